This design comes from an exercise in tuning for small area on the open sky130 flow, not from production work. The RTL was checked by simulation tests, not by an equivalence proof against the original design. The runs stand in the order in which they began. Some may have run side by side, so a run need not build on the results above it, and the first need not be the original design. Not every run is shown, and edits may drop behaviour that the tests do not exercise. The clock cells of runs 8 to 10 and 12 to 14 come from the design's own scripts or RTL, not from TritonCTS. No driver is modelled on the clock port, so clock power and skew are understated where the tree is cut down; a real chip needs a root buffer or a tree. Power and IR drop assume default switching activity.

`flow/design.v`:
```
module PWM(
input PCLK,
input PRESERN,  
input PSEL,  
input PENABLE,  
output wire PREADY,  
output wire PSLVERR,  
input PWRITE,  
input [31:0] PADDR,  
input wire [31:0] PWDATA,  
output wire [31:0] PRDATA,  
output reg power,
output reg pitch,
output reg yaw
);
reg [31:0] motorduty_cycle;
reg [31:0] motorpwm_count; 
reg [31:0] yawduty_cycle;
reg [31:0] yawpwm_count;
reg [31:0] pitchduty_cycle;
reg [31:0] pitchpwm_count;
wire power_write_enable = (PENABLE && PWRITE && PADDR[3:0] == 'h0);
wire yaw_write_enable = (PENABLE && PWRITE && PADDR[3:0] == 'h4);
wire pitch_write_enable = (PENABLE && PWRITE && PADDR[3:0] == 'h8);
assign PSLVERR = 0;
assign PREADY = 1;
assign PRDATA = 0;
always @(posedge PCLK)
begin
	if (!PRESERN)
	begin
		motorpwm_count <= 0;
		motorduty_cycle <= 0;
		power <= 0;
	end
	else
	begin
	if (motorpwm_count >= 1000000)
		motorpwm_count <= 0;
	else 
		motorpwm_count <= motorpwm_count + 1;
	if (power_write_enable)
		motorduty_cycle <= PWDATA;
	if (motorpwm_count >= motorduty_cycle)
		power <= 0;
	else
		power <= 1;
	end
end
always @(posedge PCLK)
begin
	if (!PRESERN)
	begin
		yawpwm_count <= 0;
		yawduty_cycle <= 0;
		yaw <= 0;
	end
	else
	begin
	if (yawpwm_count >= 2000000)
		yawpwm_count <= 0;
	else
		yawpwm_count <= yawpwm_count + 1;
	if (yaw_write_enable)
		yawduty_cycle <= PWDATA;
	if (yawpwm_count >= yawduty_cycle)
		yaw <= 0;
	else
		yaw <= 1;
	end
end
always @(posedge PCLK)
begin
	if (!PRESERN)
	begin
		pitchpwm_count <= 0;
		pitchduty_cycle <= 0;
		pitch <= 0;
	end
	else
	begin
	if (pitchpwm_count >= 2000000)
		pitchpwm_count <= 0;
	else
		pitchpwm_count <= pitchpwm_count + 1;
	if (pitch_write_enable)
		pitchduty_cycle <= PWDATA;
	if (pitchpwm_count >= pitchduty_cycle)
		pitch <= 0;
	else
		pitch <= 1;
	end
end
endmodule
```
`flow/run.sh`:
```
#!/bin/bash
# synth_recipe.tcl (not shown) runs the flow's synth.tcl, then flattens the netlist and writes it again
# the make line also repeats each setting of config.mk as NAME=value (left out here)
make -C /OpenROAD-flow-scripts/flow DESIGN_CONFIG=/design/flow/config.mk WORK_HOME=/design/flow/orfs CLKGATE_MAP_FILE= SYNTH_SCRIPT=/design/flow/synth_recipe.tcl finish
```
`flow/config.mk`:
```
export PLATFORM = sky130hd
export DESIGN_NAME = PWM
export DESIGN_NICKNAME = PWM
export VERILOG_FILES = /design/flow/design.v
export SDC_FILE = /design/flow/constraint.sdc
export NUM_CORES = 4
export LEC_CHECK = 0
export CAP_MARGIN = 20
export CORE_MARGIN = 2
export CORE_UTILIZATION = 40
export PLACE_DENSITY = 0.6
export SLEW_MARGIN = 20
```
`flow/constraint.sdc`:
```
create_clock -name core_clock -period 4.0 [get_ports {PCLK}]
set_input_delay 0.8000 -clock core_clock [delete_from_list [all_inputs] [get_ports {PCLK}]]
set_output_delay 0.8000 -clock core_clock [all_outputs]
set_load 0.01 [all_outputs]
```
==> results.txt, run 1 <==
mapped cell area 0.00972 mm^2; die area 0.0256 mm^2; crit path kind register to register; clock share of power 43.6%; Clock Skew 0.00856 ns; CP Data Required Time 4.29 ns; cell count after synthesis 1163; Worst Setup End Kind register; largest area contributor in the netlist dfxtp_1; root buf cell clkbuf_16; Starting Density 40.3%; Reg clk slew, reported paths 0.07 ns; Avg Cell Area, Syn 8.36 um^2; hold_buf cts 0; post-layout min period 2.21 ns; share of layout cells above drive strength 1 4.04%; sequential element share of the synthesized area 40.1%; DR vias 7312; PD cells 349 mW/mm^2; Resized Gates After CTS 0; IO Port Bufs 42; main area contributors after synthesis dfxtp_1 (40%), ha_1 (13%), nand2_1 (9.6%); Net Sw Frac 23.6%; TritonRoute pass-1 iters 6; Boundary Pins 106; initial antenna violation count 2; Arr. time, crit path 2.50 ns; Yosys cell types 45; RSZ-0062 raised after global routing no; Yosys top cell area share 40.1%; Fmax 453 MHz; dpl hpwl 14.8 mm; Psw 909 uW; Die Ht 160 um; Core Area 0.0241 mm^2; # clock sinks 195; # fillers 2478; TritonCTS clock tree built; Worst Hold Slack 0.452 ns; Ys Warns 1; clock latency (worst-skew pair) 0.44 ns; final net count 1396; gpl congestion 0.780; largest net degree at the start of global routing 96; CTS Buf Count 17; FF-to-FF setup slack 1.79 ns; Main synth FF type dfxtp_1; worst-margin pin slew 0.802 ns; Setup Viol. Count Final 0; number of vias per cell 4.68; Worst setup SP type register; crit-path max FO 7; H-tree depth 4; first-pass GRT wire length 33.9 mm; most common cell after layout, fill and taps aside nand2_1; register cell area after layout 0.00390 mm^2; Inst Count DP 1530; fraction of registers with async set/reset 0%; Pins Over Slew Limit 0; met2 wire length 9.01 mm; met3 wire length 848 um; Die X 160 um; total gr overflow 0; multi-input logic area 0.00525 mm^2; Flop pwr share 51.5%; Post-Route WL 20.1 mm; setup TNS 0 ns; Post-synth EDFFs 0; drt drc 0; non-filler cells, final 1562; Min-Delay Path Class register to register; Pint 2940 uW; Max-Cap Viols 0; ANT nets after route 0; area grow syn2layout 13.3%; wire length on met1 9.89 mm; status complete, no violations; Antenna diodes 0; FP Rows 57; maximum clock insertion buffer count 2; routed len/inst 12.8 um; Max Used Layer met5; postcts setup bufs 0; Leak 0.00405 uW; Final Total Pwr 3850 uW; Tcrit/Tclk final 55.1%; vias in the first global route 6871; maximum vdd drop 0.200 mV; Fin. Hold Viols 0; Slew HR 46.5%; gr usage total 16.2%; most frequent cells in the layout nand2_1 (248), dfxtp_1 (195), inv_1 (107), ha_1 (102), nor2_1 (90); FF+latch count, synth 195; Initial DRC Count 305; Comb power frac 4.9%
path summary, 6_finish.rpt:
kind,startpoint,endpoint,cells after the start
worst max-delay path,yawpwm_count[2],yaw,6
worst min register to register,pitchduty_cycle[12],pitchduty_cycle[12],2
worst min-delay path,pitchduty_cycle[12],pitchduty_cycle[12],2
worst max register to register,yawpwm_count[2],yaw,6
area by class of cell:
class | instances | area share, %
repair buffers | 51 | 4.39
clock inverters | 13 | 1.16
clock buffers | 19 | 4.02
inverters | 107 | 3.65
flip-flops and latches | 195 | 35.4
well taps | 324 | 3.68
multi-input cells | 853 | 47.7
flip-flops by register name, summed over array words and instances, names as in the netlist:
signal,flops
pitchpwm_count,32
yawpwm_count,32
yaw,1
motorpwm_count,32
power,1
motorduty_cycle,32
yawduty_cycle,32
pitchduty_cycle,32
pitch,1
routing by layer:
metal	vias up	track usage, %
met5	-	0
met4	4	5.57
met3	25	3.66
met2	89	26.1
met1	3343	21.5
li1	3851	-
synthesized netlist by cell type, drive strengths merged, types with 25 or more instances:
master	count
clkbuf	28
xor2	36
buf	46
a21oi	36
ha	102
a21boi	96
dfxtp	195
nand2	249
nor2	91
nand3	25
inv	107
per-stage QoR:
stage / cell area [um^2] / setup WS [ns] / utilization, %
2_1_floorplan: 9970 / 2.12 / -
3_3_place_gp: 10400 / 1.14 / 43.3
3_5_place_dp: 10400 / 1.12 / 43.3
4_1_cts: 11000 / 1.60 / 45.7
5_1_grt: 11000 / 1.69 / 45.7
6_report: 11000 / 1.79 / 45.7
power by group through the flow:
stage	clock network, uW	logic [uW]	registers [uW]
after floorplan	0	125	2020
after global placement	0	188	2030
after detailed placement	0	190	2030
after CTS	1730	190	1980
after global routing	1810	213	1980
final	1680	188	1980
cells by family after synthesis:
family | after synthesis | share of synthesized area, %
AO/OA/AOI/OAI | 181 | 12.6
XOR/XNOR | 54 | 4.86
adder cells (fa/ha/maj) | 102 | 13.1
buffers and inverters | 181 | 8.47
flip-flops | 195 | 40.1
other | 2 | 0.0772
AND/OR/NAND/NOR | 448 | 20.7
worst max-delay path, cell delays in order, from the launching register on:
cell     delay, ns
dfxtp_1       0.48
ha_1          0.31
a211o_1       0.29
a31oi_1       0.15
o31ai_1       0.11
a211o_1       0.34
a21oi_1       0.38
==> run 2, diff against run 1 <==
==> flow/design.v (replaced) <==
module PWM(
input PCLK,
input PRESERN,  
input PSEL,  
input PENABLE,  
output wire PREADY,  
output wire PSLVERR,  
input PWRITE,  
input [31:0] PADDR,  
input wire [31:0] PWDATA,  
output wire [31:0] PRDATA,  
output reg power,
output reg pitch,
output reg yaw
);
assign PSLVERR = 0;
assign PREADY = 1;
assign PRDATA = 0;
wire wr = PENABLE & PWRITE;
wire power_write_enable = wr & (PADDR[3:0] == 4'h0);
wire yaw_write_enable   = wr & (PADDR[3:0] == 4'h4);
wire pitch_write_enable = wr & (PADDR[3:0] == 4'h8);
wire big21 = |PWDATA[31:21];
wire big20 = big21 | PWDATA[20];
reg [19:0] mcnt;
reg [20:0] ycnt;
wire mwrap = &(mcnt | ~20'hF4240);
wire ywrap = &(ycnt | ~21'h1E8480);
always @(posedge PCLK) begin
	if (!PRESERN || mwrap)
		mcnt <= 0;
	else
		mcnt <= mcnt + 1'b1;
	if (!PRESERN || ywrap)
		ycnt <= 0;
	else
		ycnt <= ycnt + 1'b1;
end
reg [19:0] mduty;
reg [20:0] yduty, pduty;
reg mbig, ybig, pbig;
reg mvalid, yvalid, pvalid;
always @(posedge PCLK) begin
	if (power_write_enable) begin
		mduty <= PWDATA[19:0];
		mbig  <= big20;
	end
	if (yaw_write_enable) begin
		yduty <= PWDATA[20:0];
		ybig  <= big21;
	end
	if (pitch_write_enable) begin
		pduty <= PWDATA[20:0];
		pbig  <= big21;
	end
end
always @(posedge PCLK) begin
	if (!PRESERN) begin
		mvalid <= 0;
		yvalid <= 0;
		pvalid <= 0;
		power <= 0;
		yaw <= 0;
		pitch <= 0;
	end else begin
		if (power_write_enable) mvalid <= 1;
		if (yaw_write_enable)   yvalid <= 1;
		if (pitch_write_enable) pvalid <= 1;
		power <= mvalid & (mbig | (mcnt < mduty));
		yaw   <= yvalid & (ybig | (ycnt < yduty));
		pitch <= pvalid & (pbig | (ycnt < pduty));
	end
end
endmodule
==> run 2 against run 1 <==
Clock skew is 0.0027 ns lower. Core utilization is 1.3 points higher. Area after synthesis is 42% lower. Largest cell class is now registers.
==> results.txt, run 2 <==
Post-Route WL 10.6 mm (-47%); Reg clk slew, reported paths 0.07 ns (about the same); cell count after synthesis 520 (-55%); Slew HR 66.7% (+20 points); postcts setup bufs 0 (unchanged); Min-Delay Path Class register to register; TritonCTS clock tree built; final net count 702 (-50%); number of vias per cell 4.93 (+5.3%); CTS Buf Count 9 (-8); setup TNS 0 ns (unchanged); sequential element share of the synthesized area 51.5% (+11 points); hold_buf cts 0 (unchanged); initial antenna violation count 0 (-2); CP peak stage delay 0.40 ns (-0.08 ns); Clock Skew 0.00583 ns (-0.00273 ns); Post-synth EDFFs 65 (+65); dpl hpwl 8.01 mm (-46%); ANT nets after route 0 (unchanged); Antenna diodes 0 (unchanged); total gr overflow 0 (unchanged); Yosys cell types 43 (-4.4%); PD cells 355 mW/mm^2 (+1.6%); area grow syn2layout 15.5%; CP Data Required Time 4.01 ns (-0.28 ns); RSZ-0062 raised after global routing no; largest area contributor in the netlist edfxtp_1; maximum clock insertion buffer count 2 (unchanged); Main synth FF type edfxtp_1; root buf cell clkbuf_16; gr usage total 15.1% (-1.1 points); maximum vdd drop 0.195 mV (-3.0%); FF+latch count, synth 112 (-43%); mapped cell area 0.00562 mm^2 (-42%); Boundary Pins 106 (unchanged); routed len/inst 14.0 um (+9.0%); Final Total Pwr 2300 uW (-40%); largest net degree at the start of global routing 24 (-75%); Fmax 488 MHz (+7.5%); status complete, no violations; drt drc 0 (unchanged); Die Ht 123 um (-23%); DR vias 3733 (-49%); crit path kind input pin to register; Inst Count DP 741 (-52%); Leak 0.00278 uW (-31%); Avg Cell Area, Syn 10.8 um^2 (+29%); Pins Over Slew Limit 0 (unchanged); count leader, synth edfxtp_1; TritonRoute pass-1 iters 4 (-2); most frequent cells in the layout edfxtp_1 (65), inv_1 (64), ha_1 (61), dfxtp_1 (47), nor2_1 (44); slowest CP cell clkdlybuf4s50_1; Initial DRC Count 182 (-40%); H-tree depth 3 (-1); vias in the first global route 3697 (-46%); fraction of registers with async set/reset 0% (unchanged); Die X 123 um (-23%); Worst setup SP type input pin; Starting Density 40.6% (+0.30 points); Yosys top cell area share 34.7% (-5.4 points); main area contributors after synthesis edfxtp_1 (35%), dfxtp_1 (17%), ha_1 (14%); Fin. Hold Viols 0 (unchanged); share of layout cells above drive strength 1 5.03% (+0.99 points); Commonest cells post-synth edfxtp_1 (65), inv_1 (64), ha_1 (61); # fillers 1252 (-49%); clock latency (worst-skew pair) 0.34 ns (-0.10 ns); IO Port Bufs 42 (unchanged); Worst Setup End Kind register; Ys Warns 1 (unchanged); worst-margin pin slew 0.494 ns (-0.308 ns); worst path cell trace clkdlybuf4s50_1 -> nor2_1 -> nand3_1 -> nor3b_2 -> buf_4; post-layout min period 2.05 ns (-0.154 ns); largest registers pduty (21), ycnt (21), yduty (21); Setup Viol. Count Final 0 (unchanged); Arr. time, crit path 2.06 ns (-0.44 ns); FP Rows 43 (-25%); gpl congestion 0.859 (+10%); # clock sinks 112 (-43%); non-filler cells, final 757 (-52%); die area 0.0150 mm^2 (-41%); Resized Gates After CTS 0 (unchanged); Max-Cap Viols 0 (unchanged); first-pass GRT wire length 17.5 mm (-48%); Core Area 0.0138 mm^2 (-43%); Tcrit/Tclk final 51.3% (-3.9 points); crit-path max FO 23 (+16); most common cell after layout, fill and taps aside edfxtp_1
run 2: worst paths after layout:
check	end	slack [ns]	start	depth (start not counted)
worst max-delay path	yduty[0]	1.95	PADDR[1]	5
worst min register to register	yaw	0.45	yvalid	2
worst max register to register	yaw	2.03	ycnt[15]	6
worst min-delay path	yaw	0.45	yvalid	2
run 2: cell type report:
type	instances	area, um^2	area share (%)
inverter	64	240	3.70
tap	180	225	3.47
clock buffer	11	243	3.74
clock inverter	5	80.1	1.23
sequential	112	2890	44.6
multi-input combinational	338	2350	36.2
timing repair buffer	47	458	7.06
run 2: power by group:
part | switching (uW) | internal (uW)
registers | 8.12 | 1230
logic | 56.0 | 51.1
clock network | 394 | 565
run 2: worst max-delay path, delay by kind of cell:
kind | cells | cell delay, ns
buf+inv | 2 | 0.75
simple gates | 3 | 0.50
run 2: cell families after synthesis:
family	share of synthesized area [%]
fa+ha+maj	13.6
buf+inv	9.08
flops	51.5
simple gates	13.7
xor+xnor	4.52
compound gates	7.50
other cells	0.134
run 2: metal layers:
| metal | routed length (um) | global-route usage (%) | up-vias | share of wire [%] |
|---|---|---|---|---|
| met5 | 0 | 0 | - | 0 |
| met4 | 158 | 5.82 | 0 | 1.5 |
| met3 | 372 | 2.93 | 8 | 3.5 |
| met2 | 5170 | 25.7 | 77 | 49 |
| met1 | 4900 | 19.1 | 1786 | 46 |
| li1 | - | - | 1862 | - |
run 2: metrics by stage:
stage	hold WS, ns	util (%)	worst slack, ns	cell area (um^2)
final	0.452	46.9	1.95	6490
after global routing	0.474	46.9	1.85	6490
after CTS	0.459	46.9	1.96	6490
after detailed placement	0.444	44.6	1.59	6170
after global placement	0.440	44.6	1.64	6170
after floorplan	0.421	-	0.807	5740
==> run 3, diff against run 2 <==
--- a/flow/design.v
+++ b/flow/design.v
@@ -22,6 +22,7 @@
 wire pitch_write_enable = wr & (PADDR[3:0] == 4'h8);
 wire big21 = |PWDATA[31:21];
 wire big20 = big21 | PWDATA[20];
+wire [20:0] nwdata = ~PWDATA[20:0];
 reg [19:0] mcnt;
 reg [20:0] ycnt;
 wire mwrap = &(mcnt | ~20'hF4240);
@@ -36,22 +37,32 @@
 	else
 		ycnt <= ycnt + 1'b1;
 end
-reg [19:0] mduty;
-reg [20:0] yduty, pduty;
+function lt21(input [20:0] c, input [20:0] nd);
+	integer i;
+	reg k;
+	begin
+		k = 1'b1;
+		for (i = 0; i < 21; i = i + 1)
+			k = (c[i] & nd[i]) | ((c[i] | nd[i]) & k);
+		lt21 = ~k;
+	end
+endfunction
+reg [19:0] mnduty;           
+reg [20:0] ynduty, pnduty;   
 reg mbig, ybig, pbig;
 reg mvalid, yvalid, pvalid;
 always @(posedge PCLK) begin
 	if (power_write_enable) begin
-		mduty <= PWDATA[19:0];
-		mbig  <= big20;
+		mnduty <= nwdata[19:0];
+		mbig   <= big20;
 	end
 	if (yaw_write_enable) begin
-		yduty <= PWDATA[20:0];
-		ybig  <= big21;
+		ynduty <= nwdata;
+		ybig   <= big21;
 	end
 	if (pitch_write_enable) begin
-		pduty <= PWDATA[20:0];
-		pbig  <= big21;
+		pnduty <= nwdata;
+		pbig   <= big21;
 	end
 end
 always @(posedge PCLK) begin
@@ -66,9 +77,9 @@
 		if (power_write_enable) mvalid <= 1;
 		if (yaw_write_enable)   yvalid <= 1;
 		if (pitch_write_enable) pvalid <= 1;
-		power <= mvalid & (mbig | (mcnt < mduty));
-		yaw   <= yvalid & (ybig | (ycnt < yduty));
-		pitch <= pvalid & (pbig | (ycnt < pduty));
+		power <= mvalid & (mbig | lt21({1'b0, mcnt}, {1'b1, mnduty}));
+		yaw   <= yvalid & (ybig | lt21(ycnt, ynduty));
+		pitch <= pvalid & (pbig | lt21(ycnt, pnduty));
 	end
 end
 endmodule
==> flow/flow/run.sh (new file) <==
#!/bin/bash
# Own layout flow: the standard ORFS flow (standard.sh), with two changes to how the layout
# is made:
#  * synthesis is the standard script, but the ABC step maps the combinational logic
#    with an area-oriented script (flow/area.abc) instead of ORFS's speed script;
#    registers, their names and cell types are untouched (mapped before ABC runs);
#  * the port buffers that ORFS inserts on every input and output use the smallest
#    buffer cell (buf_1) instead of the default choice.
# Each tool's output goes to its own log in this folder (ORFS keeps per-step logs under orfs/logs).
set -euo pipefail
cd "$(dirname "$0")/.."
W=$PWD
ABC_SCRIPT=$W/flow/area.abc

{
  echo 'proc synth {args} { yosys synth -nofsm -noshare {*}$args }'
  cat <<TCL
proc abc {args} {
  set i [lsearch -exact \$args -script]
  if { \$i >= 0 } { set args [lreplace \$args [expr {\$i+1}] [expr {\$i+1}] {$ABC_SCRIPT}] }
  puts "area abc: \$args"
  yosys abc {*}\$args
}
TCL
  tail -n +2 synth_recipe.tcl
} > own_synth.tcl

bash standard.sh SYNTH_SCRIPT=$W/own_synth.tcl \
  "BUFFER_PORTS_ARGS=-buffer_cell sky130_fd_sc_hd__buf_1" finish > make_flow.log 2>&1
==> flow/flow/area.abc (new file) <==
strash
ifraig
scorr
dc2
dretime
strash
&get -n
&dch -f
&nf -a
&put
topo
==> flow/standard.sh (new file) <==
#!/bin/bash
# synth_recipe.tcl (not shown) runs the flow's synth.tcl, then flattens the netlist and writes it again
# the make line also repeats each setting of config.mk as NAME=value (left out here)
make -C /OpenROAD-flow-scripts/flow DESIGN_CONFIG=/design/flow/config.mk WORK_HOME=/design/flow/orfs CLKGATE_MAP_FILE= SYNTH_SCRIPT=/design/flow/synth_recipe.tcl "${@:-finish}"
removed: flow/run.sh
==> run 3 against run 2 <==
Global-route usage fell by 1.0 points. Non-clock buffer count did not move. Routed wire length fell by 19%. Count of clock-buffer cells in the layout shrank 2. Flip-flop and latch count did not move. Die area fell by 17%. Worst setup slack got worse by 0.92 ns. Fmax shrank 31%. Critical path type is now register to register. Largest cell class unchanged.
==> results.txt, run 3 <==
Yosys cell types 37 (-14%); maximum clock insertion buffer count 2 (unchanged); Main synth FF type edfxtp_1; post-synthesis adder-cell area fraction 0.537% (-13 points); gpl congestion 0.800 (-6.9%); Arr. time, crit path 3.26 ns (+1.20 ns); non-filler cells, final 608 (-20%); status complete, no violations; routed len/inst 14.2 um (+1.2%); Resized Gates After CTS 0 (unchanged); dpl hpwl 6.10 mm (-24%); CP peak stage delay 0.39 ns (about the same); area grow syn2layout 12.9%; Worst Setup End Kind register; initial antenna violation count 0 (unchanged); cell count after synthesis 404 (-22%); post-layout min period 2.97 ns (+0.923 ns); pre-CTS setup slack 1.05 ns (-0.540 ns); largest registers pnduty (21), ycnt (21), ynduty (21); drt drc 0 (unchanged); number of vias per cell 5.35 (+8.5%); vias in the first global route 2971 (-20%); slowest CP cell edfxtp_1; Inst Count DP 592 (-20%); Tcrit/Tclk final 74.3% (+23 points); count leader, synth edfxtp_1; maximum vdd drop 0.268 mV (+38%); mux cell area share after synthesis 0% (unchanged); Fin. Hold Viols 0 (unchanged); Post-Route WL 8.61 mm (-19%); largest net degree at the start of global routing 24 (unchanged); H-tree depth 3 (unchanged); main area contributors after synthesis edfxtp_1 (42%), dfxtp_1 (20%), buf_4 (5.5%); Min-Delay Path Class register to register; Antenna diodes 0 (unchanged); crit-path max FO 2 (-91%); gr usage total 14.1% (-1.0 points); most common cell after layout, fill and taps aside edfxtp_1; Initial DRC Count 162 (-11%); Boundary Pins 106 (unchanged); CP Data Required Time 4.29 ns (+0.28 ns); PD cells 445 mW/mm^2 (+25%); share of layout cells above drive strength 1 5.16% (+0.14 points); Commonest cells post-synth edfxtp_1 (65), dfxtp_1 (47), buf_4 (34); mapped cell area 0.00466 mm^2 (-17%); Starting Density 41.0% (+0.34 points); Ys Warns 1 (unchanged); FF+latch count, synth 112 (unchanged); post-route cell area 0.00526 mm^2 (-19%); Worst setup SP type register; Yosys top cell area share 41.9% (+7.2 points); TritonCTS clock tree built; Avg Cell Area, Syn 11.5 um^2 (+6.7%); first-pass GRT wire length 14.1 mm (-20%); clock latency (worst-skew pair) 0.34 ns (about the same); Reg clk slew, reported paths 0.07 ns (about the same); compound-cell area share of the yosys netlist 16.8% (+9.3 points); Clock Skew 0.00661 ns (+0.000778 ns); final net count 531 (-24%); largest family of logic cells by synthesized area compound AO/OA/AOI/OAI gates; RSZ-0062 raised after global routing no; Setup Viol. Count Final 0 (unchanged); most frequent cells in the layout edfxtp_1 (65), dfxtp_1 (47), buf_1 (42), conb_1 (34), a21oi_1 (29); post-synthesis xor/xnor area fraction 0.752% (-3.8 points); worst path cell trace a22oi_1 -> a21oi_1 -> a221oi_1 -> o21ai_0 -> a22oi_1 -> o21ai_0 -> a222oi_1 -> a2bb2oi_1 -> o21ai_0 -> a22oi_1 -> o21ai_0 -> a222oi_1 -> a2bb2oi_1 -> o311a_1; Fmax 336 MHz (-31%); worst setup margin 1.03 ns (-0.923 ns); total gr overflow 0 (unchanged); fraction of registers with async set/reset 0% (unchanged); root buf cell clkbuf_16; largest area contributor in the netlist edfxtp_1; crit path kind register to register; die area 0.0125 mm^2 (-17%); IO Port Bufs 42 (unchanged); ANT nets after route 0 (unchanged); Pins Over Slew Limit 0 (unchanged); TritonRoute pass-1 iters 6 (+2); Final Util 46.3% (-0.65 points); Core Area 0.0114 mm^2 (-18%); Die Ht 112 um (-8.6%); DR vias 3252 (-13%); crit-path most repeated cell o21ai_0; # clock sinks 112 (unchanged); setup TNS 0 ns (unchanged); Leak 0.00182 uW (-35%); sequential element share of the synthesized area 62.1% (+11 points); Die X 112 um (-8.6%); Max-Cap Viols 0 (unchanged); Synth Area in Simple Gates 12.4% (-1.3 points); FP Rows 39 (-9.3%); Post-synth EDFFs 65 (unchanged); Cell Area, Placed 0.00491 mm^2 (-20%); postcts setup bufs 0 (unchanged); hold_buf cts 0 (unchanged); # fillers 1022 (-18%); CTS Buf Count 9 (unchanged)
run 3: cell types whose count changed in the layout (fill, tap and decap cells not counted), moves of 16 or more:
cell,previous run,this run
a22oi_1,0,20
and3_1,5,24
buf_1,0,42
clkdlybuf4s50_1,42,0
clkinv_1,0,23
ha_1,61,2
inv_1,64,0
nand2_1,25,7
nor2_1,44,26
nor3_1,6,27
o22ai_1,0,19
xor2_1,17,1
run 3: path summary, 6_finish.rpt:
kind	start	endpoint	slack (ns)	depth (start not counted)
max	pnduty[2]	pitch	1.03	14
min	mvalid	power	0.45	1
max reg2reg	pnduty[2]	pitch	1.03	14
min reg2reg	mvalid	power	0.45	1
run 3: layout make-up:
cell class              instances  area [um^2]  area share [%]
clock inverters                 7          126            2.40
repair buffers                 47          195            3.71
multi-input cells             267         1560            29.6
flip-flops and latches        112         2890            55.0
inverters                      23         86.3            1.64
well taps                     143          179            3.40
clock buffers                   9          225            4.28
run 3: layer usage:
| metal | GRT usage (%) | vias to the layer above | share of wire (%) |
|---|---|---|---|
| met3 | 2.01 | 11 | 3.9 |
| met1 | 18.5 | 1566 | 46 |
| met4 | 7.56 | 0 | 1.9 |
| met5 | 0 | - | 0 |
| met2 | 22.9 | 81 | 48 |
| li1 | - | 1594 | - |
run 3: per-stage QoR:
step / power [uW] / hold WS (ns)
floorplan: 1330 / 0.428
global placement: 1340 / 0.435
detailed placement: 1340 / 0.445
CTS: 2370 / 0.456
global route: 2430 / 0.469
finish: 2340 / 0.452
run 3: kinds of logic (layout without fill, tap and decap cells):
family | after synthesis | in the layout
compound gates | 116 | 116
xor+xnor | 4 | 4
fa+ha+maj | 2 | 2
buf+inv | 57 | 86
flops | 112 | 112
other cells | 2 | 34
simple gates | 111 | 111
run 3: where the power goes:
| part | total [uW] | switching, uW | internal, uW |
|---|---|---|---|
| Sequential | 1240 | 11.3 | 1230 |
| Clock | 1020 | 404 | 620 |
| Combinational | 76.4 | 52.3 | 24.1 |
run 3: critical path: cells and delay by family (launching register included):
kind,cells,cell delay (ns)
flip-flops,1,0.39
AO/OA/AOI/OAI,14,2.56
==> run 4, diff against run 3 <==
==> flow/design.v (replaced) <==
module PWM(
input PCLK,
input PRESERN,  
input PSEL,  
input PENABLE,  
output wire PREADY,  
output wire PSLVERR,  
input PWRITE,  
input [31:0] PADDR,  
input wire [31:0] PWDATA,  
output wire [31:0] PRDATA,  
output reg power,
output reg pitch,
output reg yaw
);
assign PSLVERR = 0;
assign PREADY = 1;
assign PRDATA = 0;
wire wr = PENABLE & PWRITE;
wire power_write_enable = wr & (PADDR[3:0] == 4'h0);
wire yaw_write_enable   = wr & (PADDR[3:0] == 4'h4);
wire pitch_write_enable = wr & (PADDR[3:0] == 4'h8);
wire big = |PWDATA[31:21];
wire [20:0] nload = ~({21{PRESERN}} & (PWDATA[20:0] | {21{big}}));
reg [19:0] mcnt;
reg [20:0] ycnt;
wire mwrap = &(mcnt | ~20'hF4240);
wire ywrap = &(ycnt | ~21'h1E8480);
always @(posedge PCLK) begin
	if (!PRESERN || mwrap)
		mcnt <= 0;
	else
		mcnt <= mcnt + 1'b1;
	if (!PRESERN || ywrap)
		ycnt <= 0;
	else
		ycnt <= ycnt + 1'b1;
end
function lt21(input [20:0] c, input [20:0] nd);
	integer i;
	reg k;
	begin
		k = 1'b1;
		for (i = 0; i < 21; i = i + 1)
			k = (c[i] & nd[i]) | ((c[i] | nd[i]) & k);
		lt21 = ~k;
	end
endfunction
reg [20:0] mnduty, ynduty, pnduty;   
always @(posedge PCLK) begin
	if (power_write_enable || !PRESERN) mnduty <= nload;
	if (yaw_write_enable   || !PRESERN) ynduty <= nload;
	if (pitch_write_enable || !PRESERN) pnduty <= nload;
end
always @(posedge PCLK) begin
	power <= PRESERN & lt21({1'b0, mcnt}, mnduty);
	yaw   <= PRESERN & lt21(ycnt, ynduty);
	pitch <= PRESERN & lt21(ycnt, pnduty);
end
endmodule
==> flow/flow/run.sh (replaced) <==
#!/bin/bash
# Own layout flow: the standard ORFS flow (standard.sh), with these changes to how the
# layout is made:
#  * synthesis is the standard script, but the ABC step maps the combinational logic
#    with an area-oriented script (flow/area.abc) instead of ORFS's speed script;
#    registers, their names and cell types are untouched (mapped before ABC runs);
#  * the port buffers that ORFS inserts on every input and output use the smallest
#    buffer cell (buf_1) instead of the default choice;
#  * clock tree synthesis uses smaller clock buffers and no dummy loads.
# Each tool's output goes to its own log in this folder (ORFS keeps per-step logs under orfs/logs).
set -euo pipefail
cd "$(dirname "$0")/.."
W=$PWD
ABC_SCRIPT=$W/flow/area.abc

{
  echo 'proc synth {args} { yosys synth -nofsm -noshare {*}$args }'
  cat <<TCL
proc abc {args} {
  set i [lsearch -exact \$args -script]
  if { \$i >= 0 } { set args [lreplace \$args [expr {\$i+1}] [expr {\$i+1}] {$ABC_SCRIPT}] }
  puts "area abc: \$args"
  yosys abc {*}\$args
}
TCL
  tail -n +2 synth_recipe.tcl
} > own_synth.tcl

export BUFFER_PORTS_ARGS="-buffer_cell sky130_fd_sc_hd__buf_1"
export CTS_ARGS="-sink_clustering_enable -repair_clock_nets -dont_use_dummy_load -buf_list {sky130_fd_sc_hd__clkbuf_4 sky130_fd_sc_hd__clkbuf_8} -sink_clustering_size 30 -sink_clustering_max_diameter 100"
bash standard.sh SYNTH_SCRIPT=$W/own_synth.tcl finish > make_flow.log 2>&1
==> flow/flow/area.abc (replaced) <==
strash
&get -n
&st
&syn2
&dch -f
&nf -a
&put
topo
==> run 4 against run 3 <==
Combinational power rose by 47%. Sequential power is essentially flat. Critical path type unchanged. Sequential share of layout area is 1.1 points higher. Routed wire length down 2.0%. Power down 19%. Critical path depth shrank 3.
==> results.txt, run 4 <==
status complete, no violations; Yosys top cell area share 41.4% (-0.48 points); PD cells 383 mW/mm^2 (-14%); Slew HR 31.4%; maximum vdd drop 0.178 mV (-33%); TritonCTS clock tree built; RSZ-0062 raised after global routing no; largest area contributor in the netlist edfxtp_1; Tcrit/Tclk final 69.6% (-4.8 points); worst-margin pin slew 1.03 ns; hold path depth 1 (unchanged); Die X 111 um (-0.95%); Arr. time, crit path 3.07 ns (-0.19 ns); # fillers 1070 (+4.7%); CTS Buf Count 9 (unchanged); Post-Route WL 8.44 mm (-2.0%); Final Total Pwr 1900 uW (-19%); maximum clock insertion buffer count 2 (unchanged); largest net degree at the start of global routing 30 (+25%); Yosys cell types 31 (-16%); drt drc 0 (unchanged); root buf cell clkbuf_8; Fin. Hold Viols 0 (unchanged); dpl hpwl 6.10 mm (about the same); final net count 522 (-1.7%); Ys Warns 1 (unchanged); post-synthesis adder-cell area fraction 0.548% (+0.011 points); crit-path max FO 2 (unchanged); Initial DRC Count 218 (+35%); Reg clk slew, reported paths 0.10 ns (+0.03 ns); reg2reg start pnduty[1]; die area 0.0123 mm^2 (-1.9%); Core Area 0.0113 mm^2 (-0.86%); cell count after synthesis 396 (-2.0%); DR vias 3142 (-3.4%); routed len/inst 14.3 um (+0.63%); Main synth FF type edfxtp_1; CP peak stage delay 0.40 ns (about the same); Commonest cells post-synth edfxtp_1 (63), dfxtp_1 (44), o21ai_0 (44); worst path cell trace a211oi_1 -> o21ai_0 -> a222oi_1 -> o21ai_0 -> a222oi_1 -> o21ai_0 -> a222oi_1 -> o21ai_0 -> a222oi_1 -> o21ai_0 -> a21oi_1; Min-Delay Path Class register to register; clock latency (worst-skew pair) 0.35 ns (about the same); Hold EP mcnt[0]; Starting Density 40.5% (-0.46 points); hold_sp mcnt[0]; postcts setup bufs 0 (unchanged); Leak 0.00164 uW (-9.9%); share of layout cells above drive strength 1 3.34% (-1.8 points); Die Ht 111 um (-0.95%); vias in the first global route 2938 (-1.1%); mapped cell area 0.00457 mm^2 (-2.0%); initial antenna violation count 0 (unchanged); Post-synth EDFFs 63 (-3.1%); most frequent cells in the layout edfxtp_1 (63), dfxtp_1 (44), buf_1 (42), o21ai_0 (41); FF+latch count, synth 107 (-4.5%); # clock sinks 107 (-4.5%); Max-Cap Viols 0 (unchanged); Worst Setup End Kind register; Buf/Inv on CP 0 (unchanged); IO Port Bufs 42 (unchanged); post-layout min period 2.78 ns (-0.191 ns); largest family of logic cells by synthesized area compound AO/OA/AOI/OAI gates; Synth Area in Simple Gates 10.1% (-2.2 points); total gr overflow 0 (unchanged); main area contributors after synthesis edfxtp_1 (41%), dfxtp_1 (19%), buf_4 (5.6%); sequential element share of the synthesized area 60.7% (-1.4 points); FF-to-FF End pitch; slowest CP cell edfxtp_1; Worst setup SP type register; CP Data Required Time 4.28 ns (about the same); hold_buf cts 0 (unchanged); ANT nets after route 0 (unchanged); count leader, synth edfxtp_1; crit path kind register to register; crit-path most repeated cell o21ai_0; TritonRoute pass-1 iters 5 (-1); Antenna diodes 0 (unchanged); number of vias per cell 5.31 (-0.77%); Fmax 359 MHz (+6.9%); H-tree depth 3 (unchanged); FP Rows 39 (unchanged); Pins Over Slew Limit 0 (unchanged); first-pass GRT wire length 13.9 mm (-0.79%); cell family with most CP delay compound AO/OA/AOI/OAI gates; fraction of registers with async set/reset 0% (unchanged); post-synthesis xor/xnor area fraction 3.83% (+3.1 points); gr usage total 14.2% (+0.048 points); mux cell area share after synthesis 0% (unchanged); Resized Gates After CTS 0 (unchanged); area grow syn2layout 8.33%; compound-cell area share of the yosys netlist 18.6% (+1.8 points); setup TNS 0 ns (unchanged); Avg Cell Area, Syn 11.5 um^2 (about the same); Boundary Pins 106 (unchanged); Worst R2R Path Depth 11 (-3); Worst Hold Slack 0.494 ns (+0.0420 ns); Clock Skew 0.0255 ns (+0.0188 ns); FF-to-FF setup slack 1.22 ns (+0.19 ns); Setup Viol. Count Final 0 (unchanged); gpl congestion 0.743 (-7.1%); most common cell after layout, fill and taps aside edfxtp_1
run 4: cell types whose count changed in the layout (fill, tap and decap cells not counted), moves of 10 or more:
cell,before,now
o21ai_0,10,41
a21oi_1,29,13
clkinv_1,23,5
nor3_1,27,7
and3_1,24,9
xor2_1,1,11
run 4: power by group:
part	internal (uW)	switching (uW)
registers	1230	37.8
clock network	203	309
logic	40.7	71.7
total	1480	419
run 4: cells by family (layout without fill, tap and decap cells):
family | after synthesis | after routing
compound gates | 129 | 129
xor+xnor | 20 | 20
other cells | 2 | 34
flops | 107 | 107
simple gates | 97 | 97
buf+inv | 39 | 60
fa+ha+maj | 2 | 2
run 4: layout make-up:
type | count | area, um^2 | share of cell area, %
inverters | 5 | 18.8 | 0.379
multi-input cells | 282 | 1670 | 33.7
flip-flops and latches | 107 | 2770 | 56.0
well taps | 143 | 179 | 3.62
repair buffers | 46 | 188 | 3.79
clock buffers | 9 | 124 | 2.50
run 4: how the worst max path moves through the flow:
stage | startpoint | end | slack (ns) | cells after the start
global route | pnduty[1] | pitch | 0.90 | 11
floorplan | PADDR[1] | mnduty[0] | 0.93 | 3
CTS | pnduty[1] | pitch | 1.23 | 11
finish | pnduty[1] | pitch | 1.22 | 11
detailed placement | pnduty[1] | pitch | 1.25 | 11
global placement | ynduty[1] | yaw | 1.29 | 11
run 4: through the flow:
stage	setup WS (ns)	instances	instance area (um^2)	utilization, %
detailed placement	1.25	583	4820	42.7
finish	1.22	592	4950	43.9
global route	0.896	592	4950	43.9
global placement	1.29	583	4820	42.7
floorplan	0.930	428	4690	-
CTS	1.23	592	4940	43.8
run 4: routing by layer:
metal / track usage [%] / vias to the layer above / share of wire (%)
li1: - / 1583 / -
met1: 19.2 / 1467 / 48
met2: 22.1 / 84 / 46
met3: 4.16 / 8 / 4.9
met4: 4.42 / 0 / 1.3
met5: 0 / - / 0
==> run 5, diff against run 4 <==
--- a/flow/flow/run.sh
+++ b/flow/flow/run.sh
@@ -27,5 +27,5 @@
 } > own_synth.tcl
 
 export BUFFER_PORTS_ARGS="-buffer_cell sky130_fd_sc_hd__buf_1"
-export CTS_ARGS="-sink_clustering_enable -repair_clock_nets -dont_use_dummy_load -buf_list {sky130_fd_sc_hd__clkbuf_4 sky130_fd_sc_hd__clkbuf_8} -sink_clustering_size 30 -sink_clustering_max_diameter 100"
+export CTS_ARGS="-sink_clustering_enable -repair_clock_nets -dont_use_dummy_load -buf_list {sky130_fd_sc_hd__clkbuf_8}"
 bash standard.sh SYNTH_SCRIPT=$W/own_synth.tcl finish > make_flow.log 2>&1
==> run 5 against run 4 <==
Routed wire length stayed put. Core utilization stayed put. Power stayed put. Combinational power hardly changed. Non-clock buffer count stayed put. First-iteration DRC count stayed put. Sequential power hardly changed. Global-route usage stayed put. Critical path type unchanged.
==> results.txt, run 5 <==
CTS Buf Count 9 (unchanged); most frequent cells in the layout edfxtp_1 (63), dfxtp_1 (44), buf_1 (42), o21ai_0 (41); crit path kind register to register; Post-Route WL 8.44 mm (unchanged); main area contributors after synthesis edfxtp_1 (41%), dfxtp_1 (19%), buf_4 (5.6%); vias in the first global route 2938 (unchanged); maximum vdd drop 0.178 mV (unchanged); number of vias per cell 5.31 (unchanged); area grow syn2layout 8.33% (unchanged); crit-path max FO 2 (unchanged); FF-to-FF setup slack 1.22 ns (about the same); largest net degree at the start of global routing 30 (unchanged); H-tree depth 3 (unchanged); status complete, no violations; # clock sinks 107 (unchanged); Reg clk slew, reported paths 0.10 ns (about the same); Core Area 0.0113 mm^2 (unchanged); first-pass GRT wire length 13.9 mm (unchanged); die area 0.0123 mm^2 (unchanged); Antenna diodes 0 (unchanged); Leak 0.00164 uW (unchanged); DR vias 3142 (unchanged); maximum clock insertion buffer count 2 (unchanged); setup TNS 0 ns (unchanged); FF+latch count, synth 107 (unchanged); Boundary Pins 106 (unchanged); Fin. Hold Viols 0 (unchanged); Arr. time, crit path 3.07 ns (about the same); RSZ-0062 raised after global routing no; cell count after synthesis 396 (unchanged); most common cell after layout, fill and taps aside edfxtp_1; Yosys top cell area share 41.4% (unchanged); sequential element share of the synthesized area 60.7% (unchanged); Pins Over Slew Limit 0 (unchanged); PD cells 383 mW/mm^2 (unchanged); gpl congestion 0.743 (unchanged); Main synth FF type edfxtp_1; Fmax 359 MHz (unchanged); dpl hpwl 6.10 mm (unchanged); TritonCTS clock tree built; Worst Setup End Kind register; hold_buf cts 0 (unchanged); root buf cell clkbuf_8; slowest CP cell edfxtp_1; Die X 111 um (unchanged); Resized Gates After CTS 0 (unchanged); gr usage total 14.2% (unchanged); largest area contributor in the netlist edfxtp_1; crit-path most repeated cell o21ai_0; share of layout cells above drive strength 1 3.34% (unchanged); final net count 522 (unchanged); CP peak stage delay 0.40 ns (about the same); Tcrit/Tclk final 69.6% (unchanged); Ys Warns 1 (unchanged); Min-Delay Path Class register to register; ANT nets after route 0 (unchanged); count leader, synth edfxtp_1; postcts setup bufs 0 (unchanged); Starting Density 40.5% (unchanged); CP Data Required Time 4.28 ns (about the same); post-route cell area 0.00495 mm^2 (unchanged); initial antenna violation count 0 (unchanged); worst path cell trace a211oi_1 -> o21ai_0 -> a222oi_1 -> o21ai_0 -> a222oi_1 -> o21ai_0 -> a222oi_1 -> o21ai_0 -> a222oi_1 -> o21ai_0 -> a21oi_1; Commonest cells post-synth edfxtp_1 (63), dfxtp_1 (44), o21ai_0 (44); drt drc 0 (unchanged); FP Rows 39 (unchanged); Max-Cap Viols 0 (unchanged); fraction of registers with async set/reset 0% (unchanged); # fillers 1070 (unchanged); Post-synth EDFFs 63 (unchanged); Setup Viol. Count Final 0 (unchanged); Avg Cell Area, Syn 11.5 um^2 (unchanged); routed len/inst 14.3 um (unchanged); TritonRoute pass-1 iters 5 (unchanged); Yosys cell types 31 (unchanged); worst-margin pin slew 1.03 ns (unchanged); Die Ht 111 um (unchanged); mapped cell area 0.00457 mm^2 (unchanged); post-layout min period 2.78 ns (unchanged); IO Port Bufs 42 (unchanged); Final Util 43.9% (unchanged); Clock Skew 0.0255 ns (unchanged); clock latency (worst-skew pair) 0.35 ns (about the same); Worst setup SP type register; Initial DRC Count 218 (unchanged); Cell Area, Placed 0.00482 mm^2 (unchanged); Slew HR 31.4% (unchanged); total gr overflow 0 (unchanged)
[run 5: layout make-up]
class	count	area, um^2	share of cell area [%]
timing repair buffer	46	188	3.79
sequential	107	2770	56.0
clock buffer	9	124	2.50
tap	143	179	3.62
inverter	5	18.8	0.379
multi-input combinational	282	1670	33.7
[run 5: path summary, 6_finish.rpt]
check / from / to / depth (start not counted)
setup / recovery: pnduty[1] / pitch / 11
hold / removal: mcnt[0] / mcnt[0] / 1
setup reg to reg: pnduty[1] / pitch / 11
hold reg to reg: mcnt[0] / mcnt[0] / 1
[run 5: per-layer routing]
layer / GRT usage (%) / vias up / share of wire (%)
li1: - / 1583 / -
met1: 19.2 / 1467 / 48
met2: 22.1 / 84 / 46
met3: 4.16 / 8 / 4.9
met4: 4.42 / 0 / 1.3
met5: 0 / - / 0
[run 5: cells by family (layout without fill, tap and decap cells)]
logic type,after synthesis,in the layout,synth area share (%)
AO/OA/AOI/OAI,129,129,18.6
flip-flops,107,107,60.7
AND/OR/NAND/NOR,97,97,10.1
buffers and inverters,39,60,6.00
XOR/XNOR,20,20,3.83
adder cells (fa/ha/maj),2,2,0.548
other,2,34,0.164
[run 5: power breakdown]
group | switching, uW | internal [uW]
registers | 37.8 | 1230
logic | 71.7 | 40.7
clock network | 309 | 203
[run 5: critical path, delay by kind of cell, from the launching register on]
family	cells	cell delay [ns]
DFF	1	0.40
AOI/OAI and AO/OA	11	2.30
[run 5: per-stage QoR]
stage               hold WS [ns]  total power, uW  setup slack (ns)  std cells
floorplan                  0.448             1380             0.930        428
global placement           0.473             1410              1.29        583
detailed placement         0.482             1410              1.25        583
CTS                        0.502             1920              1.23        592
global route               0.538             1990             0.896        592
finish                     0.494             1900              1.22        592
==> run 6, diff against run 5 <==
--- a/flow/design.v
+++ b/flow/design.v
@@ -26,15 +26,20 @@
 reg [20:0] ycnt;
 wire mwrap = &(mcnt | ~20'hF4240);
 wire ywrap = &(ycnt | ~21'h1E8480);
+localparam [19:0] MCLR = 20'hF4241;
+localparam [20:0] YCLR = 21'h1E8481;
+reg [19:0] mnext;
+reg [20:0] ynext;
+integer i;
+always @* begin
+	for (i = 0; i < 20; i = i + 1)
+		mnext[i] = (mcnt[i] ^ (&(mcnt | ~((20'd1 << i) - 20'd1)))) & PRESERN & ~(MCLR[i] & mwrap);
+	for (i = 0; i < 21; i = i + 1)
+		ynext[i] = (ycnt[i] ^ (&(ycnt | ~((21'd1 << i) - 21'd1)))) & PRESERN & ~(YCLR[i] & ywrap);
+end
 always @(posedge PCLK) begin
-	if (!PRESERN || mwrap)
-		mcnt <= 0;
-	else
-		mcnt <= mcnt + 1'b1;
-	if (!PRESERN || ywrap)
-		ycnt <= 0;
-	else
-		ycnt <= ycnt + 1'b1;
+	mcnt <= mnext;
+	ycnt <= ynext;
 end
 function lt21(input [20:0] c, input [20:0] nd);
 	integer i;
==> run 6 against run 5 <==
Critical endpoint is now ycnt[19]. Design area is 2.2% lower. Via count is 7.7% lower. Global-route usage is 0.18 points higher. Die area is 1.8% lower. Clock skew is 0.012 ns lower. Flip-flop and latch count stayed put. Core utilization is 0.56 points higher. Highest routed layer unchanged.
==> results.txt, run 6 <==
status complete, no violations; register cell area after layout 0.00277 mm^2 (unchanged); reg2reg start ycnt[0]; # clock sinks 107 (unchanged); H-tree depth 3 (unchanged); Antenna diodes 0 (unchanged); most common cell after layout, fill and taps aside edfxtp_1; mapped cell area 0.00448 mm^2 (-1.9%); share of layout cells above drive strength 1 3.30% (-0.039 points); Tcrit/Tclk final 72.3% (+2.7 points); non-filler cells, final 564 (-4.7%); total gr overflow 0 (unchanged); FF-to-FF setup slack 1.11 ns (-0.11 ns); FP Rows 38 (-2.6%); Yosys top cell area share 42.2% (+0.80 points); Setup Viol. Count Final 0 (unchanged); worst setup path start ycnt[0]; post-layout min period 2.89 ns (+0.108 ns); gpl congestion 0.723 (-2.8%); DR vias 2899 (-7.7%); Clock Skew 0.0134 ns (-0.0120 ns); setup TNS 0 ns (unchanged); pre-CTS setup slack 1.13 ns (-0.122 ns); maximum clock insertion buffer count 2 (unchanged); Fmax 346 MHz (-3.7%); number of vias per cell 5.14 (-3.2%); ANT nets after route 0 (unchanged); Min-Delay Path Class register to register; Leak 0.00172 uW (+5.0%); Resized Gates After CTS 0 (unchanged); Worst setup SP type register; cell count after synthesis 373 (-5.8%); Worst Setup End Kind register; initial antenna violation count 0 (unchanged); crit path kind register to register; hold_sp mnduty[20]; hold_buf cts 0 (unchanged); multi-input logic area 0.00158 mm^2 (-5.0%); Pins Over Slew Limit 0 (unchanged); Die X 110 um (-0.92%); crit-path max FO 5 (+3); Initial DRC Count 96 (-56%); CP Data Required Time 4.22 ns (-0.06 ns); dpl hpwl 5.74 mm (-5.9%); Main synth FF type edfxtp_1; CTS Buf Count 9 (unchanged); Arr. time, crit path 3.11 ns (+0.04 ns); area grow syn2layout 8.01%; Avg Cell Area, Syn 12.0 um^2 (+4.2%); vias in the first global route 2660 (-9.5%); Reg clk slew, reported paths 0.09 ns (about the same); root buf cell clkbuf_8; Inst Count DP 555 (-4.8%); largest net degree at the start of global routing 54 (+80%); Fin. Hold Viols 0 (unchanged); RSZ-0062 raised after global routing no; Starting Density 41.2% (+0.64 points); maximum vdd drop 0.235 mV (+31%); main area contributors after synthesis edfxtp_1 (42%), dfxtp_1 (20%), buf_4 (5.7%); TritonCTS clock tree built; sequential element share of the synthesized area 61.9% (+1.2 points); Post-Route WL 8.01 mm (-5.1%); Hold EP power; hold path depth 1 (unchanged); Ys Warns 1 (unchanged); die area 0.0121 mm^2 (-1.8%); FF+latch count, synth 107 (unchanged); FF-to-FF End ycnt[19]; drt drc 0 (unchanged); Worst R2R Path Depth 13 (+2); count leader, synth edfxtp_1; postcts setup bufs 0 (unchanged); Max-Cap Viols 0 (unchanged); Slew HR 29.4% (-2.0 points); first-pass GRT wire length 13.0 mm (-7.0%); Yosys cell types 31 (unchanged); IO Port Bufs 42 (unchanged); worst-margin pin slew 1.06 ns (+0.0300 ns); routed len/inst 14.2 um (-0.40%); Core Area 0.0109 mm^2 (-3.4%); final net count 505 (-3.3%); Commonest cells post-synth edfxtp_1 (63), dfxtp_1 (44), o21ai_0 (44); Die Ht 110 um (-0.92%); most frequent cells in the layout edfxtp_1 (63), dfxtp_1 (44), o21ai_0 (42), buf_1 (41), conb_1 (34); Boundary Pins 106 (unchanged); worst setup margin 1.11 ns (-0.108 ns); clock latency (worst-skew pair) 0.36 ns (about the same); largest area contributor in the netlist edfxtp_1; PD cells 389 mW/mm^2 (+1.6%); fraction of registers with async set/reset 0% (unchanged); TritonRoute pass-1 iters 4 (-1); Post-synth EDFFs 63 (unchanged); gr usage total 14.4% (+0.18 points); # fillers 1034 (-3.4%)
==> run 6: cell types whose count changed after synthesis, moves of 6 or more <==
cell / change
a31oi_1: -6
and2_0: +20
ha_1: +8
a222oi_1: -8
nor2_1: -10
nand3_1: -9
o22a_1: -7
nand2_1: -6
==> run 6: where the power goes <==
part	total, uW	switching, uW	internal (uW)	leakage, uW
registers	1270	34.1	1230	0.000974
clock network	513	310	203	0.0000647
logic	104	68.0	36.0	0.000683
==> run 6: how the worst max path moves through the flow <==
stage | endpoint | slack (ns) | cells after the start
after CTS | ycnt[19] | 1.09 | 13
after detailed placement | ycnt[19] | 1.13 | 13
final | ycnt[19] | 1.11 | 13
after global routing | ycnt[19] | 0.83 | 13
after floorplan | mnduty[0] | 0.93 | 3
after global placement | ycnt[19] | 1.19 | 13
==> run 6: critical path, cell delays in order (launching register included) <==
cell     delay, ns
dfxtp_1       0.41
ha_1          0.19
and3_1        0.18
and3_1        0.21
and3_1        0.22
and3_1        0.19
and2_0        0.23
and3_1        0.22
and2_0        0.21
nand2_1       0.11
nor2_1        0.15
and2_0        0.23
xnor2_1       0.14
nor2_1        0.05
==> run 6: per-stage QoR <==
stage	utilization, %	hold slack (ns)	power [uW]	cell area, um^2
floorplan	-	0.408	1370	4600
global placement	43.2	0.423	1390	4710
detailed placement	43.3	0.422	1400	4720
CTS	44.5	0.435	1910	4840
global route	44.5	0.442	1980	4840
finish	44.5	0.431	1880	4840
==> run 6: logic make-up (layout without fill, tap and decap cells) <==
kind of cell / Yosys count / in the layout / share of synthesized area [%]
AO/OA/AOI/OAI: 123 / 123 / 17.4
flip-flops: 107 / 107 / 61.9
AND/OR/NAND/NOR: 84 / 84 / 9.72
buffers and inverters: 36 / 55 / 5.86
XOR/XNOR: 11 / 11 / 2.15
adder cells (fa/ha/maj): 10 / 10 / 2.79
other: 2 / 34 / 0.168
==> run 6: layout make-up <==
class	instances	share of cell area (%)
Clock buffer	9	2.56
Inverter	2	0.155
Multi-Input combinational cell	262	32.7
Sequential cell	107	57.3
Tap cell	140	3.62
Timing Repair Buffer	44	3.67
==> run 6: metal layers <==
layer / up-vias / part of all wire [%] / track usage [%]
met5: - / 0 / 0
met4: 0 / 1.1 / 4.16
met3: 6 / 6.2 / 5.33
met2: 76 / 47 / 23.3
met1: 1348 / 46 / 17.9
li1: 1469 / - / -
==> run 7, diff against run 6 <==
--- a/flow/config.mk
+++ b/flow/config.mk
@@ -5,8 +5,8 @@
 export SDC_FILE = /design/flow/constraint.sdc
 export NUM_CORES = 4
 export LEC_CHECK = 0
-export CAP_MARGIN = 20
+export CAP_MARGIN = 0
 export CORE_MARGIN = 2
 export CORE_UTILIZATION = 40
 export PLACE_DENSITY = 0.6
-export SLEW_MARGIN = 20
+export SLEW_MARGIN = 0
==> run 7 against run 6 <==
Still clean. Die area is the same. Hold slack gained 0.0041 ns. Worst setup slack lost 0.0084 ns. Area after synthesis is the same. Clock skew grew 0.0032 ns. Via count grew 0.45%. Global-route usage shrank 0.15 points. Flip-flop and latch count is the same. Highest routed layer unchanged.
==> results.txt, run 7 <==
status complete, no violations; most common cell after layout, fill and taps aside edfxtp_1; FF+latch count, synth 107 (unchanged); ANT nets after route 0 (unchanged); Post-Route WL 7.92 mm (-1.1%); total gr overflow 0 (unchanged); TritonCTS clock tree built; initial antenna violation count 0 (unchanged); Fmax 345 MHz (-0.29%); main area contributors after synthesis edfxtp_1 (42%), dfxtp_1 (20%), buf_4 (5.7%); PD cells 391 mW/mm^2 (+0.36%); most frequent cells in the layout edfxtp_1 (63), dfxtp_1 (44), o21ai_0 (43), buf_1 (41), conb_1 (34); largest net degree at the start of global routing 54 (unchanged); Slew HR 23.1% (-6.3 points); largest area contributor in the netlist edfxtp_1; Pins Over Slew Limit 0 (unchanged); Starting Density 41.2% (unchanged); fraction of registers with async set/reset 0% (unchanged); Avg Cell Area, Syn 12.0 um^2 (unchanged); Ys Warns 1 (unchanged); Die X 110 um (unchanged); mapped cell area 0.00448 mm^2 (unchanged); routed len/inst 14.1 um (-0.92%); CTS Buf Count 9 (unchanged); Main synth FF type edfxtp_1; Core Area 0.0109 mm^2 (unchanged); Worst Setup End Kind register; Resized Gates After CTS 0 (unchanged); Yosys cell types 31 (unchanged); cell count after synthesis 373 (unchanged); number of vias per cell 5.17 (+0.63%); IO Port Bufs 42 (unchanged); clock latency (worst-skew pair) 0.36 ns (about the same); hold_buf cts 0 (unchanged); Fin. Hold Viols 0 (unchanged); count leader, synth edfxtp_1; Tcrit/Tclk final 72.5% (+0.21 points); Max-Cap Viols 0 (unchanged); post-route cell area 0.00483 mm^2 (-0.23%); Leak 0.00172 uW (-0.33%); Die Ht 110 um (unchanged); Worst setup SP type register; post-layout min period 2.90 ns (+0.00838 ns); Antenna diodes 0 (unchanged); drt drc 0 (unchanged); final net count 504 (-0.20%); RSZ-0062 raised after global routing no; TritonRoute pass-1 iters 4 (unchanged); area grow syn2layout 7.76%; Setup Viol. Count Final 0 (unchanged); Commonest cells post-synth edfxtp_1 (63), dfxtp_1 (44), o21ai_0 (44); crit-path max FO 5 (unchanged); Arr. time, crit path 3.11 ns (about the same); maximum clock insertion buffer count 2 (unchanged); Cell Area, Placed 0.00471 mm^2 (-0.24%); first-pass GRT wire length 12.8 mm (-0.96%); # clock sinks 107 (unchanged); Post-synth EDFFs 63 (unchanged); worst-margin pin slew 1.14 ns (+0.0824 ns); H-tree depth 3 (unchanged); Min-Delay Path Class register to register; die area 0.0121 mm^2 (unchanged); CP Data Required Time 4.21 ns (about the same); root buf cell clkbuf_8; dpl hpwl 5.69 mm (-0.92%); Yosys top cell area share 42.2% (unchanged); DR vias 2912 (+0.45%); share of layout cells above drive strength 1 3.07% (-0.23 points); Clock Skew 0.0166 ns (+0.00321 ns); vias in the first global route 2708 (+1.8%); # fillers 1032 (-0.19%); gpl congestion 0.723 (unchanged); Reg clk slew, reported paths 0.09 ns (about the same); setup TNS 0 ns (unchanged); Initial DRC Count 114 (+19%); Boundary Pins 106 (unchanged); sequential element share of the synthesized area 61.9% (unchanged); maximum vdd drop 0.194 mV (-17%); FP Rows 38 (unchanged); gr usage total 14.2% (-0.15 points); postcts setup bufs 0 (unchanged); crit path kind register to register
## run 7: cell type report
cell class	instances	area, um^2	share of cell area [%]
clock buffer	9	124	2.56
sequential	107	2770	57.4
multi-input combinational	262	1580	32.8
timing repair buffer	43	166	3.45
inverter	2	7.51	0.155
tap	140	175	3.63
## run 7: routing by layer
| metal | track usage (%) | wire length (um) | vias up |
|---|---|---|---|
| met3 | 5.04 | 390 | 6 |
| li1 | - | - | 1467 |
| met2 | 23.2 | 3720 | 68 |
| met1 | 17.7 | 3730 | 1371 |
| met5 | 0 | 0 | - |
| met4 | 4.07 | 76 | 0 |
## run 7: worst paths after layout
path / from / endpoint / slack, ns / cells after the start
max reg2reg: ycnt[0] / ycnt[19] / 1.10 / 13
max: ycnt[0] / ycnt[19] / 1.10 / 13
min reg2reg: mnduty[20] / power / 0.43 / 1
min: mnduty[20] / power / 0.43 / 1
## run 7: cells by family after synthesis
logic type                 after synthesis  share of synthesized area, %
AOI/OAI and AO/OA                      123                          17.4
DFF                                    107                          61.9
and+or+nand+nor                         84                          9.72
buffers and inverters                   36                          5.86
xor gates and xnor gates                11                          2.15
adders and majority gates               10                          2.79
other                                    2                         0.168
## run 7: metrics by stage
| stage | std cells | hold slack [ns] | setup WS [ns] | utilization [%] | total power (uW) |
|---|---|---|---|---|---|
| final | 563 | 0.435 | 1.10 | 44.4 | 1890 |
| after global routing | 563 | 0.454 | 0.814 | 44.4 | 1970 |
| after CTS | 563 | 0.439 | 1.09 | 44.4 | 1920 |
| after detailed placement | 554 | 0.428 | 1.13 | 43.2 | 1400 |
| after global placement | 554 | 0.423 | 1.19 | 43.2 | 1390 |
| after floorplan | 405 | 0.408 | 0.930 | - | 1370 |
## run 7: where the power goes
part           total, uW  switching, uW  internal (uW)
sequential          1270           33.7           1230
combinational        103           68.3           34.9
clock                516            313            203
total               1890            415           1470
## run 7: worst max-delay path, stage by stage, from the launching register on
cell,delay [ns]
dfxtp_1,0.41
ha_1,0.19
and3_1,0.18
and3_1,0.21
and3_1,0.21
and3_1,0.19
and2_0,0.23
and3_1,0.22
and2_0,0.22
nand2_1,0.11
nor2_1,0.15
and2_0,0.23
xnor2_1,0.14
nor2_1,0.05
==> run 8, diff against run 7 <==
--- a/flow/flow/run.sh
+++ b/flow/flow/run.sh
@@ -6,7 +6,9 @@
 #    registers, their names and cell types are untouched (mapped before ABC runs);
 #  * the port buffers that ORFS inserts on every input and output use the smallest
 #    buffer cell (buf_1) instead of the default choice;
-#  * clock tree synthesis uses smaller clock buffers and no dummy loads.
+#  * clock tree synthesis uses smaller clock buffers and no dummy loads, and its tree is then
+#    replaced by a flat one (flow/flat_clock.tcl): the clock port drives four clkbuf_16, each
+#    driving the clock pins of a group of nearby registers.
 # Each tool's output goes to its own log in this folder (ORFS keeps per-step logs under orfs/logs).
 set -euo pipefail
 cd "$(dirname "$0")/.."
@@ -28,4 +30,7 @@
 
 export BUFFER_PORTS_ARGS="-buffer_cell sky130_fd_sc_hd__buf_1"
 export CTS_ARGS="-sink_clustering_enable -repair_clock_nets -dont_use_dummy_load -buf_list {sky130_fd_sc_hd__clkbuf_8}"
+export POST_CTS_TCL=$W/flow/flat_clock.tcl
+export MY_CLK_NBUF=4
+export MY_CLK_BUF=sky130_fd_sc_hd__clkbuf_16
 bash standard.sh SYNTH_SCRIPT=$W/own_synth.tcl finish > make_flow.log 2>&1
==> flow/flow/flat_clock.tcl (new file) <==
# POST_CTS hook (ORFS POST_CTS_TCL): replace the clock tree that CTS built with a flat one: the clock port drives
# MY_CLK_NBUF clock buffers directly, each placed at the centre of a group of sinks found by
# k-means on the sinks' positions.
set nbuf [expr {[info exists ::env(MY_CLK_NBUF)] ? $::env(MY_CLK_NBUF) : 4}]
set bufm [expr {[info exists ::env(MY_CLK_BUF)] ? $::env(MY_CLK_BUF) : "sky130_fd_sc_hd__clkbuf_16"}]
set block [ord::get_db_block]
set clknet [$block findNet PCLK]

# undo the CTS tree: move every sink below a clock buffer back onto the clock net
proc undo_tree {block clknet} {
  set changed 1
  while {$changed} {
    set changed 0
    foreach it [$clknet getITerms] {
      set inst [$it getInst]
      set m [[$inst getMaster] getName]
      if {[string match "sky130_fd_sc_hd__clkbuf_*" $m] && [$it isInputSignal]} {
        set out [$inst findITerm X]
        set onet [$out getNet]
        set loads {}
        foreach lt [$onet getITerms] { if {[$lt isInputSignal]} { lappend loads $lt } }
        $it disconnect
        $out disconnect
        foreach lt $loads { $lt disconnect; $lt connect $clknet }
        odb::dbInst_destroy $inst
        odb::dbNet_destroy $onet
        set changed 1
      }
    }
  }
}
undo_tree $block $clknet

set sinks {}
foreach it [$clknet getITerms] {
  set inst [$it getInst]
  set bb [$inst getBBox]
  lappend sinks [list $it [expr {([$bb xMin]+[$bb xMax])/2}] [expr {([$bb yMin]+[$bb yMax])/2}]]
}
puts "clock sinks: [llength $sinks]"
set sorted [lsort -real -index 1 $sinks]
set cent {}
# start from a grid of seeds
set side [expr {int(ceil(sqrt($nbuf)))}]
set ys [lsort -real -index 2 $sinks]
for {set k 0} {$k < $nbuf} {incr k} {
  set s [lindex $sorted [expr {int(($k + 0.5) * [llength $sorted] / $nbuf)}]]
  set t [lindex $ys [expr {int((($k * 7 % $nbuf) + 0.5) * [llength $ys] / $nbuf)}]]
  lappend cent [list [lindex $s 1] [lindex $t 2]]
}
for {set iter 0} {$iter < 50} {incr iter} {
  for {set k 0} {$k < $nbuf} {incr k} { set sx($k) 0; set sy($k) 0; set n($k) 0 }
  set assign {}
  foreach s $sinks {
    set best 0; set bd 1e30
    for {set k 0} {$k < $nbuf} {incr k} {
      set c [lindex $cent $k]
      set d [expr {hypot([lindex $s 1]-[lindex $c 0], [lindex $s 2]-[lindex $c 1])}]
      if {$d < $bd} { set bd $d; set best $k }
    }
    lappend assign $best
    set sx($best) [expr {$sx($best) + [lindex $s 1]}]
    set sy($best) [expr {$sy($best) + [lindex $s 2]}]
    incr n($best)
  }
  set cent {}
  for {set k 0} {$k < $nbuf} {incr k} {
    if {$n($k) > 0} { lappend cent [list [expr {$sx($k)/$n($k)}] [expr {$sy($k)/$n($k)}]] } else { lappend cent {0 0} }
  }
}
set master [[ord::get_db] findMaster $bufm]
for {set k 0} {$k < $nbuf} {incr k} {
  set inst [odb::dbInst_create $block $master "clkbuf_flat_$k"]
  set net [odb::dbNet_create $block "clknet_flat_$k"]
  $net setSigType CLOCK
  [$inst findITerm A] connect $clknet
  [$inst findITerm X] connect $net
  set c [lindex $cent $k]
  $inst setLocation [expr {int([lindex $c 0])}] [expr {int([lindex $c 1])}]
  $inst setPlacementStatus PLACED
  set bufnet($k) $net
  puts "clock buffer $k: $n($k) sinks at $c"
}
set i 0
foreach s $sinks {
  set it [lindex $s 0]
  set k [lindex $assign $i]
  $it disconnect
  $it connect $bufnet($k)
  incr i
}
detailed_placement
check_placement -verbose
estimate_parasitics -placement
==> run 8 against run 7 <==
Hold slack gained 0.0032 ns. Largest power group unchanged. First-iteration DRC count rose by 18%. Clock power down 14%. Via count fell by 1.4%. Critical endpoint unchanged. Critical path depth did not move. Routed wire length is 1.8% lower. Power decreased by 3.8%. Die area unchanged.
==> results.txt, run 8 <==
setup TNS 0 ns (unchanged); routed len/inst 13.9 um (-0.87%); Starting Density 41.2% (unchanged); drt drc 0 (unchanged); Slew HR 23.5% (+0.37 points); Setup Viol. Count Final 0 (unchanged); final net count 499 (-0.99%); Ys Warns 1 (unchanged); Antenna diodes 0 (unchanged); Max-Cap Viols 0 (unchanged); Post-synth EDFFs 63 (unchanged); Worst Setup End Kind register; largest net degree at the start of global routing 54 (unchanged); Tcrit/Tclk final 72.2% (-0.23 points); Yosys top cell area share 42.2% (unchanged); fraction of registers with async set/reset 0% (unchanged); register cell area after layout 0.00277 mm^2 (unchanged); worst setup path start ycnt[1]; reg2reg start ycnt[1]; crit-path most repeated cell and3_1; # fillers 1029 (-0.29%); FF+latch count, synth 107 (unchanged); mapped cell area 0.00448 mm^2 (unchanged); count leader, synth edfxtp_1; RSZ-0062 raised after global routing no; Arr. time, crit path 2.91 ns (-0.20 ns); worst setup path endpoint ycnt[19]; area grow syn2layout 7.23%; total gr overflow 0 (unchanged); most frequent cells in the layout edfxtp_1 (63), dfxtp_1 (44), o21ai_0 (43), buf_1 (41), conb_1 (34); largest area contributor in the netlist edfxtp_1; Fin. Hold Viols 0 (unchanged); Fmax 346 MHz (+0.32%); Commonest cells post-synth edfxtp_1 (63), dfxtp_1 (44), o21ai_0 (44); Yosys cell types 31 (unchanged); maximum vdd drop 0.243 mV (+25%); Die Ht 110 um (unchanged); post-layout min period 2.89 ns (-0.00912 ns); cell count after synthesis 373 (unchanged); Clock Skew 0.0105 ns (-0.00614 ns); Die X 110 um (unchanged); die area 0.0121 mm^2 (unchanged); Worst R2R Path Depth 13 (unchanged); gpl congestion 0.723 (unchanged); multi-input logic area 0.00158 mm^2 (unchanged); cell family with most CP delay simple AND/OR/NAND/NOR gates; first-pass GRT wire length 12.7 mm (-1.5%); FF-to-FF setup slack 1.11 ns (about the same); worst path cell trace ha_1 -> and3_1 -> and3_1 -> and3_1 -> and3_1 -> and2_0 -> and3_1 -> and2_0 -> nand2_1 -> nor2_1 -> and2_0 -> xnor2_1 -> nor2_1; status complete, no violations; CP peak stage delay 0.41 ns (about the same); Post-Route WL 7.78 mm (-1.8%); Buf/Inv on CP 0 (unchanged); worst-margin pin slew 1.14 ns (-0.00548 ns); IO Port Bufs 42 (unchanged); TritonRoute pass-1 iters 5 (+1); Initial DRC Count 134 (+18%); number of vias per cell 5.15 (-0.49%); Leak 0.00170 uW (-0.90%); # clock sinks 107 (unchanged); Boundary Pins 106 (unchanged); most common cell after layout, fill and taps aside edfxtp_1; gr usage total 13.6% (-0.62 points); FP Rows 38 (unchanged); slowest CP cell dfxtp_1; crit-path max FO 5 (unchanged); Reg clk slew, reported paths 0.10 ns (about the same); dpl hpwl 5.69 mm (unchanged); sequential element share of the synthesized area 61.9% (unchanged); CP Data Required Time 4.02 ns (-0.19 ns); Final Util 44.1% (-0.22 points); Worst setup SP type register; main area contributors after synthesis edfxtp_1 (42%), dfxtp_1 (20%), buf_4 (5.7%); Pins Over Slew Limit 0 (unchanged); FF-to-FF End ycnt[19]; vias in the first global route 2667 (-1.5%); Min-Delay Path Class register to register; ANT nets after route 0 (unchanged); share of layout cells above drive strength 1 1.91% (-1.2 points); clock latency (worst-skew pair) 0.16 ns (-0.20 ns); initial antenna violation count 0 (unchanged); PD cells 378 mW/mm^2 (-3.3%); Avg Cell Area, Syn 12.0 um^2 (unchanged); crit path kind register to register; Core Area 0.0109 mm^2 (unchanged); WP depth 13 (unchanged); DR vias 2872 (-1.4%); Main synth FF type edfxtp_1
-- run 8: worst register-to-register path: cells and delay by family, from the launching register on --
kind	cells	cell delay (ns)
simple gates	11	1.99
flops	1	0.41
xor+xnor	1	0.14
fa+ha+maj	1	0.19
-- run 8: cell type report --
class	instances	share of cell area [%]
timing repair buffer	43	3.46
tap	140	3.64
inverter	2	0.156
buffer	4	2.08
sequential	107	57.7
multi-input combinational	262	33.0
-- run 8: routing by layer --
metal  track usage [%]  wire [um]  up-vias  share of wire, %
met2              22.9       3660       67                47
met3              2.19        316        6               4.1
met5                 0          0        -                 0
met4              4.07         83        0               1.1
met1              18.0       3720     1337                48
li1                  -          -     1462                 -
-- run 8: cell families after synthesis --
kind of cell | share of synthesized area, %
compound gates | 17.4
flops | 61.9
fa+ha+maj | 2.79
xor+xnor | 2.15
simple gates | 9.72
other cells | 0.168
buf+inv | 5.86
-- run 8: power by group --
| group | leakage, uW | switching, uW | internal, uW |
|---|---|---|---|
| clock | 0.0000493 | 261 | 185 |
| combinational | 0.000677 | 67.8 | 34.9 |
| sequential | 0.000974 | 33.5 | 1230 |
| total | 0.00170 | 363 | 1450 |
-- run 8: how the worst min path moves through the flow --
stage                    start    end  slack, ns  cells after the start
floorplan           mnduty[20]  power       0.41                      1
global placement    mnduty[20]  power       0.42                      1
detailed placement  mnduty[20]  power       0.43                      1
global route        mnduty[20]  power       0.46                      1
finish              mnduty[20]  power       0.44                      1
-- run 8: stage by stage --
step | hold WS [ns] | total power (uW) | worst slack (ns) | instances | area (um^2)
final | 0.438 | 1820 | 1.11 | 558 | 4810
after global routing | 0.458 | 1890 | 0.821 | 558 | 4810
after detailed placement | 0.428 | 1400 | 1.13 | 554 | 4710
after global placement | 0.423 | 1390 | 1.19 | 554 | 4710
after floorplan | 0.408 | 1370 | 0.930 | 405 | 4600
==> run 9, diff against run 8 <==
--- a/flow/design.v
+++ b/flow/design.v
@@ -28,14 +28,22 @@
 wire ywrap = &(ycnt | ~21'h1E8480);
 localparam [19:0] MCLR = 20'hF4241;
 localparam [20:0] YCLR = 21'h1E8481;
+reg [20:0] mt;
+reg [21:0] yt;
 reg [19:0] mnext;
 reg [20:0] ynext;
 integer i;
 always @* begin
-	for (i = 0; i < 20; i = i + 1)
-		mnext[i] = (mcnt[i] ^ (&(mcnt | ~((20'd1 << i) - 20'd1)))) & PRESERN & ~(MCLR[i] & mwrap);
-	for (i = 0; i < 21; i = i + 1)
-		ynext[i] = (ycnt[i] ^ (&(ycnt | ~((21'd1 << i) - 21'd1)))) & PRESERN & ~(YCLR[i] & ywrap);
+	mt[0] = 1'b1;
+	for (i = 0; i < 20; i = i + 1) begin
+		mt[i+1] = mt[i] & mcnt[i];
+		mnext[i] = PRESERN & ~(MCLR[i] & mwrap) & ~mt[i+1] & (mcnt[i] | mt[i]);
+	end
+	yt[0] = 1'b1;
+	for (i = 0; i < 21; i = i + 1) begin
+		yt[i+1] = yt[i] & ycnt[i];
+		ynext[i] = PRESERN & ~(YCLR[i] & ywrap) & ~yt[i+1] & (ycnt[i] | yt[i]);
+	end
 end
 always @(posedge PCLK) begin
 	mcnt <= mnext;
==> run 9 against run 8 <==
Worst setup slack got worse by 0.21 ns. Design area fell by 1.5%. Critical endpoint unchanged. Global-route usage rose by 0.46 points. Register-to-register slack got worse by 0.21 ns. Via count rose by 1.4%.
==> results.txt, run 9 <==
slowest CP cell dfxtp_1; FF-to-FF setup slack 0.91 ns (-0.21 ns); largest area contributor in the netlist edfxtp_1; Avg Cell Area, Syn 12.0 um^2 (-0.45%); hold_sp mcnt[0]; Yosys top cell area share 43.0% (+0.77 points); area grow syn2layout 7.53%; Leak 0.00162 uW (-4.8%); crit-path most repeated cell and3_1; drt drc 0 (unchanged); Cell Area, Placed 0.00463 mm^2 (-1.5%); fraction of registers with async set/reset 0% (unchanged); Slew HR 24.2% (+0.73 points); status complete, no violations; Comb power frac 5.8% (about the same); Pint 1460 uW (+0.12%); Buf/Inv on CP 0 (unchanged); CP peak stage delay 0.48 ns (+0.07 ns); crit-path max FO 9 (+4); post-layout min period 3.09 ns (+0.205 ns); Worst R2R Path Depth 11 (-2); worst path cell trace and4_1 -> and3_1 -> and4_1 -> and3_1 -> and3_1 -> and2_0 -> and3_1 -> and2_0 -> and3_1 -> xnor2_1 -> nor2_1; largest net degree at the start of global routing 54 (unchanged); IO Port Bufs 42 (unchanged); reg2reg start ycnt[1]; sequential element share of the synthesized area 63.0% (+1.1 points); vias in the first global route 2802 (+5.1%); share of layout cells above drive strength 1 2.17% (+0.26 points); Reg clk slew, reported paths 0.12 ns (+0.02 ns); total gr overflow 0 (unchanged); Flop pwr share 69.9% (about the same); Initial DRC Count 242 (+81%); most common cell after layout, fill and taps aside edfxtp_1; dpl hpwl 5.69 mm (about the same); register cell area after layout 0.00277 mm^2 (unchanged); PD cells 383 mW/mm^2 (+1.5%); FF-to-FF End ycnt[19]; most frequent cells in the layout edfxtp_1 (63), o21ai_0 (53), dfxtp_1 (44), buf_1 (41), conb_1 (34); multi-input logic area 0.00151 mm^2 (-4.6%); Arr. time, crit path 3.15 ns (+0.24 ns); CP Data Required Time 4.05 ns (+0.03 ns); hold path depth 1 (unchanged); Boundary Pins 106 (unchanged); Pins Over Slew Limit 0 (unchanged); RSZ-0062 raised after global routing no; Worst setup SP type register; maximum vdd drop 0.215 mV (-11%); Setup Viol. Count Final 0 (unchanged); cell family with most CP delay simple AND/OR/NAND/NOR gates; cell count after synthesis 368 (-1.3%); Ys Warns 1 (unchanged); first-pass GRT wire length 13.2 mm (+4.0%); count leader, synth edfxtp_1; post-route cell area 0.00473 mm^2 (-1.5%); initial antenna violation count 0 (unchanged); Commonest cells post-synth edfxtp_1 (63), o21ai_0 (54), dfxtp_1 (44); Psw 359 uW (-0.84%); gr usage total 14.1% (+0.46 points); main area contributors after synthesis edfxtp_1 (43%), dfxtp_1 (20%), o21ai_0 (6.1%); DR vias 2912 (+1.4%); Post-Route WL 7.88 mm (+1.3%); Max-Cap Viols 0 (unchanged); Net Sw Frac 19.8% (-0.15 points); Core Area 0.0108 mm^2 (-0.87%); Hold EP mcnt[0]; final net count 485 (-2.8%); FF+latch count, synth 107 (unchanged); # fillers 1031 (+0.19%); mapped cell area 0.00440 mm^2 (-1.8%); Main synth FF type edfxtp_1; Fmax 323 MHz (-6.6%); clock latency (worst-skew pair) 0.18 ns (+0.02 ns); die area 0.0119 mm^2 (-1.7%); Worst Setup End Kind register; Starting Density 40.8% (-0.38 points); crit path kind register to register; TritonRoute pass-1 iters 4 (-1); worst-margin pin slew 1.14 ns (+0.000832 ns); routed len/inst 14.2 um (+2.0%); setup TNS 0 ns (unchanged); Clock Skew 0.0266 ns (+0.0161 ns); gpl congestion 0.760 (+5.2%); clock share of power 24.3% (-0.2 points); Die X 109 um (-0.86%); Min-Delay Path Class register to register; number of vias per cell 5.26 (+2.1%); Post-synth EDFFs 63 (unchanged); Die Ht 109 um (-0.86%); ANT nets after route 0 (unchanged); Fin. Hold Viols 0 (unchanged); FP Rows 38 (unchanged); # clock sinks 107 (unchanged); Tcrit/Tclk final 77.4% (+5.1 points); Yosys cell types 28 (-9.7%); Antenna diodes 0 (unchanged)
-- run 9: cell families after synthesis --
logic type | count (synthesis) | synth area share, %
buf+inv | 34 | 5.80
simple gates | 75 | 9.12
flops | 107 | 63.0
other cells | 2 | 0.171
compound gates | 143 | 20.5
xor+xnor | 7 | 1.39
-- run 9: worst max path at each step --
stage / start / to / slack, ns / cells after the start
finish: ycnt[1] / ycnt[19] / 0.91 / 11
global route: ycnt[1] / ycnt[19] / 0.57 / 11
detailed placement: mcnt[0] / mcnt[19] / 0.97 / 11
floorplan: PADDR[1] / mnduty[0] / 0.93 / 3
global placement: ycnt[1] / ycnt[19] / 1.05 / 11
-- run 9: stage by stage --
stage | utilization [%] | power [uW] | hold slack [ns] | cells | worst slack (ns)
floorplan | - | 1370 | 0.442 | 400 | 0.930
global placement | 42.9 | 1400 | 0.474 | 550 | 1.05
detailed placement | 42.9 | 1400 | 0.491 | 550 | 0.968
global route | 43.9 | 1900 | 0.524 | 554 | 0.571
finish | 43.9 | 1810 | 0.510 | 554 | 0.905
-- run 9: power groups by stage --
stage / clock network, uW / registers (uW) / logic, uW
2_1_floorplan: 0 / 1280 / 89.8
3_3_place_gp: 0 / 1290 / 103
3_5_place_dp: 0 / 1290 / 106
5_1_grt: 500 / 1280 / 121
6_report: 441 / 1270 / 106
-- run 9: area by class of cell --
type	instances	area share [%]
Multi-Input combinational cell	259	31.9
Sequential cell	107	58.6
Buffer	4	2.11
Tap cell	140	3.70
Timing Repair Buffer	44	3.67
-- run 9: routing by layer --
layer / part of all wire (%) / track usage [%] / vias up
met1: 48 / 19.6 / 1351
met2: 46 / 22.9 / 74
met5: 0 / 0 / -
li1: - / - / 1480
met3: 4.8 / 2.03 / 7
met4: 1.1 / 3.85 / 0
==> run 10, diff against run 9 <==
--- a/flow/flow/flat_clock.tcl
+++ b/flow/flow/flat_clock.tcl
@@ -1,6 +1,6 @@
 # POST_CTS hook (ORFS POST_CTS_TCL): replace the clock tree that CTS built with a flat one: the clock port drives
 # MY_CLK_NBUF clock buffers directly, each placed at the centre of a group of sinks found by
-# k-means on the sinks' positions.
+# k-means on the sinks' positions (groups of at most ceil(sinks / buffers) sinks).
 set nbuf [expr {[info exists ::env(MY_CLK_NBUF)] ? $::env(MY_CLK_NBUF) : 4}]
 set bufm [expr {[info exists ::env(MY_CLK_BUF)] ? $::env(MY_CLK_BUF) : "sky130_fd_sc_hd__clkbuf_16"}]
 set block [ord::get_db_block]
@@ -48,20 +48,31 @@
   set t [lindex $ys [expr {int((($k * 7 % $nbuf) + 0.5) * [llength $ys] / $nbuf)}]]
   lappend cent [list [lindex $s 1] [lindex $t 2]]
 }
-for {set iter 0} {$iter < 50} {incr iter} {
-  for {set k 0} {$k < $nbuf} {incr k} { set sx($k) 0; set sy($k) 0; set n($k) 0 }
-  set assign {}
+# k-means with a size cap, so that no buffer drives many more sinks than the others:
+# each round, sink-centre pairs are taken nearest first and a sink goes to the nearest
+# centre that still has room
+set cap [expr {int(ceil(double([llength $sinks]) / $nbuf))}]
+for {set iter 0} {$iter < 40} {incr iter} {
+  set pairs {}
+  set si 0
   foreach s $sinks {
-    set best 0; set bd 1e30
     for {set k 0} {$k < $nbuf} {incr k} {
       set c [lindex $cent $k]
-      set d [expr {hypot([lindex $s 1]-[lindex $c 0], [lindex $s 2]-[lindex $c 1])}]
-      if {$d < $bd} { set bd $d; set best $k }
+      lappend pairs [list [expr {hypot([lindex $s 1]-[lindex $c 0], [lindex $s 2]-[lindex $c 1])}] $si $k]
     }
-    lappend assign $best
-    set sx($best) [expr {$sx($best) + [lindex $s 1]}]
-    set sy($best) [expr {$sy($best) + [lindex $s 2]}]
-    incr n($best)
+    incr si
+  }
+  set pairs [lsort -real -index 0 $pairs]
+  for {set k 0} {$k < $nbuf} {incr k} { set sx($k) 0; set sy($k) 0; set n($k) 0 }
+  set assign [lrepeat [llength $sinks] -1]
+  foreach p $pairs {
+    set si [lindex $p 1]; set k [lindex $p 2]
+    if {[lindex $assign $si] >= 0 || $n($k) >= $cap} { continue }
+    lset assign $si $k
+    set s [lindex $sinks $si]
+    set sx($k) [expr {$sx($k) + [lindex $s 1]}]
+    set sy($k) [expr {$sy($k) + [lindex $s 2]}]
+    incr n($k)
   }
   set cent {}
   for {set k 0} {$k < $nbuf} {incr k} {
==> run 10 against run 9 <==
Still clean on timing, DRC and antenna. Via count increased by 0.82%. Critical path depth unchanged. Clock skew is 0.0074 ns lower. Area after synthesis is the same. Flip-flop and latch count did not move. Power is 0.50% higher. Critical endpoint is now mcnt[19]. Largest power group unchanged.
==> results.txt, run 10 <==
slowest CP cell dfxtp_1; FF+latch count, synth 107 (unchanged); Tcrit/Tclk final 76.6% (-0.77 points); sequential element share of the synthesized area 63.0% (unchanged); Yosys cell types 28 (unchanged); routed len/inst 14.4 um (+1.4%); Arr. time, crit path 3.10 ns (-0.05 ns); Main synth FF type edfxtp_1; Setup Viol. Count Final 0 (unchanged); count leader, synth edfxtp_1; clock latency (worst-skew pair) 0.17 ns (about the same); mapped cell area 0.00440 mm^2 (unchanged); CP Data Required Time 4.03 ns (-0.02 ns); FP Rows 38 (unchanged); crit-path max FO 6 (-3); fraction of registers with async set/reset 0% (unchanged); Post-synth EDFFs 63 (unchanged); area grow syn2layout 7.53% (unchanged); total gr overflow 0 (unchanged); CP peak stage delay 0.43 ns (-0.05 ns); Ys Warns 1 (unchanged); dpl hpwl 5.69 mm (unchanged); die area 0.0119 mm^2 (unchanged); vias in the first global route 2802 (unchanged); DR vias 2936 (+0.82%); Slew HR 24.4% (+0.21 points); cell count after synthesis 368 (unchanged); Worst Setup End Kind register; Post-Route WL 7.99 mm (+1.4%); Leak 0.00162 uW (unchanged); number of vias per cell 5.30 (+0.82%); ANT nets after route 0 (unchanged); # clock sinks 107 (unchanged); final net count 485 (unchanged); Pins Over Slew Limit 0 (unchanged); Boundary Pins 106 (unchanged); share of layout cells above drive strength 1 2.17% (unchanged); Antenna diodes 0 (unchanged); main area contributors after synthesis edfxtp_1 (43%), dfxtp_1 (20%), o21ai_0 (6.1%); status complete, no violations; most common cell after layout, fill and taps aside edfxtp_1; PD cells 385 mW/mm^2 (+0.50%); FF-to-FF setup slack 0.94 ns (+0.03 ns); Worst R2R Path Depth 11 (unchanged); drt drc 0 (unchanged); FF-to-FF End mcnt[19]; gpl congestion 0.760 (unchanged); crit-path most repeated cell and3_1; Yosys top cell area share 43.0% (unchanged); reg2reg start mcnt[0]; worst-margin pin slew 1.13 ns (-0.00316 ns); gr usage total 14.3% (+0.22 points); post-layout min period 3.06 ns (-0.0308 ns); worst path cell trace and3_1 -> and2_0 -> and3_1 -> and3_1 -> and4_1 -> and3_1 -> and3_1 -> and2_0 -> and3_1 -> and3_1 -> nor3_1; initial antenna violation count 0 (unchanged); Fin. Hold Viols 0 (unchanged); RSZ-0062 raised after global routing no; gr busiest metal met2; Avg Cell Area, Syn 12.0 um^2 (unchanged); GR Util met2 23.4% (+0.44 points); Die X 109 um (unchanged); setup TNS 0 ns (unchanged); worst setup path endpoint mcnt[19]; Clock Skew 0.0192 ns (-0.00742 ns); Die Ht 109 um (unchanged); Fmax 326 MHz (+1.0%); maximum vdd drop 0.332 mV (+54%); GR Util met3 3.29% (+1.3 points); Reg clk slew, reported paths 0.11 ns (about the same); GR Util met1 19.5% (-0.077 points); Initial DRC Count 228 (-5.8%); Worst setup SP type register; Starting Density 40.8% (unchanged); worst setup path start mcnt[0]; Final Total Pwr 1820 uW (+0.50%); largest net degree at the start of global routing 54 (unchanged); most frequent cells in the layout edfxtp_1 (63), o21ai_0 (53), dfxtp_1 (44), buf_1 (41), conb_1 (34); crit path kind register to register; IO Port Bufs 42 (unchanged); first-pass GRT wire length 13.2 mm (+0.58%); Max-Cap Viols 0 (unchanged); # fillers 1030 (-0.097%); largest area contributor in the netlist edfxtp_1; Commonest cells post-synth edfxtp_1 (63), o21ai_0 (54), dfxtp_1 (44); Core Area 0.0108 mm^2 (unchanged); Min-Delay Path Class register to register; TritonRoute pass-1 iters 6 (+2)
==> run 10: per-stage QoR <==
step	utilization, %	hold slack, ns	cell area [um^2]	setup slack [ns]	std cells
final	43.9	0.508	4730	0.936	554
after global routing	43.9	0.542	4730	0.621	554
after detailed placement	42.9	0.491	4630	0.968	550
after global placement	42.9	0.474	4630	1.05	550
after floorplan	-	0.442	4520	0.930	400
==> run 10: worst max-delay path, delay by kind of cell, from the launching register on <==
family / cells / cell delay [ns]
DFF: 1 / 0.43
and+or+nand+nor: 11 / 2.48
==> run 10: per-layer routing <==
layer  part of all wire [%]  up-vias
li1                       -     1479
met1                     48     1374
met2                     46       78
met3                    4.6        5
met4                   0.81        0
met5                      0        -
==> run 10: logic make-up after synthesis <==
group                     count (synthesis)  share of synthesized area [%]
other                                     2                          0.171
and+or+nand+nor                          75                           9.12
buffers and inverters                    34                           5.80
xor gates and xnor gates                  7                           1.39
DFF                                     107                           63.0
AOI/OAI and AO/OA                       143                           20.5
==> run 10: worst min path at each step <==
| stage | start | to | slack (ns) | cells after the start |
|---|---|---|---|---|
| 3_3_place_gp | mcnt[0] | mcnt[0] | 0.47 | 1 |
| 3_5_place_dp | mcnt[0] | mcnt[0] | 0.49 | 1 |
| 6_report | mcnt[0] | mcnt[0] | 0.51 | 1 |
| 2_1_floorplan | mcnt[0] | mcnt[0] | 0.44 | 1 |
| 5_1_grt | mcnt[0] | mcnt[0] | 0.54 | 1 |
==> run 10: report_power, final <==
group	switching (uW)	internal [uW]	leakage, uW
registers	34.8	1230	0.000974
clock network	265	185	0.0000493
logic	67.9	37.7	0.000595
total	368	1460	0.00162
==> run 10: final cells by class <==
cell class	count	area, um^2	area share [%]
Timing Repair Buffer	44	174	3.67
Buffer	4	100	2.11
Multi-Input combinational cell	259	1510	31.9
Tap cell	140	175	3.70
Sequential cell	107	2770	58.6
==> run 11, diff against run 10 <==
--- a/flow/flow/run.sh
+++ b/flow/flow/run.sh
@@ -6,9 +6,7 @@
 #    registers, their names and cell types are untouched (mapped before ABC runs);
 #  * the port buffers that ORFS inserts on every input and output use the smallest
 #    buffer cell (buf_1) instead of the default choice;
-#  * clock tree synthesis uses smaller clock buffers and no dummy loads, and its tree is then
-#    replaced by a flat one (flow/flat_clock.tcl): the clock port drives four clkbuf_16, each
-#    driving the clock pins of a group of nearby registers.
+#  * clock tree synthesis uses smaller clock buffers and no dummy loads.
 # Each tool's output goes to its own log in this folder (ORFS keeps per-step logs under orfs/logs).
 set -euo pipefail
 cd "$(dirname "$0")/.."
@@ -30,7 +28,4 @@
 
 export BUFFER_PORTS_ARGS="-buffer_cell sky130_fd_sc_hd__buf_1"
 export CTS_ARGS="-sink_clustering_enable -repair_clock_nets -dont_use_dummy_load -buf_list {sky130_fd_sc_hd__clkbuf_8}"
-export POST_CTS_TCL=$W/flow/flat_clock.tcl
-export MY_CLK_NBUF=4
-export MY_CLK_BUF=sky130_fd_sc_hd__clkbuf_16
 bash standard.sh SYNTH_SCRIPT=$W/own_synth.tcl finish > make_flow.log 2>&1
removed: flow/flow/flat_clock.tcl
==> run 11 against run 10 <==
Still clean on timing, DRC and antenna. Sequential share of layout area shrank 0.29 points. Hold slack lost 0.0071 ns. Fmax shrank 0.44%. Core utilization grew 0.22 points. Global-route usage grew 0.19 points. Register-to-register slack is essentially flat. Routed wire length shrank 0.59%. Flip-flop and latch count is the same. Combinational power is essentially flat. Critical path type unchanged.
==> results.txt, run 11 <==
status complete, no violations; main area contributors after synthesis edfxtp_1 (43%), dfxtp_1 (20%), o21ai_0 (6.1%); Core Area 0.0108 mm^2 (unchanged); share of layout cells above drive strength 1 3.34% (+1.2 points); Pins Over Slew Limit 0 (unchanged); maximum clock insertion buffer count 2; gpl congestion 0.760 (unchanged); Initial DRC Count 205 (-10%); routed len/inst 14.2 um (-1.5%); Tcrit/Tclk final 76.9% (+0.34 points); Worst setup SP type register; Die Ht 109 um (unchanged); H-tree depth 3; Slew HR 24.5% (+0.093 points); largest family of logic cells by synthesized area compound AO/OA/AOI/OAI gates; setup TNS 0 ns (unchanged); cell count after synthesis 368 (unchanged); Resized Gates After CTS 0; post-route cell area 0.00476 mm^2 (+0.50%); Antenna diodes 0 (unchanged); root buf cell clkbuf_8; # fillers 1029 (-0.097%); vias in the first global route 2857 (+2.0%); area grow syn2layout 8.07%; crit-path max FO 9 (+3); Clock Skew 0.0288 ns (+0.00966 ns); Max-Cap Viols 0 (unchanged); maximum vdd drop 0.195 mV (-41%); FP Rows 38 (unchanged); hold_buf cts 0; Worst Setup End Kind register; first-pass GRT wire length 13.3 mm (+0.52%); dpl hpwl 5.69 mm (unchanged); Cell Area, Placed 0.00463 mm^2 (unchanged); count leader, synth edfxtp_1; Leak 0.00163 uW (+0.95%); final net count 490 (+1.0%); most common cell after layout, fill and taps aside edfxtp_1; drt drc 0 (unchanged); most frequent cells in the layout edfxtp_1 (63), o21ai_0 (53), dfxtp_1 (44), buf_1 (41), conb_1 (34); post-synthesis adder-cell area fraction 0% (unchanged); Avg Cell Area, Syn 12.0 um^2 (unchanged); Main synth FF type edfxtp_1; IO Port Bufs 42 (unchanged); PD cells 395 mW/mm^2 (+2.5%); compound-cell area share of the yosys netlist 20.5% (unchanged); mux cell area share after synthesis 0% (unchanged); gr usage total 14.5% (+0.19 points); Arr. time, crit path 3.34 ns (+0.24 ns); # clock sinks 107 (unchanged); DR vias 2941 (+0.17%); post-layout min period 3.08 ns (+0.0135 ns); RSZ-0062 raised after global routing no; Yosys cell types 28 (unchanged); mapped cell area 0.00440 mm^2 (unchanged); largest net degree at the start of global routing 54 (unchanged); ANT nets after route 0 (unchanged); Min-Delay Path Class register to register; Ys Warns 1 (unchanged); total gr overflow 0 (unchanged); Reg clk slew, reported paths 0.10 ns (about the same); clock latency (worst-skew pair) 0.36 ns (+0.19 ns); crit path kind register to register; Fin. Hold Viols 0 (unchanged); post-synthesis xor/xnor area fraction 1.39% (unchanged); CTS Buf Count 9; TritonRoute pass-1 iters 4 (-2); CP Data Required Time 4.26 ns (+0.23 ns); FF+latch count, synth 107 (unchanged); number of vias per cell 5.26 (-0.73%); largest area contributor in the netlist edfxtp_1; Setup Viol. Count Final 0 (unchanged); sequential element share of the synthesized area 63.0% (unchanged); Fmax 325 MHz (-0.44%); TritonCTS clock tree built; worst-margin pin slew 1.13 ns (-0.00139 ns); Commonest cells post-synth edfxtp_1 (63), o21ai_0 (54), dfxtp_1 (44); Post-synth EDFFs 63 (unchanged); Yosys top cell area share 43.0% (unchanged); Starting Density 40.8% (unchanged); Post-Route WL 7.94 mm (-0.59%); Die X 109 um (unchanged); Synth Area in Simple Gates 9.12% (unchanged); initial antenna violation count 0 (unchanged); die area 0.0119 mm^2 (unchanged); fraction of registers with async set/reset 0% (unchanged); Boundary Pins 106 (unchanged); postcts setup bufs 0
[run 11: cell count changes in the layout (fill, tap and decap cells not counted)]
cell and delta:
clkbuf_8 +9, clkbuf_16 -4
[run 11: logic make-up after synthesis]
group,Yosys count
other cells,2
flops,107
simple gates,75
compound gates,143
buf+inv,34
xor+xnor,7
[run 11: worst paths after layout]
path,from,endpoint,slack [ns],cells after the start
hold / removal,mcnt[0],mcnt[0],0.50,1
hold reg to reg,mcnt[0],mcnt[0],0.50,1
setup reg to reg,ycnt[1],ycnt[19],0.92,11
setup / recovery,ycnt[1],ycnt[19],0.92,11
[run 11: stage by stage]
| step | utilization, % | hold WS [ns] | total power [uW] | instances | worst slack (ns) |
|---|---|---|---|---|---|
| 2_1_floorplan | - | 0.442 | 1370 | 400 | 0.930 |
| 3_3_place_gp | 42.9 | 0.474 | 1400 | 550 | 1.05 |
| 3_5_place_dp | 42.9 | 0.491 | 1400 | 550 | 0.968 |
| 4_1_cts | 44.1 | 0.501 | 1910 | 559 | 0.942 |
| 5_1_grt | 44.1 | 0.532 | 1970 | 559 | 0.598 |
| 6_report | 44.1 | 0.501 | 1880 | 559 | 0.922 |
[run 11: area by class of cell]
class | count | area, um^2 | area share, %
multi-input combinational | 259 | 1510 | 31.8
sequential | 107 | 2770 | 58.3
tap | 140 | 175 | 3.68
clock buffer | 9 | 124 | 2.60
timing repair buffer | 44 | 174 | 3.66
[run 11: where the power goes]
part | switching [uW] | internal [uW]
Sequential | 34.8 | 1230
Combinational | 67.8 | 37.7
Clock | 302 | 203
Total | 404 | 1470
[run 11: metal layers]
| layer | share of wire, % | vias to the layer above | track usage, % |
|---|---|---|---|
| li1 | - | 1490 | - |
| met1 | 47 | 1360 | 19.3 |
| met2 | 47 | 85 | 23.4 |
| met3 | 4.8 | 6 | 3.29 |
| met4 | 1.2 | 0 | 4.67 |
| met5 | 0 | - | 0 |
[run 11: critical path: stages, from the launching register on]
cell and delay [ns]:
dfxtp_1 0.47, and4_1 0.31, and3_1 0.28, and4_1 0.28
and3_1 0.28, and3_1 0.22, and2_0 0.24, and3_1 0.22
and2_0 0.24, and3_1 0.25, xnor2_1 0.13, nor2_1 0.05
==> run 12, diff against run 11 <==
--- a/flow/flow/run.sh
+++ b/flow/flow/run.sh
@@ -6,7 +6,9 @@
 #    registers, their names and cell types are untouched (mapped before ABC runs);
 #  * the port buffers that ORFS inserts on every input and output use the smallest
 #    buffer cell (buf_1) instead of the default choice;
-#  * clock tree synthesis uses smaller clock buffers and no dummy loads.
+#  * clock tree synthesis uses smaller clock buffers and no dummy loads, and its tree is then
+#    replaced by a flat one (flow/flat_clock.tcl): the clock port drives four clkbuf_16, each
+#    driving the clock pins of a group of nearby registers.
 # Each tool's output goes to its own log in this folder (ORFS keeps per-step logs under orfs/logs).
 set -euo pipefail
 cd "$(dirname "$0")/.."
@@ -28,4 +30,7 @@
 
 export BUFFER_PORTS_ARGS="-buffer_cell sky130_fd_sc_hd__buf_1"
 export CTS_ARGS="-sink_clustering_enable -repair_clock_nets -dont_use_dummy_load -buf_list {sky130_fd_sc_hd__clkbuf_8}"
+export POST_CTS_TCL=$W/flow/flat_clock.tcl
+export MY_CLK_NBUF=4
+export MY_CLK_BUF=sky130_fd_sc_hd__clkbuf_16
 bash standard.sh SYNTH_SCRIPT=$W/own_synth.tcl finish > make_flow.log 2>&1
==> flow/flow/flat_clock.tcl: back to that of run 10 <==
--- a/flow/config.mk
+++ b/flow/config.mk
@@ -8,5 +8,6 @@
 export CAP_MARGIN = 0
 export CORE_MARGIN = 2
 export CORE_UTILIZATION = 40
+export GPL_TIMING_DRIVEN = 0
 export PLACE_DENSITY = 0.6
 export SLEW_MARGIN = 0
==> run 12 against run 11 <==
Hold slack improved by 0.0040 ns. Combinational power increased by 25%. Routed wire length increased by 2.0%. Register-to-register slack about the same. Power decreased by 1.5%. Worst setup slack got worse by 0.00087 ns. Highest routed layer unchanged. Area after synthesis unchanged. Still clean. Critical endpoint unchanged. Final cell count increased by 5.2%. Via count increased by 3.0%. Fmax about the same. Clock power decreased by 11%.
==> results.txt, run 12 <==
status complete, no violations; TritonRoute pass-1 iters 5 (+1); Pins Over Slew Limit 0 (unchanged); Worst R2R Path Depth 11 (unchanged); Core Area 0.0108 mm^2 (unchanged); met2 wire length 3.84 mm (+3.8%); die area 0.0119 mm^2 (unchanged); non-filler cells, final 588 (+5.2%); Die X 109 um (unchanged); Antenna diodes 0 (unchanged); ANT nets after route 0 (unchanged); FF+latch count, synth 107 (unchanged); RSZ-0062 raised after global routing no; Die Ht 109 um (unchanged); sequential element share of the synthesized area 63.0% (unchanged); IO Port Bufs 42 (unchanged); Worst Setup End Kind register; Worst setup SP type register; initial antenna violation count 0 (unchanged); Yosys cell types 28 (unchanged); PD cells 370 mW/mm^2 (-6.4%); CP Data Required Time 4.02 ns (-0.24 ns); Yosys top cell area share 43.0% (unchanged); Avg Cell Area, Syn 12.0 um^2 (unchanged); Reg clk slew, reported paths 0.11 ns (about the same); Clock Skew 0.0117 ns (-0.0171 ns); maximum vdd drop 0.306 mV (+57%); Arr. time, crit path 3.10 ns (-0.24 ns); crit-path max FO 9 (unchanged); reg2reg start ycnt[1]; Starting Density 40.8% (unchanged); Max Used Layer met4; count leader, synth edfxtp_1; first-pass GRT wire length 13.0 mm (-2.2%); area grow syn2layout 13.7%; Fmax 325 MHz (about the same); met3 wire length 334 um (-13%); Min-Delay Path Class register to register; post-route cell area 0.00500 mm^2 (+5.2%); FP Rows 38 (unchanged); most common cell after layout, fill and taps aside edfxtp_1; Slew HR 20.1% (-4.4 points); Max-Cap Viols 0 (unchanged); total gr overflow 0 (unchanged); crit path kind register to register; hold path depth 1 (unchanged); Post-Route WL 8.10 mm (+2.0%); Commonest cells post-synth edfxtp_1 (63), o21ai_0 (54), dfxtp_1 (44); Boundary Pins 106 (unchanged); Hold EP mcnt[0]; wire length on met1 3.81 mm (+1.1%); cell count after synthesis 368 (unchanged); Initial DRC Count 205 (unchanged); gpl congestion 0.759 (-0.21%); largest net degree at the start of global routing 55 (+1.9%); Leak 0.00181 uW (+11%); worst-margin pin slew 1.19 ns (+0.0535 ns); vias in the first global route 2769 (-3.1%); main area contributors after synthesis edfxtp_1 (43%), dfxtp_1 (20%), o21ai_0 (6.1%); final net count 519 (+5.9%); post-layout min period 3.08 ns (+0.000873 ns); Ys Warns 1 (unchanged); worst setup path start ycnt[1]; largest area contributor in the netlist edfxtp_1; FF-to-FF End ycnt[19]; number of vias per cell 5.15 (-2.1%); gr usage total 14.0% (-0.42 points); share of layout cells above drive strength 1 9.60% (+6.3 points); dpl hpwl 5.82 mm (+2.3%); fraction of registers with async set/reset 0% (unchanged); drt drc 0 (unchanged); most frequent cells in the layout edfxtp_1 (63), o21ai_0 (53), dfxtp_1 (44), buf_1 (41); DR vias 3029 (+3.0%); # clock sinks 107 (unchanged); FF-to-FF setup slack 0.92 ns (about the same); Fin. Hold Viols 0 (unchanged); mapped cell area 0.00440 mm^2 (unchanged); clock latency (worst-skew pair) 0.16 ns (-0.20 ns); Tcrit/Tclk final 77.0% (about the same); Setup Viol. Count Final 0 (unchanged); Post-synth EDFFs 63 (unchanged); Main synth FF type edfxtp_1; Worst Hold Slack 0.505 ns (+0.00397 ns); routed len/inst 13.8 um (-3.0%); Inst Count DP 584 (+6.2%); hold_sp mcnt[0]; Cell Area, Placed 0.00490 mm^2 (+5.8%)
-- run 12: cell counts after synthesis --
Identical to the previous run, type by type.
-- run 12: cell families (layout without fill, tap and decap cells) --
family / Yosys count / after routing / synth area share (%)
AO/OA/AOI/OAI: 143 / 143 / 20.5
flip-flops: 107 / 107 / 63.0
AND/OR/NAND/NOR: 75 / 75 / 9.12
buffers and inverters: 34 / 82 / 5.80
XOR/XNOR: 7 / 7 / 1.39
other: 2 / 34 / 0.171
-- run 12: metal layers --
layer  vias to the layer above  GRT usage, %
met2                        72          24.0
met5                         -             0
met4                         0          4.21
met3                         8          1.97
li1                       1550             -
met1                      1399          18.6
-- run 12: worst max-delay path: stages (launching register included) --
cell and delay (ns):
dfxtp_1 0.46, and4_1 0.30, and3_1 0.27, and4_1 0.29, and3_1 0.26, and3_1 0.22
and2_0 0.25, and3_1 0.23, and2_0 0.24, and3_1 0.24, xnor2_1 0.13, nor2_1 0.05
-- run 12: area by class of cell --
class,count,area [um^2]
tap,140,175
sequential,107,2770
timing repair buffer,44,189
fill,986,5790
multi-input combinational,259,1510
buffer,38,355
-- run 12: per-stage QoR --
stage	worst slack [ns]	TNS, ns	total power (uW)	utilization, %
after global routing	0.582	0	1920	46.4
after detailed placement	0.908	0	1430	45.4
after global placement	-0.826	-21.24	1420	45.0
after floorplan	0.930	0	1370	-
final	0.921	0	1850	46.4
-- run 12: how the worst max path moves through the flow --
stage                 endpoint  slack [ns]  depth (start not counted)
floorplan            mnduty[0]        0.93                          3
global placement    pnduty[19]       -0.83                          2
detailed placement    ycnt[19]        0.91                         11
global route          ycnt[19]        0.58                         11
finish                ycnt[19]        0.92                         11
-- run 12: where the power goes --
| part | switching (uW) | internal (uW) | total [uW] |
|---|---|---|---|
| sequential | 34.8 | 1230 | 1270 |
| clock | 264 | 185 | 449 |
| combinational | 72.0 | 60.7 | 133 |
| total | 371 | 1480 | 1850 |
==> run 13, diff against run 12 <==
--- a/flow/config.mk
+++ b/flow/config.mk
@@ -7,7 +7,6 @@
 export LEC_CHECK = 0
 export CAP_MARGIN = 0
 export CORE_MARGIN = 2
-export CORE_UTILIZATION = 40
-export GPL_TIMING_DRIVEN = 0
-export PLACE_DENSITY = 0.6
+export CORE_UTILIZATION = 60
+export PLACE_DENSITY = 0.75
 export SLEW_MARGIN = 0
==> run 13 against run 12 <==
Clock power down 4%. Sequential power about the same. Flip-flop and latch count unchanged. Fmax down 2.8%. Synthesized cell count unchanged. Global-route usage up 6.9 points. Power down 2.1%. First-iteration DRC count up 48%. Register-to-register slack worse by 0.09 ns. Routed wire length up 3.0%. Via count up 0.53%. Critical path type unchanged. Highest routed layer unchanged.
==> results.txt, run 13 <==
Core Area 0.00718 mm^2 (-34%); hold path depth 1 (unchanged); slowest CP cell dfxtp_1; Worst R2R Path Depth 11 (unchanged); Worst Setup End Kind register; Min-Delay Path Class register to register; count leader, synth edfxtp_1; register cell area after layout 0.00277 mm^2 (unchanged); Post-synth EDFFs 63 (unchanged); Antenna diodes 0 (unchanged); Arr. time, crit path 3.19 ns (+0.09 ns); Tcrit/Tclk final 79.2% (+2.2 points); initial antenna violation count 0 (unchanged); final net count 484 (-6.7%); die area 0.00804 mm^2 (-32%); TritonRoute pass-1 iters 5 (unchanged); cell family with most CP delay simple AND/OR/NAND/NOR gates; Avg Cell Area, Syn 12.0 um^2 (unchanged); Net Sw Frac 19.7% (-0.40 points); IO Port Bufs 42 (unchanged); clock share of power 23.9% (-0.4 points); Reg clk slew, reported paths 0.09 ns (-0.02 ns); Yosys cell types 28 (unchanged); Die X 89.7 um (-18%); sequential element share of the synthesized area 63.0% (unchanged); Pins Over Slew Limit 0 (unchanged); # fillers 577 (-41%); WP depth 11 (unchanged); Setup Viol. Count Final 0 (unchanged); setup TNS 0 ns (unchanged); Comb power frac 5.9% (-1.3 points); Flop pwr share 70.2% (+1.7 points); multi-input logic area 0.00151 mm^2 (unchanged); most frequent cells in the layout edfxtp_1 (63), o21ai_0 (53), dfxtp_1 (44), buf_1 (41), conb_1 (34); most common cell after layout, fill and taps aside edfxtp_1; gr usage total 21.0% (+6.9 points); clock latency (worst-skew pair) 0.16 ns (about the same); crit path kind register to register; # clock sinks 107 (unchanged); largest area contributor in the netlist edfxtp_1; cell count after synthesis 368 (unchanged); maximum vdd drop 0.209 mV (-32%); DR vias 3045 (+0.53%); gpl congestion 0.787 (+3.7%); crit-path most repeated cell and3_1; worst path cell trace and4_1 -> and3_1 -> and4_1 -> and3_1 -> and3_1 -> and2_0 -> and3_1 -> and2_0 -> and3_1 -> xnor2_1 -> nor2_1; mapped cell area 0.00440 mm^2 (unchanged); PD cells 387 mW/mm^2 (+4.8%); Post-Route WL 8.34 mm (+3.0%); main area contributors after synthesis edfxtp_1 (43%), dfxtp_1 (20%), o21ai_0 (6.1%); Slew HR 20.5% (+0.36 points); FP Rows 31 (-18%); Leak 0.00161 uW (-11%); Initial DRC Count 304 (+48%); share of layout cells above drive strength 1 1.94% (-7.7 points); Fin. Hold Viols 0 (unchanged); worst-margin pin slew 1.19 ns (+0.00715 ns); Worst Hold Slack 0.495 ns (-0.0100 ns); status complete, no violations; post-layout min period 3.17 ns (+0.0878 ns); dpl hpwl 5.83 mm (+0.23%); area grow syn2layout 6.20%; first-pass GRT wire length 12.7 mm (-2.1%); largest net degree at the start of global routing 54 (-1.8%); ANT nets after route 0 (unchanged); CP Data Required Time 4.02 ns (about the same); CP peak stage delay 0.47 ns (about the same); Yosys top cell area share 43.0% (unchanged); total gr overflow 0 (unchanged); Die Ht 89.7 um (-18%); Boundary Pins 106 (unchanged); number of vias per cell 5.95 (+15%); Starting Density 61.3% (+21 points); Clock Skew 0.00451 ns (-0.00723 ns); Buf/Inv on CP 0 (unchanged); Ys Warns 1 (unchanged); vias in the first global route 2658 (-4.0%); Max-Cap Viols 0 (unchanged); Main synth FF type edfxtp_1; RSZ-0062 raised after global routing no; routed len/inst 16.3 um (+18%); fraction of registers with async set/reset 0% (unchanged); Fmax 316 MHz (-2.8%); crit-path max FO 9 (unchanged); Final Util 65.1% (+19 points); Pint 1450 uW (-1.6%); FF+latch count, synth 107 (unchanged); Commonest cells post-synth edfxtp_1 (63), o21ai_0 (54), dfxtp_1 (44); Worst setup SP type register; Psw 356 uW (-4.0%); drt drc 0 (unchanged)
-- run 13: power by group through the flow --
stage                     registers, uW  logic (uW)  clock network [uW]
after floorplan                    1280        89.8                   0
after global placement             1290         103                   0
after detailed placement           1290         106                   0
after global routing               1280         121                 484
final                              1270         107                 433
-- run 13: final cells by class --
cell class | instances | area share (%)
multi-input cells | 259 | 32.3
well taps | 99 | 2.65
flip-flops and latches | 107 | 59.3
plain buffers | 4 | 2.14
repair buffers | 43 | 3.56
-- run 13: final timing paths --
path	from	to	slack, ns
hold / removal	mcnt[0]	mcnt[0]	0.49
hold reg to reg	mcnt[0]	mcnt[0]	0.49
setup reg to reg	ycnt[1]	ycnt[19]	0.83
setup / recovery	ycnt[1]	ycnt[19]	0.83
-- run 13: layer usage --
metal / track usage, % / vias up / wire length (um)
met3: 4.84 / 6 / 553
met2: 34.2 / 100 / 4170
li1: - / 1474 / -
met5: 0 / - / 0
met1: 28.9 / 1465 / 3540
met4: 4.88 / 0 / 86
-- run 13: logic make-up (layout without fill, tap and decap cells) --
logic type | count (synthesis) | count (layout) | share of synthesized area (%)
AO/OA/AOI/OAI | 143 | 143 | 20.5
flip-flops | 107 | 107 | 63.0
AND/OR/NAND/NOR | 75 | 75 | 9.12
buffers and inverters | 34 | 47 | 5.80
XOR/XNOR | 7 | 7 | 1.39
other | 2 | 34 | 0.171
-- run 13: stage by stage --
step | instance area [um^2] | power, uW | worst slack (ns) | instances
2_1_floorplan | 4520 | 1370 | 0.930 | 400
3_3_place_gp | 4570 | 1400 | 1.07 | 508
3_5_place_dp | 4570 | 1400 | 0.921 | 508
5_1_grt | 4670 | 1880 | 0.615 | 512
6_report | 4670 | 1810 | 0.834 | 512
==> run 14, diff against run 13 <==
--- a/flow/config.mk
+++ b/flow/config.mk
@@ -7,6 +7,6 @@
 export LEC_CHECK = 0
 export CAP_MARGIN = 0
 export CORE_MARGIN = 2
-export CORE_UTILIZATION = 60
-export PLACE_DENSITY = 0.75
+export CORE_UTILIZATION = 75
+export PLACE_DENSITY = 0.85
 export SLEW_MARGIN = 0
==> run 14 against run 13 <==
Final cell count down 5.3%. Register-to-register slack about the same. Power up 0.97%. Routed wire length is 6.6% higher. Design area fell by 0.72%. Synthesized cell count stayed put. First-iteration DRC count increased by 32%. Flip-flop and latch count did not move. Fmax is 0.14% lower. Hold slack improved by 0.015 ns.
==> results.txt, run 14 <==
status complete, no violations; Final Total Pwr 1830 uW (+0.97%); share of layout cells above drive strength 1 1.94% (unchanged); dpl hpwl 6.17 mm (+5.7%); Buf/Inv on CP 0 (unchanged); FF-to-FF End ycnt[19]; sequential element share of the synthesized area 63.0% (unchanged); Setup Viol. Count Final 0 (unchanged); TritonRoute pass-1 iters 5 (unchanged); Commonest cells post-synth edfxtp_1 (63), o21ai_0 (54), dfxtp_1 (44); count leader, synth edfxtp_1; reg2reg start ycnt[1]; die area 0.00650 mm^2 (-19%); number of vias per cell 6.57 (+10%); Main synth FF type edfxtp_1; Initial DRC Count 401 (+32%); most frequent cells in the layout edfxtp_1 (63), o21ai_0 (53), dfxtp_1 (44), buf_1 (41), conb_1 (34); ANT nets after route 0 (unchanged); Boundary Pins 106 (unchanged); mapped cell area 0.00440 mm^2 (unchanged); drt drc 0 (unchanged); Post-synth EDFFs 63 (unchanged); Inst Count DP 481 (-5.3%); Leak 0.00161 uW (unchanged); # clock sinks 107 (unchanged); first-pass GRT wire length 14.1 mm (+11%); worst path cell trace and4_1 -> and3_1 -> and4_1 -> and3_1 -> and3_1 -> and2_0 -> and3_1 -> and2_0 -> and3_1 -> xnor2_1 -> nor2_1; worst-margin pin slew 1.20 ns (+0.00433 ns); Ys Warns 1 (unchanged); hold_sp mcnt[0]; Arr. time, crit path 3.19 ns (about the same); Fin. Hold Viols 0 (unchanged); crit-path most repeated cell and3_1; DR vias 3186 (+4.6%); maximum vdd drop 0.372 mV (+78%); Tcrit/Tclk final 79.3% (+0.11 points); Die X 80.6 um (-10%); gpl congestion 0.857 (+9.0%); Pins Over Slew Limit 0 (unchanged); setup TNS 0 ns (unchanged); Clock Skew 0.0108 ns (+0.00633 ns); area grow syn2layout 5.43%; cell family with most CP delay simple AND/OR/NAND/NOR gates; main area contributors after synthesis edfxtp_1 (43%), dfxtp_1 (20%), o21ai_0 (6.1%); FP Rows 27 (-13%); Avg Cell Area, Syn 12.0 um^2 (unchanged); Final Util 83.3% (+18 points); FF-to-FF setup slack 0.83 ns (about the same); final net count 484 (unchanged); Yosys top cell area share 43.0% (unchanged); crit-path max FO 9 (unchanged); most common cell after layout, fill and taps aside edfxtp_1; FF+latch count, synth 107 (unchanged); Fmax 315 MHz (-0.14%); Starting Density 79.0% (+18 points); non-filler cells, final 485 (-5.3%); Hold EP mcnt[0]; fraction of registers with async set/reset 0% (unchanged); gr usage total 29.1% (+8.1 points); Min-Delay Path Class register to register; Die Ht 80.6 um (-10%); PD cells 394 mW/mm^2 (+1.7%); CP Data Required Time 4.02 ns (about the same); largest net degree at the start of global routing 30 (-44%); Core Area 0.00557 mm^2 (-22%); # fillers 316 (-45%); largest area contributor in the netlist edfxtp_1; Antenna diodes 0 (unchanged); Post-Route WL 8.89 mm (+6.6%); Reg clk slew, reported paths 0.10 ns (about the same); slowest CP cell dfxtp_1; total gr overflow 0 (unchanged); cell count after synthesis 368 (unchanged); post-layout min period 3.17 ns (+0.00450 ns); IO Port Bufs 42 (unchanged); routed len/inst 18.3 um (+13%); crit path kind register to register; Slew HR 20.2% (-0.30 points); Max-Cap Viols 0 (unchanged); Worst setup SP type register; initial antenna violation count 0 (unchanged); CP peak stage delay 0.50 ns (+0.03 ns); RSZ-0062 raised after global routing no; Worst R2R Path Depth 11 (unchanged); Worst Setup End Kind register; Yosys cell types 28 (unchanged); vias in the first global route 2874 (+8.1%); clock latency (worst-skew pair) 0.16 ns (about the same); hold path depth 1 (unchanged)
## run 14: cells by family (layout without fill, tap and decap cells)
group	Yosys count	count (layout)	share of synthesized area (%)
flip-flops	107	107	63.0
buffers and inverters	34	47	5.80
other	2	34	0.171
AND/OR/NAND/NOR	75	75	9.12
XOR/XNOR	7	7	1.39
AO/OA/AOI/OAI	143	143	20.5
## run 14: layout make-up
class | instances | area, um^2 | share of cell area (%)
well taps | 72 | 90.1 | 1.94
repair buffers | 43 | 166 | 3.59
plain buffers | 4 | 100 | 2.16
flip-flops and latches | 107 | 2770 | 59.7
multi-input cells | 259 | 1510 | 32.6
## run 14: metal layers
metal | vias up | GRT usage (%) | wire (um)
met3 | 10 | 4.38 | 878
met4 | 0 | 7.46 | 111
met5 | - | 0 | 0
met2 | 179 | 48.6 | 4390
met1 | 1517 | 40.4 | 3510
li1 | 1480 | - | -
## run 14: how the worst max path moves through the flow
stage                        start   endpoint  slack (ns)  cells after the start
after floorplan           PADDR[1]  mnduty[0]        0.93                      3
after global placement     ycnt[1]   ycnt[19]        1.05                     11
after detailed placement   ycnt[1]   ycnt[19]        0.94                     11
after global routing       ycnt[1]   ycnt[19]        0.57                     11
final                      ycnt[1]   ycnt[19]        0.83                     11
## run 14: power breakdown
part	switching (uW)	total [uW]	leakage [uW]	internal, uW
Combinational	73.4	110	0.000590	37.1
Clock	260	445	0.0000493	184
Sequential	39.4	1270	0.000974	1230
## run 14: stage by stage
step | hold WS (ns) | area (um^2) | worst slack [ns]
floorplan | 0.442 | 4520 | 0.930
global placement | 0.473 | 4540 | 1.05
detailed placement | 0.482 | 4540 | 0.937
global route | 0.524 | 4640 | 0.565
finish | 0.509 | 4640 | 0.829

## re-timing with driven ports
The results above use ideal ports. As a check the final layouts listed here were re-extracted and re-timed, cells and wires unchanged. Step 1 sets driving cells, clkbuf_16 on the clock port and buf_2 on the other inputs (assumed; they add their load-dependent delay and slew). Step 2 also shifts input and output timing later by t, the mid clock arrival at the registers, as if the neighbouring blocks saw the same clock. a / b / c = ideal ports / drivers / drivers and shift; a / b = the first two.
run	t, ns	slack for setup (ns)	worst register clock-pin slew, ns	worst slew at a driven data input, ns	cell pins on the clock port's net
run 1	0.481	1.795 / 1.795 / 1.436	0.07 / 0.07	0.08	1
run 2	0.382	1.949 / 1.964 / 1.582	0.07 / 0.07	0.04	1
run 3	0.376	1.026 / 1.026 / 1.026	0.07 / 0.07	0.04	1
run 4	0.374	1.217 / 1.217 / 1.217	0.10 / 0.10	0.03	1
run 5	0.374	1.217 / 1.217 / 1.217	0.10 / 0.10	0.03	1
run 6	0.391	1.109 / 1.109 / 1.109	0.09 / 0.09	0.03	1
run 7	0.390	1.101 / 1.101 / 1.101	0.09 / 0.09	0.04	1
run 8	0.237	1.110 / 1.110 / 1.110	0.10 / 0.10	0.03	4
run 9	0.242	0.905 / 0.905 / 0.905	0.12 / 0.12	0.03	4
run 10	0.241	0.936 / 0.936 / 0.936	0.11 / 0.11	0.03	4
run 11	0.380	0.922 / 0.922 / 0.922	0.10 / 0.10	0.03	1
run 12	0.237	0.921 / 0.921 / 0.921	0.11 / 0.11	0.04	4
run 13	0.232	0.834 / 0.834 / 0.834	0.09 / 0.09	0.04	4
run 14	0.236	0.829 / 0.829 / 0.829	0.10 / 0.10	0.03	4
After both steps every run listed still meets setup and hold. The setup slack of run 2, which loses most, moves by +0.015 ns with the drivers and by -0.367 ns with both steps.
